This design comes from an exercise in tuning for small area, a short achievable clock period and few clock cycles on the open sky130 flow, not from production work.
The RTL was checked by simulation tests, not by an equivalence proof against the original design.
The runs stand in the order in which they began. Some may have run side by side, so a run need not build on the results above it, and the first need not be the original design.
Some runs may be left out. An edit can pass the tests and still lose a function that they never use.
No activity file was given, so power comes from the tool's default toggle rates.

**run.sh**
```bash
#!/bin/bash
# synth_recipe.tcl (not shown) runs the flow's synth.tcl, then flattens the netlist and writes it again
# the make line also repeats each setting of config.mk as NAME=value (left out here)
make -C /OpenROAD-flow-scripts/flow DESIGN_CONFIG=/design/flow/config.mk WORK_HOME=/design/flow/orfs CLKGATE_MAP_FILE= SYNTH_SCRIPT=/design/flow/synth_recipe.tcl finish
```
**config.mk**
```make
export PLATFORM = sky130hd
export DESIGN_NAME = cpu
export DESIGN_NICKNAME = cpu
export VERILOG_FILES = /design/flow/design.v
export SDC_FILE = /design/flow/constraint.sdc
export NUM_CORES = 4
export LEC_CHECK = 0
export CAP_MARGIN = 20
export CORE_MARGIN = 2
export CORE_UTILIZATION = 40
export SLEW_MARGIN = 20
```
**constraint.sdc**
```tcl
create_clock -name core_clock -period 10.0 [get_ports {clk}]
set_input_delay 2.0000 -clock core_clock [delete_from_list [all_inputs] [get_ports {clk}]]
set_output_delay 2.0000 -clock core_clock [all_outputs]
set_load 0.01 [all_outputs]
```
**design.v**
```verilog
`timescale 1ns/1ps
module pc_reg (
    input  wire        clk,
    input  wire        reset,
    input  wire        update_n,  
    input  wire [31:0] pc_in,
    output reg  [31:0] pc_out
);
    always @(posedge clk or posedge reset) begin
        if (reset)
            pc_out <= 32'h0;
        else if (!update_n)
            pc_out <= pc_in;
    end
endmodule
module regs (
    input  wire        clk,
    input  wire        rst,
    input  wire        reg_write,
    input  wire [4:0]  rs1_addr,
    input  wire [4:0]  rs2_addr,
    input  wire [4:0]  wt_addr,
    input  wire [31:0] wt_data,
    output wire [31:0] rs1_data,
    output wire [31:0] rs2_data
);
    reg [31:0] register [1:31];
    assign rs1_data = (rs1_addr == 5'd0) ? 32'h0 : register[rs1_addr];
    assign rs2_data = (rs2_addr == 5'd0) ? 32'h0 : register[rs2_addr];
    integer i;
    always @(negedge clk or posedge rst) begin
        if (rst) begin
            for (i = 1; i < 32; i = i + 1)
                register[i] <= 32'h0;
        end else if ((wt_addr != 5'd0) && reg_write)
            register[wt_addr] <= wt_data;
    end
endmodule
module immgen (
    input  wire [2:0]  ImmSel,
    input  wire [31:7] instr,
    output reg  [31:0] immediate
);
    always @(*) begin
        case (ImmSel)
            3'b000:  immediate = {{20{instr[31]}}, instr[31:20]};                                 
            3'b001:  immediate = {{20{instr[31]}}, instr[31:25], instr[11:7]};                    
            3'b010:  immediate = {{19{instr[31]}}, instr[31], instr[7], instr[30:25], instr[11:8], 1'b0};  
            3'b011:  immediate = {{11{instr[31]}}, instr[31], instr[19:12], instr[20], instr[30:21], 1'b0};  
            3'b100:  immediate = {instr[31:12], 12'b0};                                        
            default: immediate = 32'h0;
        endcase
    end
endmodule
module controller (
    input  wire [4:0] opcode,
    input  wire [2:0] fun3,
    input  wire       fun7,
    output reg  [2:0] ImmSel,
    output reg  [3:0] ALUControl,
    output reg        ALUSrcB,
    output reg        PCTarget,
    output reg        Branch,
    output reg        InverseBranch,
    output reg        MemRW,
    output reg  [2:0] RWType,
    output reg        Jump,
    output reg  [1:0] MemtoReg,
    output reg        RegWrite
);
    always @(*) begin
        ImmSel = 3'b000;
        ALUControl = 4'b0000;
        ALUSrcB = 1'b0;
        PCTarget = 1'b0;
        Branch = 1'b0;
        InverseBranch = 1'b0;
        MemRW = 1'b0;
        RWType = 3'b010;
        Jump = 1'b0;
        MemtoReg = 2'd0;
        RegWrite = 1'b0;
        case (opcode)
        5'b01100: begin  
            ALUSrcB = 1'b0;
            ALUControl = {fun7, fun3};
            RegWrite = 1'b1;
            MemtoReg = 2'd0;
        end
        5'b00100: begin  
            ImmSel = 3'b000;
            ALUSrcB = 1'b1;
            ALUControl = {fun3 == 3'b101 ? fun7 : 1'b0, fun3};
            RegWrite = 1'b1;
            MemtoReg = 2'd0;
        end
        5'b00000: begin  
            ImmSel = 3'b000;
            ALUSrcB = 1'b1;
            ALUControl = 4'b0000;
            MemRW = 1'b0;
            RWType = fun3;
            RegWrite = 1'b1;
            MemtoReg = 2'd1;
        end
        5'b11001: begin  
            ImmSel = 3'b000;
            ALUSrcB = 1'b1;
            ALUControl = 4'b0000;
            PCTarget = 1'b1;
            Jump = 1'b1;
            RegWrite = 1'b1;
            MemtoReg = 2'd2;
        end
        5'b01000: begin  
            ImmSel = 3'b001;
            ALUSrcB = 1'b1;
            ALUControl = 4'b0000;
            MemRW = 1'b1;
            RWType = fun3;
        end
        5'b11000: begin  
            ImmSel = 3'b010;
            ALUSrcB = 1'b0;
            case (fun3)
                3'b000: ALUControl = 4'b1000;  
                3'b001: ALUControl = 4'b1000;  
                3'b100: ALUControl = 4'b0010;  
                3'b101: ALUControl = 4'b0010;  
                3'b110: ALUControl = 4'b0011;  
                3'b111: ALUControl = 4'b0011;  
                default: ALUControl = 4'b0000;
            endcase
            Branch = 1'b1;
            InverseBranch = fun3[0] ^ fun3[2];
            PCTarget = 1'b0;
        end
        5'b11011: begin  
            ImmSel = 3'b011;
            PCTarget = 1'b0;
            Jump = 1'b1;
            RegWrite = 1'b1;
            MemtoReg = 2'd2;
        end
        5'b01101: begin  
            ImmSel = 3'b100;
            RegWrite = 1'b1;
            MemtoReg = 2'd3;
        end
        5'b00101: begin  
            ImmSel = 3'b100;
            PCTarget = 1'b0;
            RegWrite = 1'b1;
            MemtoReg = 2'd2;
        end
        default: ;
        endcase
    end
endmodule
module alu (
    input  wire [31:0] a,
    input  wire [3:0]  op,
    input  wire [31:0] b,
    output reg  [31:0] result,
    output wire        zero
);
    always @(*) begin
        case (op)
            4'b0000: result = a + b;
            4'b1000: result = a - b;
            4'b0001: result = a << b[4:0];
            4'b0010: result = ($signed(a) < $signed(b)) ? 32'd1 : 32'd0;
            4'b0011: result = (a < b) ? 32'd1 : 32'd0;
            4'b0100: result = a ^ b;
            4'b0101: result = a >> b[4:0];
            4'b1101: result = $signed(a) >>> b[4:0];
            4'b0110: result = a | b;
            4'b0111: result = a & b;
            default: result = 32'h0;
        endcase
    end
    assign zero = (result == 32'h0);
endmodule
module hazard_unit (
    input  wire [4:0] id_rs1_addr,
    input  wire [4:0] id_rs2_addr,
    input  wire [4:0] id_opcode,
    input  wire       ex_Load,
    input  wire       ex_PCSrc,
    input  wire [4:0] ex_rd_addr,
    output wire       Stall,
    output wire       Flush
);
    wire rs1_in_use = (id_rs1_addr != 5'd0) &&
        (id_opcode == 5'b01100 || id_opcode == 5'b00100 || id_opcode == 5'b00000 ||
         id_opcode == 5'b01000 || id_opcode == 5'b11000 || id_opcode == 5'b11001);
    wire rs2_in_use = (id_rs2_addr != 5'd0) &&
        (id_opcode == 5'b01100 || id_opcode == 5'b01000 || id_opcode == 5'b11000);
    assign Stall = ex_Load && ((id_rs1_addr == ex_rd_addr && rs1_in_use) ||
                               (id_rs2_addr == ex_rd_addr && rs2_in_use));
    assign Flush = ex_PCSrc;
endmodule
module forwarding_unit (
    input  wire       mem_RegWrite,
    input  wire [4:0] mem_rd_addr,
    input  wire       wb_RegWrite,
    input  wire [4:0] wb_rd_addr,
    input  wire [4:0] ex_rs1_addr,
    input  wire [4:0] ex_rs2_addr,
    output reg  [1:0] rs1,   
    output reg  [1:0] rs2
);
    always @(*) begin
        if (mem_RegWrite && mem_rd_addr != 5'd0 && mem_rd_addr == ex_rs1_addr)
            rs1 = 2'b01;
        else if (wb_RegWrite && wb_rd_addr != 5'd0 && wb_rd_addr == ex_rs1_addr)
            rs1 = 2'b10;
        else
            rs1 = 2'b00;
        if (mem_RegWrite && mem_rd_addr != 5'd0 && mem_rd_addr == ex_rs2_addr)
            rs2 = 2'b01;
        else if (wb_RegWrite && wb_rd_addr != 5'd0 && wb_rd_addr == ex_rs2_addr)
            rs2 = 2'b10;
        else
            rs2 = 2'b00;
    end
endmodule
module memory_handler (
    input  wire        MemRW,
    input  wire [2:0]  RWType,
    input  wire [31:0] addr,
    input  wire [31:0] wdata,
    output reg  [31:0] rdata,
    input  wire [31:0] mem_rdata,
    output reg  [31:0] mem_wdata,
    output reg  [3:0]  mem_we
);
    wire [1:0] where = addr[1:0];
    wire [7:0]  byte_sel = mem_rdata[{where, 3'b000} +: 8];
    wire [15:0] half_sel = mem_rdata[{where[1], 4'b0000} +: 16];
    always @(*) begin
        if (MemRW == 1'b0) begin
            case (RWType)
                3'b000:  rdata = {{24{byte_sel[7]}}, byte_sel};
                3'b100:  rdata = {24'b0, byte_sel};
                3'b001:  rdata = {{16{half_sel[15]}}, half_sel};
                3'b101:  rdata = {16'b0, half_sel};
                3'b010:  rdata = mem_rdata;
                default: rdata = 32'h0;
            endcase
            mem_wdata = 32'h0;
            mem_we = 4'b0000;
        end else begin
            case (RWType)
                3'b000: begin
                    mem_wdata = {4{wdata[7:0]}};
                    mem_we = 4'b0001 << where;
                end
                3'b001: begin
                    mem_wdata = {2{wdata[15:0]}};
                    mem_we = 4'b0011 << where;
                end
                3'b010: begin
                    mem_wdata = wdata;
                    mem_we = 4'b1111;
                end
                default: begin
                    mem_wdata = 32'h0;
                    mem_we = 4'b0000;
                end
            endcase
            rdata = 32'h0;
        end
    end
endmodule
module cpu (
    input  wire        clk,
    input  wire        reset,
    output wire [31:0] imem_addr,
    input  wire [31:0] imem_data,
    output wire [3:0]  dmem_we,
    output wire [11:2] dmem_addr,
    output wire [31:0] dmem_wdata,
    input  wire [31:0] dmem_rdata
);
    wire Stall, Flush;
    wire        ex_PCSrc;
    wire [31:0] ex_pc_target;
    wire [31:0] if_pc;
    pc_reg pc_instance (
        .clk(clk), .reset(reset), .update_n(Stall),
        .pc_in(ex_PCSrc ? ex_pc_target : if_pc + 32'd4),
        .pc_out(if_pc)
    );
    assign imem_addr = if_pc;
    reg [31:0] id_pc, id_instr;
    always @(posedge clk or posedge reset) begin
        if (reset) begin
            id_pc <= 32'h0;
            id_instr <= 32'h00000013;
        end else if (Flush) begin
            id_pc <= 32'h0;
            id_instr <= 32'h00000013;
        end else if (!Stall) begin
            id_pc <= if_pc;
            id_instr <= imem_data;
        end
    end
    wire [2:0]  d_ImmSel;
    wire [3:0]  d_ALUControl;
    wire        d_ALUSrcB, d_PCTarget, d_Branch, d_InverseBranch, d_MemRW, d_Jump, d_RegWrite;
    wire [2:0]  d_RWType;
    wire [1:0]  d_MemtoReg;
    controller controller_instance (
        .opcode(id_instr[6:2]), .fun3(id_instr[14:12]), .fun7(id_instr[30]),
        .ImmSel(d_ImmSel), .ALUControl(d_ALUControl), .ALUSrcB(d_ALUSrcB),
        .PCTarget(d_PCTarget), .Branch(d_Branch), .InverseBranch(d_InverseBranch),
        .MemRW(d_MemRW), .RWType(d_RWType), .Jump(d_Jump),
        .MemtoReg(d_MemtoReg), .RegWrite(d_RegWrite)
    );
    wire        wb_RegWrite;
    wire [4:0]  wb_rd_addr;
    wire [31:0] wb_rd_data;
    wire [31:0] d_rs1_data, d_rs2_data, d_imm;
    regs regs_instance (
        .clk(clk), .rst(reset),
        .rs1_addr(id_instr[19:15]), .rs2_addr(id_instr[24:20]),
        .rs1_data(d_rs1_data), .rs2_data(d_rs2_data),
        .reg_write(wb_RegWrite), .wt_addr(wb_rd_addr), .wt_data(wb_rd_data)
    );
    immgen immgen_instance (.ImmSel(d_ImmSel), .instr(id_instr[31:7]), .immediate(d_imm));
    reg [31:0] ex_pc, ex_rs1_data, ex_rs2_data, ex_imm;
    reg [4:0]  ex_rs1_addr, ex_rs2_addr, ex_rd_addr;
    reg [3:0]  ex_ALUControl;
    reg        ex_ALUSrcB, ex_PCTarget, ex_Branch, ex_InverseBranch, ex_MemRW, ex_Jump, ex_RegWrite;
    reg [2:0]  ex_RWType;
    reg [1:0]  ex_MemtoReg;
    always @(posedge clk or posedge reset) begin
        if (reset) begin
            ex_pc <= 32'h0; ex_rs1_data <= 32'h0; ex_rs2_data <= 32'h0; ex_imm <= 32'h0;
            ex_rs1_addr <= 5'd0; ex_rs2_addr <= 5'd0; ex_rd_addr <= 5'd0;
            ex_ALUControl <= 4'b0000; ex_ALUSrcB <= 1'b0; ex_PCTarget <= 1'b0;
            ex_Branch <= 1'b0; ex_InverseBranch <= 1'b0; ex_MemRW <= 1'b0;
            ex_RWType <= 3'b010; ex_Jump <= 1'b0; ex_MemtoReg <= 2'd0; ex_RegWrite <= 1'b0;
        end else if (Stall || Flush) begin
            ex_pc <= 32'h0; ex_rs1_data <= 32'h0; ex_rs2_data <= 32'h0; ex_imm <= 32'h0;
            ex_rs1_addr <= 5'd0; ex_rs2_addr <= 5'd0; ex_rd_addr <= 5'd0;
            ex_ALUControl <= 4'b0000; ex_ALUSrcB <= 1'b0; ex_PCTarget <= 1'b0;
            ex_Branch <= 1'b0; ex_InverseBranch <= 1'b0; ex_MemRW <= 1'b0;
            ex_RWType <= 3'b010; ex_Jump <= 1'b0; ex_MemtoReg <= 2'd0; ex_RegWrite <= 1'b0;
        end else begin
            ex_pc <= id_pc; ex_rs1_data <= d_rs1_data; ex_rs2_data <= d_rs2_data; ex_imm <= d_imm;
            ex_rs1_addr <= id_instr[19:15]; ex_rs2_addr <= id_instr[24:20]; ex_rd_addr <= id_instr[11:7];
            ex_ALUControl <= d_ALUControl; ex_ALUSrcB <= d_ALUSrcB; ex_PCTarget <= d_PCTarget;
            ex_Branch <= d_Branch; ex_InverseBranch <= d_InverseBranch; ex_MemRW <= d_MemRW;
            ex_RWType <= d_RWType; ex_Jump <= d_Jump; ex_MemtoReg <= d_MemtoReg; ex_RegWrite <= d_RegWrite;
        end
    end
    wire        mem_RegWrite;
    wire [4:0]  mem_rd_addr_w;
    wire [31:0] mem_fwd_data;
    wire [1:0]  fwd_rs1, fwd_rs2;
    forwarding_unit forwarding_instance (
        .mem_RegWrite(mem_RegWrite), .mem_rd_addr(mem_rd_addr_w),
        .wb_RegWrite(wb_RegWrite), .wb_rd_addr(wb_rd_addr),
        .ex_rs1_addr(ex_rs1_addr), .ex_rs2_addr(ex_rs2_addr),
        .rs1(fwd_rs1), .rs2(fwd_rs2)
    );
    reg [31:0] fd_rs1_data, fd_rs2_data;
    always @(*) begin
        case (fwd_rs1)
            2'b01:   fd_rs1_data = mem_fwd_data;
            2'b10:   fd_rs1_data = wb_rd_data;
            default: fd_rs1_data = ex_rs1_data;
        endcase
        case (fwd_rs2)
            2'b01:   fd_rs2_data = mem_fwd_data;
            2'b10:   fd_rs2_data = wb_rd_data;
            default: fd_rs2_data = ex_rs2_data;
        endcase
    end
    wire [31:0] ex_alu_result;
    wire        ex_zero;
    alu alu_instance (
        .a(fd_rs1_data), .b(ex_ALUSrcB ? ex_imm : fd_rs2_data),
        .op(ex_ALUControl), .result(ex_alu_result), .zero(ex_zero)
    );
    assign ex_pc_target = ex_PCTarget ? ex_alu_result : ex_pc + ex_imm;
    assign ex_PCSrc = ex_Jump || (ex_Branch & (ex_InverseBranch ^ ex_zero));
    hazard_unit hazard_instance (
        .id_rs1_addr(id_instr[19:15]), .id_rs2_addr(id_instr[24:20]), .id_opcode(id_instr[6:2]),
        .ex_Load(ex_RegWrite && ex_MemtoReg == 2'd1), .ex_PCSrc(ex_PCSrc), .ex_rd_addr(ex_rd_addr),
        .Stall(Stall), .Flush(Flush)
    );
    reg [31:0] mem_rs2_data, mem_pc_incr, mem_pc_target, mem_alu_result, mem_imm;
    reg [4:0]  mem_rd_addr;
    reg        mem_MemRW, mem_Jump, mem_RegWrite_r;
    reg [2:0]  mem_RWType;
    reg [1:0]  mem_MemtoReg;
    always @(posedge clk or posedge reset) begin
        if (reset) begin
            mem_rs2_data <= 32'h0; mem_pc_incr <= 32'h0; mem_pc_target <= 32'h0;
            mem_alu_result <= 32'h0; mem_imm <= 32'h0; mem_rd_addr <= 5'd0;
            mem_MemRW <= 1'b0; mem_RWType <= 3'b010; mem_Jump <= 1'b0;
            mem_MemtoReg <= 2'd0; mem_RegWrite_r <= 1'b0;
        end else begin
            mem_rs2_data <= fd_rs2_data; mem_pc_incr <= ex_pc + 32'd4; mem_pc_target <= ex_pc_target;
            mem_alu_result <= ex_alu_result; mem_imm <= ex_imm; mem_rd_addr <= ex_rd_addr;
            mem_MemRW <= ex_MemRW; mem_RWType <= ex_RWType; mem_Jump <= ex_Jump;
            mem_MemtoReg <= ex_MemtoReg; mem_RegWrite_r <= ex_RegWrite;
        end
    end
    wire [31:0] mem_data_in;
    memory_handler memory_handler_instance (
        .MemRW(mem_MemRW), .RWType(mem_RWType), .addr(mem_alu_result), .wdata(mem_rs2_data),
        .rdata(mem_data_in), .mem_rdata(dmem_rdata), .mem_wdata(dmem_wdata), .mem_we(dmem_we)
    );
    assign dmem_addr = mem_alu_result[11:2];
    wire [31:0] mem_pc_write = mem_Jump ? mem_pc_incr : mem_pc_target;
    assign mem_RegWrite = mem_RegWrite_r;
    assign mem_rd_addr_w = mem_rd_addr;
    assign mem_fwd_data = (mem_MemtoReg == 2'd2) ? mem_pc_write :
                          (mem_MemtoReg == 2'd3) ? mem_imm : mem_alu_result;
    reg [31:0] wb_alu_result, wb_data_in, wb_pc_write, wb_imm;
    reg [4:0]  wb_rd_addr_r;
    reg [1:0]  wb_MemtoReg;
    reg        wb_RegWrite_r;
    always @(posedge clk or posedge reset) begin
        if (reset) begin
            wb_alu_result <= 32'h0; wb_data_in <= 32'h0; wb_pc_write <= 32'h0; wb_imm <= 32'h0;
            wb_rd_addr_r <= 5'd0; wb_MemtoReg <= 2'd0; wb_RegWrite_r <= 1'b0;
        end else begin
            wb_alu_result <= mem_alu_result; wb_data_in <= mem_data_in; wb_pc_write <= mem_pc_write;
            wb_imm <= mem_imm; wb_rd_addr_r <= mem_rd_addr; wb_MemtoReg <= mem_MemtoReg;
            wb_RegWrite_r <= mem_RegWrite_r;
        end
    end
    assign wb_RegWrite = wb_RegWrite_r;
    assign wb_rd_addr = wb_rd_addr_r;
    assign wb_rd_data = (wb_MemtoReg == 2'd0) ? wb_alu_result :
                        (wb_MemtoReg == 2'd1) ? wb_data_in :
                        (wb_MemtoReg == 2'd2) ? wb_pc_write : wb_imm;
endmodule
```
==> results of run 1 <==
where the power goes:
group / switching, W / internal (W) / leakage (nW)
clock network: 0.00272 / 0.00394 / 2.87
logic: 0.00444 / 0.00213 / 15.8
registers: 0.00126 / 0.00770 / 20.5
routing by layer:
metal,global-route usage,share of wire,up-vias,routed length (um)
li1,-,-,31770,-
met1,0.5034,0.38,37980,149800
met2,0.5108,0.39,6674,155500
met3,0.1471,0.15,1730,58010
met4,0.2243,0.077,22,30150
met5,0,0.00057,-,224
cell usage after synthesis, types with 23 or more instances:
| library cell | n | area share |
|---|---|---|
| o21ai_0 | 1207 | 0.075 |
| nor2b_1 | 40 | 0.0031 |
| mux2_2 | 123 | 0.017 |
| a22oi_1 | 398 | 0.037 |
| a222oi_1 | 65 | 0.0081 |
| nand2b_1 | 29 | 0.0023 |
| nand4_1 | 139 | 0.011 |
| a22o_1 | 238 | 0.026 |
| a31oi_1 | 36 | 0.0028 |
| mux2i_1 | 214 | 0.027 |
| ha_1 | 130 | 0.020 |
| and3_1 | 93 | 0.0073 |
| nor4_1 | 27 | 0.0021 |
| o31ai_1 | 34 | 0.0032 |
| o211ai_1 | 42 | 0.0039 |
| dfrtn_1 | 992 | 0.31 |
| xnor2_1 | 71 | 0.0077 |
| nand2_1 | 1421 | 0.066 |
| buf_2 | 60 | 0.0037 |
| clkbuf_1 | 627 | 0.029 |
| nand3_1 | 176 | 0.011 |
| nor3b_1 | 23 | 0.0022 |
| dfrtp_1 | 559 | 0.17 |
| xor2_1 | 34 | 0.0037 |
| o22ai_1 | 34 | 0.0027 |
| inv_1 | 138 | 0.0065 |
| nor2_1 | 332 | 0.016 |
| nor3_1 | 257 | 0.016 |
| a211oi_1 | 56 | 0.0052 |
| buf_1 | 64 | 0.0030 |
| a21oi_1 | 437 | 0.027 |
| a221oi_1 | 263 | 0.029 |
| and2_1 | 43 | 0.0034 |
cell families after synthesis:
group | synth area share
multiplexers | 0.04469
buffers and inverters | 0.04503
AND/OR/NAND/NOR | 0.1476
AO/OA/AOI/OAI | 0.2455
adder cells (fa/ha/maj) | 0.02102
flip-flops | 0.4847
XOR/XNOR | 0.01146
worst paths after layout:
path | slack, ns | endpoint
setup / recovery | 0.32 | pc_instance.pc_out[4]
hold / removal | 0.36 | wb_imm[29]
setup reg to reg | 0.32 | pc_instance.pc_out[4]
hold reg to reg | 0.36 | wb_imm[29]
max in group asynchronous | 2.13 | regs_instance.register[1][29]
min in group asynchronous | 2.48 | ex_rs2_data[9]
final cells by class:
cell class | count | area (sq um)
diodes | 26 | 65.06
clock buffers | 224 | 4725
clock inverters | 73 | 1090
fillers | 18710 | 108000
inverters | 142 | 539.3
multi-input cells | 6275 | 38740
flip-flops and latches | 1554 | 38900
well taps | 2656 | 3323
repair buffers | 478 | 4290
metrics by stage:
step           hold WS, ns  power, W
5_1_grt             0.3728   0.02294
4_1_cts             0.3610   0.02186
3_5_place_dp        0.3554   0.01526
6_report            0.3604   0.02218
2_1_floorplan       0.3312   0.01237
3_3_place_gp        0.3509   0.01515
flip-flops by register name, indices dropped and copies added, names as in the netlist, 32 cells and up:
| name | count |
|---|---|
| wb_imm | 32 |
| regs_instance.register | 992 |
| mem_alu_result | 32 |
| ex_rs2_data | 32 |
| mem_pc_incr | 32 |
| wb_alu_result | 32 |
| mem_pc_target | 32 |
| wb_pc_write | 32 |
| pc_instance.pc_out | 32 |
| mem_rs2_data | 32 |
| ex_rs1_data | 32 |
| wb_data_in | 32 |
| id_pc | 32 |
| mem_imm | 32 |
| ex_pc | 32 |
| ex_imm | 32 |
==> impl_metrics.py, run 1 <==
metrics = {
    "route": {
        "drcViolationCount": 0,
        "drtAntennaViolNets": 0,
        "wire_per_inst_um": 34.45,
        "vias_per_cell": 6.841,
        "drt_first_pass_iters": 11,
        "routed_wl_um": 393700,
        "num_vias": 78180,
        "drt_iter0_markers": 14210,
    },
    "cts": {
        "root_buffer": "clkbuf_16",
        "cts_htree_levels": 4,
        "clockBufferDepth": 3,
        "cts_tree": "yes",
        "cts_hold_buf": 0,
        "clk_pin_slew_ns": 0.06,
        "ctsResizeCount": 0,
        "cts_post_setup_buffers_inserted": 0,
        "cts.sinks": 1554,
        "clk_latency_ns": 0.84,
        "numCtsBuffers": 161,
    },
    "floorplan": {
        "die_area_sq_um": 204200,
        "coreArea_sq_um": 199700,
        "die_x_um": 451.9,
        "io_pins": 144,
        "initial_core_util": 0.4019,
        "die_y_um": 451.9,
        "rows": 164,
    },
    "synth": {
        "synth.avg_cell_area_sq_um": 9.177,
        "ys.warnings.count": 9,
        "syn_inst": 8744,
        "synth-edff-count": 0,
        "synth-seq-cells": 1554,
        "ys_types": 96,
        "ys_seq_area_frac": 0.4847,
        "syn-cell-area_sq_um": 80240,
        "synth_fp_nets": 8943,
        "async_reset_ff_frac": 1.000,
        "synth_ff_type": "dfrtn_1",
    },
    "timing": {
        "min_period_over_period": 0.9681,
        "worst_slew_margin_rel": 0.08597,
        "fin_ws_ns": 0.3193,
        "finalMaxSlewViolations": 0,
        "rsz0062_at_grt": "false",
        "min_period_ns": 9.681,
        "setup_violations": 0,
        "fin_skew_ns": 0.09907,
        "worst_pin_slew_ns": 1.361,
        "hold_violations": 0,
        "max_freq_ghz": 0.1033,
        "fin_tns_setup_ns": 0,
    },
    "placement": {
        "dp.cells": 11100,
        "pre_cts_ws_ns": 0.7357,
        "dp_hpwl_um": 244800,
        "routabilityCongestion": 1.016,
        "place_area_sq_um": 85650,
        "io_buffer_count": 141,
    },
    "critical_path": {
        "crit_type": "flop to flop",
        "reg2reg_depth": 31,
        "crit_family": "simple AND/OR/NAND/NOR gates",
        "worstPathRequired_ns": 10.76,
        "cpMaxStageDelayCell": "dfrtp_1",
        "crit_top_cell": "buf_4",
        "crit_path_end_kind": "flop",
        "critPathArrivalTime_ns": 10.44,
        "cp_slowest_stage_delay_ns": 0.96,
        "cp.depth": 31,
        "r2r-start": "wb_rd_addr_r[2]",
        "critPathLaunchType": "flop",
        "crit_buf_inv": 9,
        "worstSetupStartpoint": "wb_rd_addr_r[2]",
        "crit_fanout": 24,
    },
    "grt": {
        "grt_use_total": 0.3766,
        "grt_max_degree": 109,
        "grt_pass1_wl_um": 552600,
        "grt_pass1_vias": 72780,
        "overflow": 0,
        "antenna_found_initial": 28,
    },
    "pwr": {
        "power_density_nw_per_um2": 242.0,
        "peakVddDrop_mv": 0.1809,
        "p_leak_nw": 39.14,
    },
    "run": {
        "drv_cap": 0,
    },
    "status": {
        "status": "finished clean",
    },
    "finish": {
        "area_delta_synth_final_pct": 14.25,
        "layout_commonest_cell": "nand2_1",
        "final_util": 0.4591,
        "stdcell_area_sq_um": 91670,
        "stdcell_count": 11430,
        "layout_common_cells": "nand2_1 (1398), o21ai_0 (1184), dfrtn_1 (992), dfrtp_1 (552), a21oi_1 (437)",
        "drive_above_1_share": 0.1094,
        "nets": 8811,
    },
    "hold_path": {
        "worstHoldPathCells": 0,
        "hold_start": "mem_imm[29]",
        "worstHoldPathType": "flop to flop",
    },
}
Testbench counts, summed over its fixed seeds: cycles 101,441.
==> run 2: changes to the inputs <==
==> design.v (replaced) <==
`timescale 1ns/1ps
module cpu (
    input  wire        clk,
    input  wire        reset,
    output wire [31:0] imem_addr,
    input  wire [31:0] imem_data,
    output wire [3:0]  dmem_we,
    output wire [11:2] dmem_addr,
    output wire [31:0] dmem_wdata,
    input  wire [31:0] dmem_rdata
);
    reg  [31:0] pc;
    wire [31:0] pc4 = pc + 32'd4;
    wire        redirect;
    wire [31:0] redirect_pc;
    wire [31:0] f_tgt;
    wire        f_pred;
    assign imem_addr = pc;
    always @(posedge clk or posedge reset) begin
        if (reset)
            pc <= 32'h0;
        else
            pc <= redirect ? redirect_pc : f_pred ? f_tgt : pc4;
    end
    wire [31:0] in = imem_data;
    wire [4:0]  opc = in[6:2];
    wire [2:0]  f3 = in[14:12];
    wire f_lui    = (opc == 5'b01101);
    wire f_auipc  = (opc == 5'b00101);
    wire f_jal    = (opc == 5'b11011);
    wire f_jalr   = (opc == 5'b11001);
    wire f_branch = (opc == 5'b11000);
    wire f_load   = (opc == 5'b00000);
    wire f_store  = (opc == 5'b01000);
    wire f_opimm  = (opc == 5'b00100);
    wire f_op     = (opc == 5'b01100);
    wire f_alu    = f_op | f_opimm;
    wire f_wr     = (f_lui | f_auipc | f_jal | f_jalr | f_load | f_alu) && (in[11:7] != 5'd0);
    reg [31:0] f_imm;
    always @(*) begin
        if (f_lui | f_auipc)
            f_imm = {in[31:12], 12'b0};
        else if (f_jal)
            f_imm = {{12{in[31]}}, in[19:12], in[20], in[30:21], 1'b0};
        else if (f_branch)
            f_imm = {{20{in[31]}}, in[7], in[30:25], in[11:8], 1'b0};
        else if (f_store)
            f_imm = {{21{in[31]}}, in[30:25], in[11:7]};
        else
            f_imm = {{21{in[31]}}, in[30:20]};
    end
    assign f_tgt  = pc + f_imm;
    assign f_pred = f_jal | (f_branch & in[31]);
    reg  [31:0] rf [1:31];
    wire [4:0]  f_rs1 = in[19:15];
    wire [4:0]  f_rs2 = in[24:20];
    reg         x_wr, w_wr;
    reg  [4:0]  x_rd, w_rd;
    reg  [31:0] w_data;
    wire [31:0] x_res;
    wire [31:0] f_rv1 = (f_rs1 == 5'd0) ? 32'h0 :
                        (w_wr && f_rs1 == w_rd) ? w_data : rf[f_rs1];
    wire [31:0] f_rv2 = (f_rs2 == 5'd0) ? 32'h0 :
                        (w_wr && f_rs2 == w_rd) ? w_data : rf[f_rs2];
    wire        byp1 = x_wr && (f_rs1 == x_rd);
    wire        byp2 = x_wr && (f_rs2 == x_rd);
    wire        f_use2 = f_op | f_branch | f_store;
    reg [31:0] x_rv1, x_opb, x_imm, x_alt;
    reg [2:0]  x_f3;
    reg        x_sub, x_sra, x_pred;
    reg        x_jalr, x_branch, x_store;
    reg        s_add, s_sll, s_slt, s_sltu, s_xor, s_sr, s_or, s_and, s_ld, s_alt;
    always @(posedge clk or posedge reset) begin
        if (reset) begin
            x_jalr <= 1'b0; x_branch <= 1'b0; x_store <= 1'b0; x_wr <= 1'b0;
        end else if (redirect) begin
            x_jalr <= 1'b0; x_branch <= 1'b0; x_store <= 1'b0; x_wr <= 1'b0;
        end else begin
            x_jalr <= f_jalr; x_branch <= f_branch; x_store <= f_store; x_wr <= f_wr;
        end
    end
    always @(posedge clk) begin
        x_rv1 <= byp1 ? x_res : f_rv1;
        x_opb <= !f_use2 ? f_imm : byp2 ? x_res : f_rv2;
        x_imm <= f_imm;
        x_alt <= (f_pred | f_jalr) ? pc4 : f_lui ? f_imm : f_tgt;
        x_pred <= f_pred;
        x_rd <= in[11:7];
        x_f3 <= f3;
        x_sub <= f_op & in[30];
        x_sra <= in[30];
        s_add  <= f_alu & (f3 == 3'd0);
        s_sll  <= f_alu & (f3 == 3'd1);
        s_slt  <= f_alu & (f3 == 3'd2);
        s_sltu <= f_alu & (f3 == 3'd3);
        s_xor  <= f_alu & (f3 == 3'd4);
        s_sr   <= f_alu & (f3 == 3'd5);
        s_or   <= f_alu & (f3 == 3'd6);
        s_and  <= f_alu & (f3 == 3'd7);
        s_ld   <= f_load;
        s_alt  <= f_lui | f_auipc | f_jal | f_jalr;
    end
    wire [31:0] a = x_rv1;
    wire [31:0] b = x_opb;
    wire        eq  = (a == b);
    wire        ltu = (a < b);
    wire        lt  = (a[31] ^ b[31]) ? a[31] : ltu;
    wire [31:0] addsub = x_sub ? (a - b) : (a + b);
    wire [31:0] sll = a << b[4:0];
    wire [31:0] srx = $signed({x_sra & a[31], a}) >>> b[4:0];
    wire [31:0] agu = a + x_imm;
    reg taken;
    always @(*) begin
        case (x_f3)
            3'd0: taken = eq;
            3'd1: taken = ~eq;
            3'd4: taken = lt;
            3'd5: taken = ~lt;
            3'd6: taken = ltu;
            default: taken = ~ltu;
        endcase
    end
    assign redirect = x_jalr | (x_branch & (taken ^ x_pred));
    assign redirect_pc = x_jalr ? {agu[31:1], 1'b0} : x_alt;
    wire [1:0] bo = agu[1:0];
    assign dmem_addr = agu[11:2];
    assign dmem_we = !x_store ? 4'b0000 :
                     (x_f3[1:0] == 2'd0) ? (4'b0001 << bo) :
                     (x_f3[1:0] == 2'd1) ? (bo[1] ? 4'b1100 : 4'b0011) : 4'b1111;
    assign dmem_wdata = (x_f3[1:0] == 2'd0) ? {4{b[7:0]}} :
                        (x_f3[1:0] == 2'd1) ? {2{b[15:0]}} : b;
    wire [7:0]  lbyte = bo[1] ? (bo[0] ? dmem_rdata[31:24] : dmem_rdata[23:16])
                              : (bo[0] ? dmem_rdata[15:8]  : dmem_rdata[7:0]);
    wire [15:0] lhalf = bo[1] ? dmem_rdata[31:16] : dmem_rdata[15:0];
    reg  [31:0] ldata;
    always @(*) begin
        case (x_f3[1:0])
            2'd0: ldata = {{24{lbyte[7] & ~x_f3[2]}}, lbyte};
            2'd1: ldata = {{16{lhalf[15] & ~x_f3[2]}}, lhalf};
            default: ldata = dmem_rdata;
        endcase
    end
    assign x_res = ({32{s_add}}  & addsub) |
                   ({32{s_sll}}  & sll) |
                   {31'b0, s_slt & lt} |
                   {31'b0, s_sltu & ltu} |
                   ({32{s_xor}}  & (a ^ b)) |
                   ({32{s_sr}}   & srx) |
                   ({32{s_or}}   & (a | b)) |
                   ({32{s_and}}  & (a & b)) |
                   ({32{s_ld}}   & ldata) |
                   ({32{s_alt}}  & x_alt);
    always @(posedge clk or posedge reset) begin
        if (reset)
            w_wr <= 1'b0;
        else
            w_wr <= x_wr;
    end
    always @(posedge clk) begin
        w_rd <= x_rd;
        w_data <= x_res;
    end
    integer i;
    always @(posedge clk) begin
        for (i = 1; i < 32; i = i + 1)
            if (w_wr && w_rd == i)
                rf[i] <= w_data;
    end
endmodule
--- a/config.mk
+++ b/config.mk
@@ -9,3 +9,4 @@
 export CORE_MARGIN = 2
 export CORE_UTILIZATION = 40
+export SETUP_SLACK_MARGIN = 5
 export SLEW_MARGIN = 20
==> impl_metrics.py, run 2 <==
metrics = {
    "status": {
        "status": "finished clean",
    },
    "synth": {
        "synth_ff_type": "edfxtp_1",
        "synth_fp_nets": 5717,
        "async_reset_ff_frac": 0.03045,
        "ys_top_cells_by_count": "edfxtp_1 (992), a22oi_1 (479), nor2_1 (451)",
        "ys_types": 95,
        "synth-edff-count": 992,
        "synth_top_area_frac": 0.4764,
        "ys_seq_area_frac": 0.5508,
        "synth.area.top_cells": "edfxtp_1 (48%), dfxtp_1 (6.0%), a22oi_1 (5.8%)",
        "syn-cell-area_sq_um": 62520,
        "syn_inst": 5487,
        "synth_top_area_cell": "edfxtp_1",
        "ys.warnings.count": 34,
        "synth-seq-cells": 1215,
        "synth_most_common_cell": "edfxtp_1",
        "synth.avg_cell_area_sq_um": 11.39,
    },
    "route": {
        "drcViolationCount": 0,
        "drt_iter0_markers": 13140,
        "drtAntennaViolNets": 0,
        "vias_per_cell": 7.435,
        "drt_first_pass_iters": 14,
        "wire_per_inst_um": 41.26,
        "routed_wl_um": 323400,
        "num_vias": 58280,
    },
    "critical_path": {
        "crit_type": "input port to flop",
        "crit_family": "simple AND/OR/NAND/NOR gates",
        "critPathLaunchType": "input port",
        "crit_path_end_kind": "flop",
        "crit_fanout": 22,
        "cp_slowest_stage_delay_ns": 0.69,
        "worstSetupStartpoint": "imem_data[22]",
        "critPathArrivalTime_ns": 5.96,
        "crit_buf_inv": 3,
        "r2r_slack_ns": 5.06,
        "crit_chain": "dlymetal6s2s_1 -> buf_12 -> nand3b_1 -> nor2_4 -> buf_4 -> a22oi_1 -> nand4_1 -> nor4_1 -> nor3_1 -> a21oi_1 -> o221ai_1 -> o21a_1",
        "worstPathRequired_ns": 10.72,
        "r2r-end": "x_opb[31]",
        "cpMaxStageDelayCell": "nor3_1",
        "r2r-start": "x_opb[4]",
        "reg2reg_depth": 15,
    },
    "floorplan": {
        "io_pins": 144,
        "die_y_um": 399.4,
        "die_x_um": 399.4,
        "initial_core_util": 0.4017,
        "rows": 145,
        "die_area_sq_um": 159500,
        "coreArea_sq_um": 155700,
    },
    "finish": {
        "nets": 5890,
        "layout_common_cells": "edfxtp_1 (992), a22oi_1 (479), nand2_1 (391), nor2_1 (355), buf_4 (281)",
        "area_delta_synth_final_pct": 17.52,
        "largest_reg_flops": 992,
        "drive_above_1_share": 0.1561,
        "layout_commonest_cell": "edfxtp_1",
        "regMostFlops": "rf",
        "fill_cells": 13970,
    },
    "timing": {
        "hold_violations": 0,
        "fin_tns_setup_ns": 0,
        "min_period_ns": 5.238,
        "fin_skew_ns": 0.04017,
        "finalMaxSlewViolations": 0,
        "min_period_over_period": 0.5238,
        "worst_pin_slew_ns": 1.225,
        "setup_violations": 0,
        "max_freq_ghz": 0.1909,
        "worst_slew_margin_rel": 0.1817,
        "rsz0062_at_grt": "true",
    },
    "cts": {
        "root_buffer": "clkbuf_16",
        "cts_hold_buf": 0,
        "cts_htree_levels": 4,
        "cts_tree": "yes",
        "clockBufferDepth": 3,
        "cts.sinks": 1215,
        "clk_latency_ns": 0.79,
        "clk_pin_slew_ns": 0.06,
        "numCtsBuffers": 131,
    },
    "pwr": {
        "power_w": 0.01516,
        "power_density_nw_per_um2": 206.3,
        "swShare": 0.3276,
        "pwr-share-seq": 0.415,
        "p_switching_w": 0.004966,
        "peakVddDrop_mv": 0.1782,
        "clkPwrFrac": 0.336,
        "comb_power_share": 0.248,
        "internal-power_w": 0.01019,
        "p_leak_nw": 25.54,
    },
    "hold_path": {
        "worstHoldPathCells": 0,
        "hold_start": "x_rd[0]",
        "holdPathEnd": "w_rd[0]",
        "worstHoldPathType": "flop to flop",
    },
    "grt": {
        "grt_use_total": 0.3912,
        "antenna_found_initial": 18,
        "grt_pass1_wl_um": 434400,
        "grt_max_degree": 54,
        "overflow": 0,
        "grt_pass1_vias": 53600,
    },
    "run": {
        "drv_cap": 0,
    },
    "placement": {
        "io_buffer_count": 141,
        "routabilityCongestion": 1.044,
        "dp_hpwl_um": 189900,
    },
}
==> run 2: cell count changes after synthesis, moves of 81 or more <==
cell / previous run / this run
a21oi_1: 437 / 248
a22oi_1: 398 / 479
clkbuf_1: 627 / 323
dfrtn_1: 992 / 0
dfrtp_1: 559 / 37
dfxtp_1: 0 / 186
edfxtp_1: 0 / 992
mux2_2: 123 / 2
mux2i_1: 214 / 61
nand2_1: 1421 / 405
nand3_1: 176 / 85
nor2_1: 332 / 451
nor3_1: 257 / 99
o21ai_0: 1207 / 223
==> run 2: how the worst max path moves through the flow <==
stage / end / slack, ns / cells past startpoint
4_1_cts: dmem_addr[8] / 4.97 / 9
3_5_place_dp: pc[31] / 3.05 / 14
5_1_grt: x_alt[30] / 4.94 / 20
2_1_floorplan: pc[14] / 4.77 / 19
6_report: x_opb[9] / 4.76 / 12
3_3_place_gp: pc[28] / 3.07 / 16
==> run 2: timing repair <==
item | 4_1_cts | 5_1_grt
setup buffers | 81 | 44
gates cloned | 1 | 3
pin swaps | 68 | 54
setup endpoints to repair | 139 | 89
resized for setup | 178 | 68
==> run 2: cell families (layout without fill, tap and decap cells) <==
group	Yosys count	in the layout	share of synthesized area
AO/OA/AOI/OAI	1860	1860	0.2187
AND/OR/NAND/NOR	1428	1429	0.1070
flip-flops	1215	1215	0.5508
buffers and inverters	549	827	0.03426
adder cells (fa/ha/maj)	164	164	0.03330
multiplexers	139	139	0.03738
XOR/XNOR	132	132	0.01849
other	0	14	0
==> run 2: cell type report <==
cell class                 count  area (sq um)  share of cell area
inverter                     142         533.0            0.007254
clock buffer                 167          3558             0.04843
antenna                       14         35.03           0.0004768
sequential                  1215         34480              0.4692
timing repair buffer         446          3895             0.05301
tap                         2058          2575             0.03504
clock inverter                72         862.1             0.01173
multi-input combinational   3724         27540              0.3748
==> run 2: layer usage <==
metal / vias up / GRT usage / part of all wire
li1: 22250 / - / -
met5: - / 0.01907 / 0.0018
met3: 1878 / 0.1609 / 0.16
met4: 30 / 0.2841 / 0.098
met2: 6375 / 0.5628 / 0.41
met1: 27740 / 0.4688 / 0.33
==> run 2: stage by stage <==
step	cell area, sq um	hold slack, ns	std cells	utilization	worst slack (ns)
after floorplan	62810	0.3730	5487	-	4.767
after global placement	67190	0.3852	7456	0.4317	3.074
after detailed placement	67190	0.3901	7456	0.4317	3.055
after CTS	72700	0.4098	7777	0.4670	4.972
after global routing	73450	0.4156	7829	0.4719	4.945
final	73480	0.4133	7838	0.4720	4.762
==> run 2: power groups by stage <==
stage / combinational, W / sequential, W / clock (W)
after floorplan: 0.00218 / 0.00616 / 0
after global placement: 0.00335 / 0.00637 / 0
after detailed placement: 0.00336 / 0.00637 / 0
after CTS: 0.00353 / 0.00627 / 0.00507
after global routing: 0.00398 / 0.00630 / 0.00528
final: 0.00377 / 0.00630 / 0.00509
Testbench counts for the RTL of run 2, summed over its fixed seeds: cycles 87,314.
==> run 3: changes to the inputs <==
--- a/design.v
+++ b/design.v
@@ -51,5 +51,7 @@
     end
     assign f_tgt  = pc + f_imm;
-    assign f_pred = f_jal | (f_branch & in[31]);
+    wire   f_same = (in[19:15] == in[24:20]);
+    wire   f_bdir = f_same ? ~(f3[0] ^ f3[2]) : in[31];
+    assign f_pred = f_jal | (f_branch & f_bdir);
     reg  [31:0] rf [1:31];
     wire [4:0]  f_rs1 = in[19:15];
@@ -66,5 +68,6 @@
     wire        byp2 = x_wr && (f_rs2 == x_rd);
     wire        f_use2 = f_op | f_branch | f_store;
-    reg [31:0] x_rv1, x_opb, x_imm, x_alt;
+    reg [31:0] x_rv1, x_opb, x_alt;
+    reg [11:0] x_imm;
     reg [2:0]  x_f3;
     reg        x_sub, x_sra, x_pred;
@@ -83,5 +86,5 @@
         x_rv1 <= byp1 ? x_res : f_rv1;
         x_opb <= !f_use2 ? f_imm : byp2 ? x_res : f_rv2;
-        x_imm <= f_imm;
+        x_imm <= f_imm[11:0];
         x_alt <= (f_pred | f_jalr) ? pc4 : f_lui ? f_imm : f_tgt;
         x_pred <= f_pred;
@@ -107,7 +110,13 @@
     wire        lt  = (a[31] ^ b[31]) ? a[31] : ltu;
     wire [31:0] addsub = x_sub ? (a - b) : (a + b);
-    wire [31:0] sll = a << b[4:0];
-    wire [31:0] srx = $signed({x_sra & a[31], a}) >>> b[4:0];
-    wire [31:0] agu = a + x_imm;
+    function [31:0] rev(input [31:0] v);
+        integer k;
+        for (k = 0; k < 32; k = k + 1) rev[k] = v[31-k];
+    endfunction
+    wire [31:0] shin = s_sll ? rev(a) : a;
+    wire [31:0] shr = $signed({x_sra & ~s_sll & a[31], shin}) >>> b[4:0];
+    wire [31:0] sll = rev(shr);
+    wire [31:0] srx = shr;
+    wire [31:0] agu = a + {{20{x_imm[11]}}, x_imm};
     reg taken;
     always @(*) begin
==> impl_metrics.py, run 3 <==
metrics = {
    "critical_path": {
        "crit_buf_inv": 3,
        "crit_path_end_kind": "flop",
        "crit_family": "simple AND/OR/NAND/NOR gates",
        "critPathArrivalTime_ns": 5.83,
        "crit_type": "input port to flop",
        "cpMaxStageDelayCell": "nor2_4",
        "critPathLaunchType": "input port",
        "crit_chain": "clkdlybuf4s50_1 -> buf_4 -> nand2_2 -> nor2_4 -> buf_4 -> a22oi_1 -> nand4_1 -> nor3_1 -> nor3_1 -> a21oi_1 -> nor2_1 -> a221o_1",
        "worstPathRequired_ns": 10.68,
        "crit_fanout": 12,
        "cp_slowest_stage_delay_ns": 0.71,
    },
    "placement": {
        "io_buffer_count": 141,
        "dp_hpwl_um": 188800,
        "routabilityCongestion": 1.027,
        "dp.cells": 7466,
    },
    "route": {
        "drtAntennaViolNets": 0,
        "num_vias": 57400,
        "routed_wl_um": 317600,
        "drcViolationCount": 0,
        "drt_iter0_markers": 12840,
        "wire_per_inst_um": 40.69,
        "vias_per_cell": 7.355,
        "drt_first_pass_iters": 13,
    },
    "hold_path": {
        "worstHoldPathType": "flop to flop",
    },
    "synth": {
        "ys_types": 85,
        "synth-edff-count": 992,
        "synth-seq-cells": 1195,
        "synth.avg_cell_area_sq_um": 11.16,
        "syn-cell-area_sq_um": 61400,
        "synth_top_area_cell": "edfxtp_1",
        "synth_top_area_frac": 0.4852,
        "synth_ff_type": "edfxtp_1",
        "synth_most_common_cell": "edfxtp_1",
        "synth.area.top_cells": "edfxtp_1 (49%), a22oi_1 (10%), dfxtp_1 (5.4%)",
        "ys.warnings.count": 34,
        "synth_fp_nets": 5729,
        "ys_seq_area_frac": 0.5544,
        "syn_inst": 5500,
        "ys_top_cells_by_count": "edfxtp_1 (992), a22oi_1 (852), nor2_1 (412)",
        "async_reset_ff_frac": 0.03096,
    },
    "grt": {
        "grt_use_total": 0.3893,
        "antenna_found_initial": 15,
        "grt_pass1_wl_um": 426100,
        "grt_max_degree": 65,
        "grt_pass1_vias": 52690,
        "overflow": 0,
    },
    "floorplan": {
        "rows": 143,
        "die_y_um": 395.8,
        "coreArea_sq_um": 152300,
        "io_pins": 144,
        "initial_core_util": 0.4032,
        "die_area_sq_um": 156600,
        "die_x_um": 395.8,
    },
    "pwr": {
        "power_density_nw_per_um2": 203.0,
        "power_w": 0.01456,
        "clkPwrFrac": 0.330,
        "p_switching_w": 0.004794,
        "peakVddDrop_mv": 0.1555,
        "comb_power_share": 0.242,
        "swShare": 0.3292,
        "internal-power_w": 0.009769,
        "pwr-share-seq": 0.428,
        "p_leak_nw": 24.69,
    },
    "finish": {
        "regMostFlops": "rf",
        "area_delta_synth_final_pct": 16.82,
        "fill_cells": 13740,
        "layout_commonest_cell": "edfxtp_1",
        "nets": 5883,
        "largest_reg_flops": 992,
        "layout_common_cells": "edfxtp_1 (992), a22oi_1 (852), nand2_1 (390), a21oi_1 (327), nor2_1 (309)",
        "drive_above_1_share": 0.1424,
        "stdcell_count": 7805,
    },
    "timing": {
        "min_period_ns": 5.149,
        "min_period_over_period": 0.5149,
        "rsz0062_at_grt": "true",
        "worst_pin_slew_ns": 1.182,
        "fin_tns_setup_ns": 0,
        "fin_skew_ns": 0.05846,
        "setup_violations": 0,
        "max_freq_ghz": 0.1942,
        "worst_slew_margin_rel": 0.2106,
        "finalMaxSlewViolations": 0,
        "hold_violations": 0,
    },
    "cts": {
        "cts_hold_buf": 0,
        "root_buffer": "clkbuf_16",
        "cts_htree_levels": 3,
        "cts_tree": "yes",
        "numCtsBuffers": 121,
        "clk_pin_slew_ns": 0.06,
        "clockBufferDepth": 3,
        "clk_latency_ns": 0.79,
        "cts.sinks": 1195,
    },
    "status": {
        "status": "finished clean",
    },
    "run": {
        "drv_cap": 0,
    },
}
-- run 3: changes by cell type after synthesis, sizes merged, moves of 16 or more --
cell    change
a211oi     +18
a21oi      +92
a221oi    -200
a22o      -174
a22oi     +373
buf        +21
clkbuf     -29
dfxtp      -20
mux4       -29
nand4      -19
nor2       -39
nor3       +16
o22ai      -38
-- run 3: area by class of cell --
| type | instances | area [sq um] | share of cell area |
|---|---|---|---|
| Timing Repair Buffer | 429 | 3742 | 0.05218 |
| Clock inverter | 80 | 938.4 | 0.01308 |
| Sequential cell | 1195 | 34090 | 0.4752 |
| Antenna cell | 15 | 37.54 | 0.0005233 |
| Multi-Input combinational cell | 3769 | 26640 | 0.3714 |
| Clock buffer | 149 | 3222 | 0.04492 |
| Tap cell | 2030 | 2540 | 0.03541 |
| Inverter | 138 | 519.2 | 0.007239 |
-- run 3: final timing paths --
check | from | end | cells past startpoint | slack (ns)
setup reg to reg | x_opb[2] | x_opb[28] | 13 | 5.08
setup / recovery | imem_data[20] | x_opb[16] | 12 | 4.85
max in group asynchronous | reset | pc[29] | 2 | 7.57
hold reg to reg | x_rd[3] | w_rd[3] | 0 | 0.41
hold / removal | x_rd[3] | w_rd[3] | 0 | 0.41
min in group asynchronous | reset | pc[9] | 2 | 1.83
-- run 3: logic make-up after synthesis --
kind of cell               after synthesis  synth area share
xor gates and xnor gates               144           0.02054
DFF                                   1195            0.5544
and+or+nand+nor                       1426            0.1098
AOI/OAI and AO/OA                     1928            0.2204
muxes                                  107           0.02688
adders and majority gates              163           0.03371
buffers and inverters                  537           0.03428
-- run 3: stage by stage --
| stage | hold WS [ns] | worst slack (ns) | utilization | instance area, sq um |
|---|---|---|---|---|
| after floorplan | 0.3730 | 5.013 | - | 61480 |
| after global placement | 0.3903 | 3.198 | 0.4339 | 66060 |
| after detailed placement | 0.3938 | 3.197 | 0.4341 | 66090 |
| after CTS | 0.4135 | 4.987 | 0.4669 | 71100 |
| after global routing | 0.4232 | 4.712 | 0.4708 | 71690 |
| final | 0.4106 | 4.851 | 0.4711 | 71730 |
-- run 3: routing by layer --
metal	GRT usage	part of all wire	vias up	wire length, um
li1	-	-	22100	-
met1	0.4755	0.34	27480	106900
met2	0.5481	0.40	6128	127600
met3	0.1692	0.17	1676	53630
met4	0.2740	0.092	16	29160
met5	0.005850	0.00088	-	279
-- run 3: what timing repair did --
item                                    CTS  global route
pin swaps                                42            29
buffers inserted                         62            31
cloned                                    0             1
gates resized for setup                 128           104
endpoints found under the setup margin  137            75
-- run 3: worst register-to-register path: cells and delay by family (launching register included) --
kind	cells	cell delay, ns
compound gates	8	3.16
simple gates	1	0.11
fa+ha+maj	1	0.43
xor+xnor	1	0.12
flops	1	0.47
buf+inv	2	0.54
-- run 3: power by group through the flow --
| stage | logic (W) | registers [W] | clock network, W |
|---|---|---|---|
| final | 0.00353 | 0.00623 | 0.00481 |
| after CTS | 0.00333 | 0.00619 | 0.00479 |
| after global placement | 0.00322 | 0.00630 | 0 |
| after detailed placement | 0.00324 | 0.00630 | 0 |
| after floorplan | 0.00207 | 0.00606 | 0 |
| after global routing | 0.00375 | 0.00622 | 0.00498 |
Testbench counts for the RTL of run 3, summed over its fixed seeds: cycles 86,159.
==> run 4: changes to the inputs <==
==> flow/run.sh (new file) <==
#!/bin/bash
# The standard layout (standard.sh: the standard synthesis, floorplan,
# placement, CTS and routing, with the standard flow's clock, constraints and settings),
# run with a tighter setup repair target than config.mk can set: the repair
# aims at 6 ns of slack, and only on the worst 5% of the failing endpoints,
# so that it sizes the critical paths without growing every near-critical one.
# make's output goes to flow_make.log; each ORFS step logs under orfs/logs.
set -euo pipefail
bash standard.sh SETUP_SLACK_MARGIN=6 TNS_END_PERCENT=5 finish > flow_make.log 2>&1
==> standard.sh (new file) <==
#!/bin/bash
# synth_recipe.tcl (not shown) runs the flow's synth.tcl, then flattens the netlist and writes it again
# the make line also repeats each setting of config.mk as NAME=value (left out here)
make -C /OpenROAD-flow-scripts/flow DESIGN_CONFIG=/design/flow/config.mk WORK_HOME=/design/flow/orfs CLKGATE_MAP_FILE= SYNTH_SCRIPT=/design/flow/synth_recipe.tcl "${@:-finish}"
--- a/config.mk
+++ b/config.mk
@@ -9,4 +9,3 @@
 export CORE_MARGIN = 2
 export CORE_UTILIZATION = 40
-export SETUP_SLACK_MARGIN = 5
 export SLEW_MARGIN = 20
removed: run.sh
==> impl_metrics.py, run 4 <==
metrics = {
    "status": {
        "status": "finished clean",
    },
    "pwr": {
        "power_density_nw_per_um2": 202.8,
        "p_switching_w": 0.004974,
        "comb_power_share": 0.252,
        "internal-power_w": 0.01003,
        "swShare": 0.3314,
        "clkPwrFrac": 0.331,
        "pwr-share-seq": 0.417,
        "peakVddDrop_mv": 0.1908,
        "p_leak_nw": 25.60,
    },
    "cts": {
        "cts.sinks": 1195,
        "cts_htree_levels": 4,
        "root_buffer": "clkbuf_16",
        "numCtsBuffers": 132,
        "clk_pin_slew_ns": 0.06,
        "clk_latency_ns": 0.80,
        "cts_tree": "yes",
        "clockBufferDepth": 3,
    },
    "synth": {
        "synth_fp_nets": 5729,
        "async_reset_ff_frac": 0.03096,
        "synth_most_common_cell": "edfxtp_1",
        "synth-edff-count": 992,
        "syn_inst": 5500,
        "ys_top_cells_by_count": "edfxtp_1 (992), a22oi_1 (852), nor2_1 (412)",
        "synth_top_area_frac": 0.4852,
        "ys_types": 85,
        "ys_seq_area_frac": 0.5544,
        "synth.area.top_cells": "edfxtp_1 (49%), a22oi_1 (10%), dfxtp_1 (5.4%)",
        "syn-cell-area_sq_um": 61400,
        "synth_top_area_cell": "edfxtp_1",
        "synth_ff_type": "edfxtp_1",
        "ys.warnings.count": 34,
        "synth.avg_cell_area_sq_um": 11.16,
        "synth-seq-cells": 1195,
    },
    "route": {
        "drtAntennaViolNets": 0,
        "drt_iter0_markers": 12410,
        "drt_first_pass_iters": 12,
        "drcViolationCount": 0,
        "routed_wl_um": 321000,
        "wire_per_inst_um": 40.59,
        "num_vias": 57940,
        "vias_per_cell": 7.326,
    },
    "critical_path": {
        "crit_path_end_kind": "output port",
        "critPathArrivalTime_ns": 2.91,
        "crit_fanout": 23,
        "critPathLaunchType": "flop",
        "worstPathRequired_ns": 8.00,
        "reg2reg_depth": 14,
        "crit_type": "flop to output port",
    },
    "placement": {
        "pre_cts_ws_ns": 3.398,
        "place_area_sq_um": 66060,
        "routabilityCongestion": 1.018,
        "io_buffer_count": 141,
        "dp_hpwl_um": 188000,
    },
    "hold_path": {
        "worstHoldPathCells": 0,
        "worstHoldPathType": "flop to flop",
    },
    "grt": {
        "grt_use_total": 0.3939,
        "grt_pass1_vias": 53780,
        "grt_max_degree": 65,
        "overflow": 0,
        "antenna_found_initial": 19,
        "grt_pass1_wl_um": 432400,
    },
    "timing": {
        "fin_skew_ns": 0.05430,
        "finalMaxSlewViolations": 0,
        "hold_violations": 0,
        "setup_violations": 0,
        "worst_slew_margin_rel": 0.1911,
        "min_period_over_period": 0.4907,
        "fin_ws_ns": 5.093,
        "min_period_ns": 4.907,
        "fin_tns_setup_ns": 0,
        "rsz0062_at_grt": "true",
        "worst_pin_slew_ns": 1.212,
        "max_freq_ghz": 0.2038,
    },
    "floorplan": {
        "die_area_sq_um": 156600,
        "coreArea_sq_um": 152300,
        "die_x_um": 395.8,
        "io_pins": 144,
        "rows": 143,
        "initial_core_util": 0.4032,
        "die_y_um": 395.8,
    },
    "finish": {
        "layout_commonest_cell": "edfxtp_1",
        "layout_common_cells": "edfxtp_1 (992), a22oi_1 (851), nand2_1 (385), a21oi_1 (324)",
        "stdcell_area_sq_um": 74010,
        "largest_reg_flops": 992,
        "drive_above_1_share": 0.1752,
        "regMostFlops": "rf",
        "area_delta_synth_final_pct": 20.54,
        "nets": 5997,
        "fill_cells": 13460,
    },
    "run": {
        "drv_cap": 0,
    },
}
==> run 4: cell counts after synthesis <==
Identical to the previous run, type by type.
==> run 4: kinds of logic (layout without fill, tap and decap cells) <==
| group | Yosys count | after routing | share of synthesized area |
|---|---|---|---|
| XOR/XNOR | 144 | 144 | 0.02054 |
| flip-flops | 1195 | 1195 | 0.5544 |
| multiplexers | 107 | 107 | 0.02688 |
| other | 0 | 10 | 0 |
| adder cells (fa/ha/maj) | 163 | 163 | 0.03371 |
| AND/OR/NAND/NOR | 1426 | 1428 | 0.1098 |
| buffers and inverters | 537 | 904 | 0.03428 |
| AO/OA/AOI/OAI | 1928 | 1928 | 0.2204 |
==> run 4: worst paths after layout <==
kind / start / to / slack (ns)
setup / recovery: x_f3[0] / dmem_wdata[26] / 5.09
hold / removal: x_rd[2] / w_rd[2] / 0.43
setup reg to reg: x_rv1[0] / x_opb[26] / 5.28
hold reg to reg: x_rd[2] / w_rd[2] / 0.43
max in group asynchronous: reset / w_wr / 7.61
min in group asynchronous: reset / pc[10] / 1.76
==> run 4: worst max-delay path: stages (launching register included) <==
cell,delay [ns]
dfxtp_1,0.31
buf_4,0.40
mux2i_1,0.19
o21ai_0,0.54
clkdlybuf4s50_1,0.67
==> run 4: area by class of cell <==
class	instances	area, sq um	share of cell area
Timing Repair Buffer	531	5030	0.06796
Clock buffer	174	3556	0.04804
Antenna cell	10	25.02	0.0003381
Sequential cell	1195	34130	0.4611
Clock inverter	61	797.0	0.01077
Multi-Input combinational cell	3770	27410	0.3704
Tap cell	2030	2540	0.03432
Inverter	138	528.0	0.007134
==> run 4: timing repair <==
action / 4_1_cts / 5_1_grt
pin swaps: 112 / 40
cloned: 6 / 3
gates resized for setup: 337 / 179
setup buffers: 148 / 58
setup endpoints to repair: 201 / 194
hold buffers: 0 / 0
==> run 4: through the flow <==
stage | utilization | cells | total power, W | hold WS, ns
after global routing | 0.4860 | 7901 | 0.01540 | 0.4292
after CTS | 0.4783 | 7838 | 0.01474 | 0.4185
after detailed placement | 0.4339 | 7449 | 0.009589 | 0.4066
after global placement | 0.4339 | 7449 | 0.009566 | 0.3994
after floorplan | - | 5500 | 0.008178 | 0.3730
final | 0.4861 | 7909 | 0.01501 | 0.4263
==> run 4: power by group through the flow <==
stage               combinational, W  sequential, W  clock (W)
floorplan                    0.00212        0.00606          0
global placement             0.00325        0.00631          0
detailed placement           0.00327        0.00632          0
CTS                          0.00356        0.00622    0.00495
global route                 0.00400        0.00625    0.00516
finish                       0.00378        0.00626    0.00497
==> run 4: metal layers <==
metal,part of all wire,GRT usage,vias to the layer above
met1,0.33,0.4734,27760
met5,0.00070,0.004926,-
met3,0.16,0.1495,1817
met2,0.41,0.5739,6029
met4,0.10,0.2913,20
li1,-,-,22320
==> run 5: changes to the inputs <==
==> flow/run.sh (replaced) <==
#!/bin/bash
# The standard layout (standard.sh: the standard synthesis, floorplan,
# placement, CTS and routing, with the standard flow's clock, constraints and settings)
# with these changes to how the resizer works:
#  - setup repair aims at 6 ns of slack, on the worst 5% of failing endpoints,
#    so it works on the critical paths without growing every other one;
#  - sizing may swap a gate for one of another footprint (the platform allows
#    only same-footprint swaps, which keeps weak gates on critical paths);
#  - the port buffers are plain buf_4 cells instead of the clock delay buffers
#    the resizer picks by default (which then could only be resized to other
#    delay cells). Every port still gets its own buffer.
# make's output goes to flow_make.log; each ORFS step logs under orfs/logs.
set -euo pipefail
bash standard.sh SETUP_SLACK_MARGIN=6 TNS_END_PERCENT=5 MATCH_CELL_FOOTPRINT=0 \
    "BUFFER_PORTS_ARGS=-buffer_cell sky130_fd_sc_hd__buf_4" finish > flow_make.log 2>&1
==> impl_metrics.py, run 5 <==
metrics = {
    "status": {
        "status": "finished clean",
    },
    "synth": {
        "synth_fp_nets": 5729,
        "syn_inst": 5500,
        "synth_ff_type": "edfxtp_1",
        "synth_top_area_frac": 0.4852,
        "synth.area.top_cells": "edfxtp_1 (49%), a22oi_1 (10%), dfxtp_1 (5.4%)",
        "synth-seq-cells": 1195,
        "synth_top_family_by_area": "compound AO/OA/AOI/OAI gates",
        "synth-edff-count": 992,
        "synth_most_common_cell": "edfxtp_1",
        "synth_top_area_cell": "edfxtp_1",
        "synth_fa_ha_area_frac": 0.03371,
        "syn-cell-area_sq_um": 61400,
        "ys.warnings.count": 34,
        "ys_top_cells_by_count": "edfxtp_1 (992), a22oi_1 (852), nor2_1 (412)",
        "ys_types": 85,
        "synth_mux_area_frac": 0.02688,
        "ys_seq_area_frac": 0.5544,
        "synth_compound_area_frac": 0.2204,
        "synth.avg_cell_area_sq_um": 11.16,
        "async_reset_ff_frac": 0.03096,
        "synth_simple_gate_area_share": 0.1098,
        "synth-xor-area-share": 0.02054,
    },
    "route": {
        "drtAntennaViolNets": 0,
        "wire_per_inst_um": 40.88,
        "drcViolationCount": 0,
        "num_vias": 57480,
        "routed_wl_um": 320400,
        "drt_iter0_markers": 12670,
        "vias_per_cell": 7.333,
        "drt_first_pass_iters": 14,
    },
    "grt": {
        "grt_use_total": 0.3922,
        "overflow": 0,
        "grt_pass1_wl_um": 430000,
        "grt_max_degree": 64,
        "grt_pass1_vias": 53500,
        "antenna_found_initial": 7,
    },
    "floorplan": {
        "rows": 143,
        "die_x_um": 395.8,
        "coreArea_sq_um": 152300,
        "die_area_sq_um": 156600,
        "die_y_um": 395.8,
        "io_pins": 144,
        "initial_core_util": 0.4032,
    },
    "pwr": {
        "comb_power_share": 0.245,
        "swShare": 0.3315,
        "pwr-share-seq": 0.421,
        "p_leak_nw": 25.27,
        "p_switching_w": 0.004947,
        "clkPwrFrac": 0.334,
        "peakVddDrop_mv": 0.1677,
        "power_w": 0.01492,
        "power_density_nw_per_um2": 204.8,
        "internal-power_w": 0.009975,
    },
    "finish": {
        "stdcell_area_sq_um": 72860,
        "layout_commonest_cell": "edfxtp_1",
        "layout_common_cells": "edfxtp_1 (992), a22oi_1 (852), buf_4 (391), nand2_1 (386), a21oi_1 (322)",
        "area_delta_synth_final_pct": 18.67,
        "drive_above_1_share": 0.1818,
        "nets": 5932,
        "largest_reg_flops": 992,
        "fill_cells": 13530,
        "regMostFlops": "rf",
    },
    "timing": {
        "worst_slew_margin_rel": 0.2029,
        "max_freq_ghz": 0.1950,
        "fin_ws_ns": 4.872,
        "min_period_ns": 5.128,
        "rsz0062_at_grt": "true",
        "fin_tns_setup_ns": 0,
        "finalMaxSlewViolations": 0,
        "setup_violations": 0,
        "fin_skew_ns": 0.06632,
        "worst_pin_slew_ns": 1.194,
        "holdWs_ns": 0.4022,
        "hold_violations": 0,
        "min_period_over_period": 0.5128,
    },
    "placement": {
        "io_buffer_count": 141,
        "dp_hpwl_um": 188100,
        "pre_cts_ws_ns": 3.665,
        "place_area_sq_um": 65720,
        "routabilityCongestion": 1.017,
    },
    "critical_path": {
        "critPathLaunchType": "input port",
        "crit_chain": "buf_6 -> or3b_2 -> nor2_4 -> buf_4 -> a22oi_1 -> and4_1 -> nand4_1 -> or4_1 -> o21ai_0 -> o21ai_0 -> a22oi_1 -> a21oi_1",
        "crit_family": "simple AND/OR/NAND/NOR gates",
        "crit_type": "input port to flop",
        "crit_fanout": 21,
        "crit_path_end_kind": "flop",
        "crit_buf_inv": 2,
        "cpMaxStageDelayCell": "buf_4",
        "worstPathRequired_ns": 10.71,
        "cp_slowest_stage_delay_ns": 0.68,
        "critPathArrivalTime_ns": 5.83,
    },
    "cts": {
        "clk_pin_slew_ns": 0.06,
        "cts_tree": "yes",
        "clockBufferDepth": 3,
        "cts_hold_buf": 0,
        "root_buffer": "clkbuf_16",
        "clk_latency_ns": 0.80,
        "cts_htree_levels": 4,
        "numCtsBuffers": 130,
        "cts.sinks": 1195,
    },
    "hold_path": {
        "worstHoldPathType": "flop to flop",
    },
    "run": {
        "drv_cap": 0,
    },
}
run 5: cell counts after synthesis:
No cell type changed its count.
run 5: worst paths after layout:
check	from	to	slack, ns	depth (start not counted)
worst min-delay path	x_rd[3]	w_rd[3]	0.40	0
min in group asynchronous	reset	pc[8]	1.46	2
worst min register to register	x_rd[3]	w_rd[3]	0.40	0
worst max register to register	x_rv1[9]	x_opb[26]	5.21	12
max in group asynchronous	reset	x_branch	7.93	2
worst max-delay path	imem_data[24]	x_opb[6]	4.87	12
run 5: kinds of logic after synthesis:
family	count (synthesis)
AO/OA/AOI/OAI	1928
AND/OR/NAND/NOR	1426
flip-flops	1195
buffers and inverters	537
adder cells (fa/ha/maj)	163
XOR/XNOR	144
multiplexers	107
run 5: cell type report:
| type | count | area [sq um] | share of cell area |
|---|---|---|---|
| diodes | 5 | 12.51 | 0.0001717 |
| clock buffers | 157 | 3480 | 0.04776 |
| well taps | 2030 | 2540 | 0.03486 |
| multi-input cells | 3774 | 27160 | 0.3727 |
| clock inverters | 75 | 892.1 | 0.01224 |
| flip-flops and latches | 1195 | 34120 | 0.4683 |
| inverters | 138 | 524.3 | 0.007195 |
| repair buffers | 464 | 4135 | 0.05675 |
run 5: power groups by stage:
| stage | clock network, W | logic, W | registers [W] |
|---|---|---|---|
| global route | 0.00518 | 0.00387 | 0.00628 |
| detailed placement | 0 | 0.00324 | 0.00634 |
| floorplan | 0 | 0.00212 | 0.00606 |
| finish | 0.00498 | 0.00365 | 0.00629 |
| global placement | 0 | 0.00322 | 0.00634 |
| CTS | 0.00496 | 0.00346 | 0.00625 |
run 5: metal layers:
metal	routed length, um	vias up	GRT usage
met5	416	-	0.006466
met4	30120	20	0.2772
met3	53430	1687	0.1627
met2	130700	5993	0.5651
met1	105700	27590	0.4726
li1	-	22190	-
run 5: repair_timing:
| item | CTS | global route |
|---|---|---|
| gates resized for setup | 198 | 126 |
| gates cloned | 8 | 4 |
| buffers inserted | 78 | 60 |
| setup endpoints to repair | 190 | 189 |
| hold endpoints to repair | 0 | 0 |
| pin swaps | 67 | 32 |
run 5: metrics by stage:
step | utilization | std cells
floorplan | - | 5500
global placement | 0.4316 | 7450
finish | 0.4785 | 7838
detailed placement | 0.4316 | 7450
CTS | 0.4713 | 7768
global route | 0.4784 | 7833
==> run 6: changes to the inputs <==
==> run.sh (new file) <==
#!/bin/bash
# synth_recipe.tcl (not shown) runs the flow's synth.tcl, then flattens the netlist and writes it again
# the make line also repeats each setting of config.mk as NAME=value (left out here)
make -C /OpenROAD-flow-scripts/flow DESIGN_CONFIG=/design/flow/config.mk WORK_HOME=/design/flow/orfs CLKGATE_MAP_FILE= SYNTH_SCRIPT=/design/flow/synth_recipe.tcl finish
--- a/config.mk
+++ b/config.mk
@@ -9,3 +9,5 @@
 export CORE_MARGIN = 2
 export CORE_UTILIZATION = 40
+export SETUP_SLACK_MARGIN = 5
 export SLEW_MARGIN = 20
+export TNS_END_PERCENT = 5
removed: flow/run.sh
removed: standard.sh
==> impl_metrics.py, run 6 <==
metrics = {
    "status": {
        "status": "finished clean",
    },
    "route": {
        "drtAntennaViolNets": 0,
        "drcViolationCount": 0,
        "wire_per_inst_um": 41.14,
        "vias_per_cell": 7.325,
        "drt_first_pass_iters": 8,
        "num_vias": 56800,
        "routed_wl_um": 319000,
        "drt_iter0_markers": 12660,
    },
    "finish": {
        "layout_common_cells": "edfxtp_1 (992), a22oi_1 (852), nand2_1 (391), a21oi_1 (328), nor2_1 (314)",
        "regMostFlops": "rf",
        "final_util": 0.4688,
        "stdcell_area_sq_um": 71380,
        "area_delta_synth_final_pct": 16.26,
        "layout_commonest_cell": "edfxtp_1",
        "nets": 5847,
        "drive_above_1_share": 0.1320,
        "largest_reg_flops": 992,
    },
    "synth": {
        "ys_seq_area_frac": 0.5544,
        "synth_fp_nets": 5729,
        "synth_ff_type": "edfxtp_1",
        "synth-seq-cells": 1195,
        "synth_top_area_cell": "edfxtp_1",
        "synth.area.top_cells": "edfxtp_1 (49%), a22oi_1 (10%), dfxtp_1 (5.4%)",
        "synth.avg_cell_area_sq_um": 11.16,
        "syn-cell-area_sq_um": 61400,
        "ys.warnings.count": 34,
        "synth_top_area_frac": 0.4852,
        "async_reset_ff_frac": 0.03096,
        "synth_most_common_cell": "edfxtp_1",
        "syn_inst": 5500,
        "ys_types": 85,
        "ys_top_cells_by_count": "edfxtp_1 (992), a22oi_1 (852), nor2_1 (412)",
        "synth-edff-count": 992,
    },
    "critical_path": {
        "r2r-start": "x_opb[3]",
        "worstPathRequired_ns": 10.71,
        "critPathArrivalTime_ns": 6.12,
        "crit_path_end_kind": "flop",
        "r2r_slack_ns": 4.89,
        "reg2reg_depth": 14,
        "r2r-end": "pc[16]",
        "crit_fanout": 19,
        "critPathLaunchType": "input port",
        "crit_type": "input port to flop",
    },
    "cts": {
        "clk_pin_slew_ns": 0.07,
        "cts.sinks": 1195,
        "cts_hold_buf": 0,
        "root_buffer": "clkbuf_16",
        "cts_htree_levels": 4,
        "clk_latency_ns": 0.80,
        "numCtsBuffers": 132,
        "clockBufferDepth": 3,
        "cts_tree": "yes",
    },
    "timing": {
        "hold_violations": 0,
        "max_freq_ghz": 0.1849,
        "worst_slew_margin_rel": 0.2007,
        "min_period_over_period": 0.5408,
        "fin_tns_setup_ns": 0,
        "min_period_ns": 5.408,
        "setup_violations": 0,
        "finalMaxSlewViolations": 0,
        "worst_pin_slew_ns": 1.197,
        "rsz0062_at_grt": "true",
        "fin_skew_ns": 0.06426,
    },
    "pwr": {
        "power_density_nw_per_um2": 205.7,
        "p_leak_nw": 24.54,
        "peakVddDrop_mv": 0.1807,
    },
    "hold_path": {
        "worstHoldPathType": "flop to flop",
        "worstHoldPathCells": 0,
        "hold_start": "x_rd[0]",
        "holdPathEnd": "w_rd[0]",
    },
    "placement": {
        "place_area_sq_um": 65930,
        "routabilityCongestion": 1.000,
        "dp_hpwl_um": 188900,
        "io_buffer_count": 141,
    },
    "floorplan": {
        "coreArea_sq_um": 152300,
        "initial_core_util": 0.4032,
        "die_area_sq_um": 156600,
        "io_pins": 144,
        "rows": 143,
        "die_y_um": 395.8,
        "die_x_um": 395.8,
    },
    "run": {
        "drv_cap": 0,
    },
    "grt": {
        "antenna_found_initial": 12,
        "overflow": 0,
        "grt_use_total": 0.3921,
        "grt_pass1_wl_um": 429900,
        "grt_pass1_vias": 52630,
        "grt_max_degree": 55,
    },
}
run 6: cell counts after synthesis:
Identical to the previous run, type by type.
run 6: layout make-up:
type                       instances  area [sq um]
fill                           13710         80880
sequential                      1195         34090
multi-input combinational       3770         26480
clock buffer                     170          3651
timing repair buffer             381          3353
tap                             2030          2540
clock inverter                    66         737.0
inverter                         138         521.8
antenna                            4         10.01
run 6: routing by layer:
| metal | vias up | GRT usage | part of all wire |
|---|---|---|---|
| met1 | 27240 | 0.4751 | 0.33 |
| met4 | 6 | 0.2896 | 0.097 |
| met3 | 1642 | 0.1507 | 0.16 |
| met5 | - | 0 | 0.00011 |
| li1 | 21990 | - | - |
| met2 | 5915 | 0.5657 | 0.41 |
run 6: cells by family (layout without fill, tap and decap cells):
kind of cell / count (synthesis) / after routing / share of synthesized area
AOI/OAI and AO/OA: 1928 / 1928 / 0.2204
xor gates and xnor gates: 144 / 144 / 0.02054
adders and majority gates: 163 / 163 / 0.03371
buffers and inverters: 537 / 755 / 0.03428
DFF: 1195 / 1195 / 0.5544
muxes: 107 / 107 / 0.02688
other: 0 / 4 / 0
and+or+nand+nor: 1426 / 1428 / 0.1098
run 6: worst max path at each step:
stage	endpoint	depth (start not counted)	from	slack, ns
2_1_floorplan	pc[17]	16	imem_data[2]	4.98
3_3_place_gp	pc[30]	18	imem_data[5]	3.25
3_5_place_dp	pc[30]	18	imem_data[5]	3.21
4_1_cts	x_rv1[3]	11	imem_data[19]	4.73
5_1_grt	dmem_we[3]	6	x_rv1[0]	4.78
6_report	x_opb[6]	13	imem_data[21]	4.59
run 6: critical path, cell delays in order:
cell and delay [ns]:
clkdlybuf4s50_1 0.47, buf_4 0.28, or3b_2 0.62, nor2_4 0.44
buf_4 0.60, a22oi_1 0.19, and4_1 0.23, nand4_1 0.09
or4_1 0.14, o21ai_0 0.29, o21ai_1 0.42, a22oi_1 0.12
a21oi_1 0.19
run 6: where the power goes:
| group | switching, W | internal, W | total [W] |
|---|---|---|---|
| Sequential | 0.000565 | 0.00570 | 0.00626 |
| Clock | 0.00221 | 0.00278 | 0.00498 |
| Combinational | 0.00210 | 0.00134 | 0.00344 |
run 6: timing repair:
action | CTS | global route
pin swaps | 31 | 14
cloned | 2 | 0
gates resized for setup | 114 | 50
endpoints found under the setup margin | 155 | 121
setup buffers | 48 | 13
run 6: through the flow:
stage / total power (W) / hold slack, ns / setup WS, ns / std cells
after global routing: 0.01507 / 0.4124 / 4.776 / 7750
after global placement: 0.009508 / 0.3887 / 3.252 / 7450
final: 0.01468 / 0.4086 / 4.592 / 7754
after floorplan: 0.008130 / 0.3730 / 4.983 / 5500
after detailed placement: 0.009537 / 0.3905 / 3.206 / 7450
after CTS: 0.01449 / 0.4096 / 4.732 / 7736

## re-timing with driven ports
How much do the figures lean on ideal ports? The routed layouts below were timed once more, with nothing changed but the port constraints.
Step 1 assumes that a clkbuf_16 drives the clock port and a buf_2 every other input.
Step 2 adds t to the input delays and takes it off the output delays; t is the mean of the earliest and latest rising clock arrival at the registers after step 1. Input paths then give back, and output paths get back, about the clock's delay inside the block.
a / b / c = no drivers / after step 1 / after step 2; a / b = the first two.
run | t (ns) | slack for setup (ns) | clock arrival spread, ns | worst data-port slew with drivers (ns)
run 2 | 0.861 | 4.762 / 4.701 / 3.840 | 0.061 / 0.061 | 0.17
run 3 | 0.842 | 4.851 / 4.888 / 4.047 | 0.061 / 0.061 | 0.11
run 4 | 0.875 | 5.093 / 4.992 / 4.515 | 0.058 / 0.058 | 0.20
run 5 | 0.846 | 4.872 / 4.913 / 4.067 | 0.069 / 0.069 | 0.07
run 6 | 0.853 | 4.592 / 4.618 / 3.765 | 0.072 / 0.071 | 0.15
After both steps every run listed still meets setup and hold. For run 2, which loses most, drivers alone change the setup slack by -0.061 ns; drivers and shift together by -0.922 ns.
